Background: an optimization exercise with open tools, aiming at a short achievable clock period and few clock cycles per item. Do not read the settings as production practice.
Where RTL was checked, it was by simulation tests only, not by an equivalence proof against the original.
The runs stand in the order in which they began. Some may have run side by side, so a run need not build on the results above it, and the first need not be the original design.
The series may have gaps, and a smaller design here may also do less where the tests do not look.
Only the layout flow was run in runs 4 and 5; the RTL was not checked for function there.
The clock cells of runs 5 to 7 and 9 to 11 come from the design's own scripts or RTL, not from TritonCTS.
The flow treats the clock pin as an ideal source. Dropping or thinning the clock tree relies on that and would not hold on a real chip.
No activity file was given, so power comes from the tool's default toggle rates.

[design/flow/config.mk]
export PLATFORM = sky130hd
export DESIGN_NAME = repacketizer
export DESIGN_NICKNAME = repacketizer
export VERILOG_FILES = /design/flow/design.v
export SDC_FILE = /design/flow/constraint.sdc
export NUM_CORES = 4
export LEC_CHECK = 0
export CAP_MARGIN = 20
export CORE_MARGIN = 10
export CORE_UTILIZATION = 40
export SLEW_MARGIN = 20
[design/flow/constraint.sdc]
create_clock -name core_clock -period 5.0 [get_ports {CLK}]
set_input_delay 1.0000 -clock core_clock [delete_from_list [all_inputs] [get_ports {CLK}]]
set_output_delay 1.0000 -clock core_clock [all_outputs]
set_load 0.01 [all_outputs]
[design/flow/design.v]
module repacketizer
  #( parameter MAXPACKET = 16,
     parameter DEST_PORT_NUMBER = 8'hdd,
     parameter SRC_PORT_NUMBER = 8'hee,
     parameter NAGLE_COUNTER = 16'h40 )
  ( CLK, RESET,
    dataFifoData, dataFifoDataEnable,
    sizeFifoData, sizeFifoDataEnable, sizeFifoDataEmpty,
    packetout, packetoutValid );
   input             CLK;
   input             RESET;
   input [7:0]       dataFifoData;
   output reg        dataFifoDataEnable;
   input [7:0]       sizeFifoData;
   output reg        sizeFifoDataEnable;
   input             sizeFifoDataEmpty;
   output [7:0]      packetout;
   output            packetoutValid;
   localparam [2:0] S_NEXT = 3'd0, S_PLAN = 3'd1, S_HDR = 3'd2,
                    S_DATA = 3'd3, S_WAIT = 3'd4;
   reg [7:0]  ns;           
   reg        nsv;          
   reg        ns_take;      
   reg [5:0]  ecnt;         
   reg [7:0]  din;          
   reg        dvalid;       
   reg [3:0]  dcnt;         
   reg [2:0]  state;
   reg [7:0]  rem;          
   reg [7:0]  totlen;
   reg [4:0]  pieceno;
   reg [7:0]  seqno;        
   reg [4:0]  used;         
   reg [3:0]  tl;           
   reg [15:0] wpos;         
   reg [7:0]  B [0:15];
   reg [7:0]  O [0:19];
   reg [19:0] V;
   reg        ld1, ld2, ld3;
   reg [7:0]  s1 [0:7];
   reg [7:0]  s2 [0:3];
   reg [7:0]  s3 [0:1];
   assign packetout = O[0];
   assign packetoutValid = V[0];
   wire       load = (state == S_WAIT) && !V[0];
   wire [3:0] space = 4'd12 - used[3:0];
   wire [3:0] tl_new = (rem[7:4] == 4'd0 && rem[3:0] < space) ? rem[3:0] : space;
   integer i;
   always @(*) begin
      ns_take = (state == S_NEXT) && (rem == 8'd0) && nsv;
   end
   always @(posedge CLK) begin
      if (RESET) begin
         sizeFifoDataEnable <= 1'b0;
         nsv <= 1'b0;
         ecnt <= 6'd0;
      end else begin
         sizeFifoDataEnable <= !sizeFifoDataEmpty && !sizeFifoDataEnable &&
                               (!nsv || ns_take);
         if (sizeFifoDataEnable)
           nsv <= 1'b1;
         else if (ns_take)
           nsv <= 1'b0;
         if (!sizeFifoDataEmpty)
           ecnt <= 6'd0;
         else if (!ecnt[5])
           ecnt <= ecnt + 6'd1;
      end
      if (sizeFifoDataEnable)
        ns <= sizeFifoData;
   end
   always @(posedge CLK) begin
      din <= dataFifoData;
      if (RESET) begin
         dataFifoDataEnable <= 1'b0;
         dvalid <= 1'b0;
         dcnt <= 4'd0;
      end else begin
         dvalid <= dataFifoDataEnable;
         if (state == S_PLAN) begin
            dataFifoDataEnable <= 1'b1;
            dcnt <= tl_new;
         end else if (dataFifoDataEnable) begin
            dataFifoDataEnable <= (dcnt != 4'd1);
            dcnt <= dcnt - 4'd1;
         end
      end
   end
   always @(posedge CLK) begin
      if (RESET) begin
         state <= S_NEXT;
         rem <= 8'd0;
         used <= 5'd0;
         seqno <= 8'd0;
         wpos <= 16'd1;
         for (i = 0; i < 16; i = i + 1) B[i] <= 8'd0;
      end else begin
         case (state)
           S_NEXT: begin
              if (rem != 8'd0) begin
                 state <= S_PLAN;
              end else if (nsv) begin
                 rem <= ns;
                 totlen <= ns;
                 pieceno <= 5'd0;
                 state <= S_PLAN;
              end else if (used != 5'd0 && ecnt[5] && !V[0]) begin
                 state <= S_WAIT;
              end
           end
           S_PLAN: begin
              tl <= tl_new;
              state <= S_HDR;
           end
           S_HDR: begin
              for (i = 0; i < 16; i = i + 1) begin
                 if (wpos[i]) B[i] <= totlen;
                 if (i >= 1 && wpos[(i+15)%16]) B[i] <= {4'd0, tl};
                 if (i >= 2 && wpos[(i+14)%16]) B[i] <= {3'd0, pieceno};
                 if (i >= 3 && wpos[(i+13)%16]) B[i] <= seqno;
              end
              wpos <= wpos << 4;
              used <= used + 5'd4 + {1'b0, tl};
              rem <= rem - {4'd0, tl};
              pieceno <= pieceno + 5'd1;
              state <= S_DATA;
           end
           S_DATA: begin
              if (dvalid) begin
                 for (i = 0; i < 16; i = i + 1)
                   if (wpos[i]) B[i] <= din;
                 wpos <= wpos << 1;
                 if (!dataFifoDataEnable)
                   state <= (used[4] || used[3:2] == 2'b11) ? S_WAIT : S_NEXT;
              end
           end
           S_WAIT: begin
              if (!V[0]) begin
                 for (i = 0; i < 16; i = i + 1) B[i] <= 8'd0;
                 wpos <= 16'd1;
                 used <= 5'd0;
                 seqno <= seqno + 8'd1;
                 state <= S_NEXT;
              end
           end
           default: state <= S_NEXT;
         endcase
      end
   end
   always @(posedge CLK) begin
      for (i = 0; i < 8; i = i + 1) s1[i] <= B[2*i] + B[2*i+1];
      for (i = 0; i < 4; i = i + 1) s2[i] <= s1[2*i] + s1[2*i+1];
      for (i = 0; i < 2; i = i + 1) s3[i] <= s2[2*i] + s2[2*i+1];
   end
   always @(posedge CLK) begin
      if (RESET) begin
         V <= 20'd0;
         ld1 <= 1'b0;
         ld2 <= 1'b0;
         ld3 <= 1'b0;
         for (i = 0; i < 20; i = i + 1) O[i] <= 8'd0;
      end else begin
         ld1 <= load;
         ld2 <= ld1;
         ld3 <= ld2;
         if (load) begin
            O[0] <= DEST_PORT_NUMBER;
            O[1] <= SRC_PORT_NUMBER;
            O[2] <= {3'd0, used};
            O[3] <= 8'd0;
            for (i = 0; i < 16; i = i + 1) O[4+i] <= B[i];
            for (i = 0; i < 20; i = i + 1) V[i] <= (i < used + 4);
         end else begin
            for (i = 0; i < 19; i = i + 1) O[i] <= O[i+1];
            O[19] <= 8'd0;
            if (ld3) O[0] <= s3[0] + s3[1];
            V <= {1'b0, V[19:1]};
         end
      end
   end
endmodule
[design/flow/run.sh]
#!/bin/bash
# synth_recipe.tcl (not shown) runs the flow's synth.tcl, then flattens the netlist and writes it again
# the make line also repeats each setting of config.mk as NAME=value (left out here)
make -C /OpenROAD-flow-scripts/flow DESIGN_CONFIG=/design/flow/config.mk WORK_HOME=/design/flow/orfs CLKGATE_MAP_FILE= SYNTH_SCRIPT=/design/flow/synth_recipe.tcl finish
==> results.sh, run 1 <==
export IMPL_post_route_drc_count=0
export IMPL_relSlewSlack=0.270
export IMPL_finalMaxSlewViolations=0
export IMPL_wl_per_cell_um=19.5
export IMPL_worst_slack_ps=1950
export IMPL_critPathLaunchType="flip-flop"
export IMPL_cpMaxStageDelayCell="dfxtp_1"
export IMPL_leakage_uw=0.0103
export IMPL_grt_overflow=0
export IMPL_placedInstanceArea_um2=24900
export IMPL_synth_compound_area_frac=0.223
export IMPL_fin_nets=2856
export IMPL_max_stage_delay_ps=620
export IMPL_ir_drop_mv=0.294
export IMPL_post_cts_resized=0
export IMPL_syn_to_final_growth_pct=10.0
export IMPL_gp_congestion=0.864
export IMPL_arrival_ps=3560
export IMPL_synthDistinctLibCells=71
export IMPL_maxCapViolations=0
export IMPL_yosys_area_share_simple=0.144
export IMPL_power_density_nw_per_um2=570
export IMPL_hpwl_um=45300
export IMPL_synth_fp_nets=2958
export IMPL_netlist_instances=2788
export IMPL_critical_path_top_delay_family="compound AO/OA/AOI/OAI gates"
export IMPL_root_buffer="clkbuf_16"
export IMPL_synth_edff_count=25
export IMPL_use_met1=0.248
export IMPL_drt_iter0_markers=2233
export IMPL_clkTransAtPathRegs_ps=60
export IMPL_synthArstFlopShare=0
export IMPL_synth_top_family_by_area="compound AO/OA/AOI/OAI gates"
export IMPL_grtUsageTotal=0.186
export IMPL_finalSetupViolCount=0
export IMPL_endpoint_kind="flip-flop"
export IMPL_finalCritPeriodShare=0.610
export IMPL_min_path_type="reg2reg"
export IMPL_cts_buffers=54
export IMPL_top_usage_layer="met2"
export IMPL_drt_pass1_iterations=6
export IMPL_crit_type="reg2reg"
export IMPL_clock_latency_ps=630
export IMPL_dp_slack_ps=1640
export IMPL_rsz0062_at_grt="no"
export IMPL_diodes=0
export IMPL_yosysSeqAreaShare=0.430
export IMPL_fin_skew_ps=36.0
export IMPL_yosysWarningCount=6
export IMPL_drtAntennaViolNets=0
export IMPL_cts_tree="done"
export IMPL_grtUsageMet3=0.0290
export IMPL_fin_util=0.444
export IMPL_synthFlopType="dfxtp_1"
export IMPL_rr_worst_depth=6
export IMPL_clk_path_buf_depth=3
export IMPL_fp_row_count=90
export IMPL_grt_max_degree=160
export IMPL_cts_sinks=510
export IMPL_muxShareOfSynthArea=0.0315
export IMPL_layout_drive_gt1_share=0.0506
export IMPL_path_buf_inv=1
export IMPL_crit_fanout=159
export IMPL_final_cell_area_um2=26700
export IMPL_fill_cells=5791
export IMPL_port_buffers=29
export IMPL_chipWidth_um=267
export IMPL_vias=19920
export IMPL_setup_tns_ps=0
export IMPL_hold_viol=0
export IMPL_synthAdderAreaFrac=0.0830
export IMPL_hold_path_cell_count=1
export IMPL_io_pins=30
export IMPL_cts_hold_buf=0
export IMPL_min_period_ps=3050
export IMPL_core_area_um2=60200
export IMPL_die_area_um2=71000
export IMPL_via_per_inst=5.67
export IMPL_synth_area_um2=24300
export IMPL_first_global_vias=18929
export IMPL_post_cts_buffers=0
export IMPL_grt_util_met2=0.300
export IMPL_path_depth=6
export IMPL_die_h_um=267
export IMPL_grt_pass1_wl_um=107000
export IMPL_fmax_mhz=328
export IMPL_syn_mean_instance_area_um2=8.72
export IMPL_h_tree_depth=2
export IMPL_worst_pin_slew_ps=1100
export IMPL_routed_wl_um=68500
export IMPL_start_util=0.404
export IMPL_antenna_found_initial=0
export IMPL_ys_ff_latch=510
export IMPL_crit_path_cell_trace="nor4b_4 > buf_12 > a211o_2 > o21a_1 > nor2_1 > a311oi_1"
export IMPL_crit_required_ps=5510
export IMPL_synth_xor_area_frac=0.0339
export IMPL_status="finished clean"
[kinds of logic (layout without fill, tap and decap cells)]
| family | after synthesis | count (layout) |
|---|---|---|
| multiplexers | 76 | 76 |
| adder cells (fa/ha/maj) | 151 | 151 |
| AND/OR/NAND/NOR | 798 | 798 |
| buffers and inverters | 325 | 266 |
| flip-flops | 510 | 510 |
| AO/OA/AOI/OAI | 834 | 834 |
| XOR/XNOR | 94 | 94 |
[metrics by stage]
step                      hold slack, ps  power, µW  instances
after floorplan                      403       9610       2788
after global placement               411      10900       3412
after detailed placement             414      11100       3412
after CTS                            429      15300       3511
after global routing                 439      16200       3511
final                                421      15200       3511
[power by group]
group	internal [µW]	leakage, µW	total, µW	switching, µW
sequential	4970	0.00419	5960	991
clock	2490	0.000899	4180	1690
combinational	2200	0.00517	5100	2900
[flip-flops by register name, summed over array words and instances (netlist names), 3 cells and up]
register and count:
O 160, B 128, s1 64, s2 32, V 20, s3 16
wpos 16, din 8, ns 8, rem 8, seqno 8, totlen 8
ecnt 6, pieceno 5, used 5, dcnt 4, tl 4, state 3
[cell usage after synthesis (19+ instances only)]
| cell | count | area [µm²] |
|---|---|---|
| a21o_1 | 20 | 150 |
| mux2i_1 | 71 | 711 |
| and3_1 | 23 | 144 |
| ha_1 | 134 | 1680 |
| o22ai_1 | 55 | 344 |
| o21a_1 | 19 | 143 |
| inv_1 | 125 | 469 |
| dfxtp_1 | 485 | 9710 |
| o211a_1 | 19 | 190 |
| a22o_1 | 30 | 263 |
| a31oi_1 | 27 | 169 |
| o21ai_0 | 69 | 345 |
| a21oi_1 | 328 | 1640 |
| nand2_1 | 345 | 1290 |
| nor3_1 | 35 | 175 |
| xor2_1 | 28 | 245 |
| and2_1 | 23 | 144 |
| nor2b_1 | 32 | 200 |
| o211ai_1 | 35 | 263 |
| buf_2 | 32 | 160 |
| edfxtp_1 | 25 | 751 |
| clkbuf_1 | 146 | 548 |
| a211oi_1 | 94 | 706 |
| a311oi_1 | 27 | 236 |
| nand3_1 | 30 | 150 |
| nor2_1 | 250 | 938 |
| xnor2_1 | 66 | 578 |
[metal layers]
metal,vias up,part of all wire
met3,174,0.070
met5,-,0
met4,0,0.035
li1,9620,-
met2,720,0.45
met1,9406,0.45
[worst paths after layout]
kind	start	endpoint	slack [ps]
setup / recovery	state[2]$_SDFFE_PP0P_	B[15][5]$_SDFFE_PP0P_	1950
hold / removal	V[8]$_SDFF_PP0_	V[7]$_SDFF_PP0_	420
setup reg to reg	state[2]$_SDFFE_PP0P_	B[15][5]$_SDFFE_PP0P_	1950
hold reg to reg	V[8]$_SDFF_PP0_	V[7]$_SDFF_PP0_	420
[final cells by class]
| cell class | instances | area, µm² | area share |
|---|---|---|---|
| Clock buffer | 76 | 1530 | 0.0570 |
| Tap cell | 782 | 978 | 0.0366 |
| Timing Repair Buffer | 41 | 423 | 0.0158 |
| Clock inverter | 23 | 329 | 0.0123 |
| Inverter | 126 | 473 | 0.0177 |
| Sequential cell | 510 | 10500 | 0.391 |
| Multi-Input combinational cell | 1953 | 12600 | 0.469 |
[cells in the final DEF, fill, tap and decap left out, types with 14 or more instances in the layout]
| cell type | instances |
|---|---|
| clkbuf_16 | 55 |
| nand3_1 | 30 |
| nor2_1 | 250 |
| or4_1 | 14 |
| o211a_1 | 19 |
| o21a_1 | 18 |
| clkbuf_1 | 14 |
| a311oi_1 | 27 |
| a21oi_1 | 328 |
| nor3_1 | 35 |
| mux2i_1 | 71 |
| a31oi_1 | 27 |
| and3_1 | 23 |
| a21o_1 | 20 |
| dfxtp_1 | 485 |
| a22oi_1 | 16 |
| fa_1 | 17 |
| xor2_1 | 28 |
| a211oi_1 | 94 |
| o22ai_1 | 55 |
| inv_1 | 124 |
| edfxtp_1 | 25 |
| clkdlybuf4s50_1 | 28 |
| xnor2_1 | 66 |
| o41ai_1 | 17 |
| nand2b_1 | 17 |
| ha_1 | 134 |
| o21ai_0 | 69 |
| nand2_1 | 345 |
| o211ai_1 | 35 |
| a22o_1 | 30 |
| and2_1 | 23 |
| a21boi_0 | 14 |
| nor2b_1 | 32 |
Testbench counts, summed over its fixed seeds: cycles 104,017, bytes 56,698.
==> run 2, diff against run 1 <==
--- a/design/flow/config.mk
+++ b/design/flow/config.mk
@@ -6,6 +6,8 @@
 export NUM_CORES = 4
 export LEC_CHECK = 0
+export ABC_CLOCK_PERIOD_IN_PS = 1500
 export CAP_MARGIN = 20
 export CORE_MARGIN = 10
 export CORE_UTILIZATION = 40
+export SETUP_SLACK_MARGIN = 3.2
 export SLEW_MARGIN = 20
==> run 2 against run 1 <==
Against the previous run: sequential share of layout area is 6.7 points lower; highest routed layer unchanged; first-iteration DRC count decreased by 4.5%; sequential power grew 2%; cell count increased by 7.0%; largest power group is now combinational cells; area after synthesis unchanged; largest cell class unchanged; final area rose by 22%; utilization grew 10 points; total power is 16% higher; critical path type unchanged.
==> results.sh, run 2 <==
export IMPL_via_per_inst=5.99
export IMPL_diodes=0
export IMPL_finalMaxSlewViolations=0
export IMPL_crit_path_cell_trace="buf_12 > nor4b_4 > buf_6 > a211oi_4 > buf_6 > buf_6 > buf_16 > a21oi_4 > buf_12 > nor2_1 > a311oi_1"
export IMPL_critPathLaunchType="flip-flop"
export IMPL_clkTransAtPathRegs_ps=70
export IMPL_rsz0062_at_grt="yes"
export IMPL_max_stage_delay_ps=360
export IMPL_regMostFlops="O"
export IMPL_hold_ws_ps=426
export IMPL_first_global_vias=21028
export IMPL_drt_pass1_iterations=7
export IMPL_grt_max_degree=119
export IMPL_cts_buffers=53
export IMPL_setup_tns_ps=0
export IMPL_cts_tree="done"
export IMPL_die_area_um2=71000
export IMPL_fin_skew_ps=40.5
export IMPL_wl_per_cell_um=23.2
export IMPL_syn_mean_instance_area_um2=8.72
export IMPL_ir_drop_mv=0.347
export IMPL_min_period_ps=2110
export IMPL_synthFlopType="dfxtp_1"
export IMPL_synth_common_cells="dfxtp_1 (485), nand2_1 (345), a21oi_1 (328)"
export IMPL_routed_wl_um=87200
export IMPL_port_buffers=29
export IMPL_drt_iter0_markers=2132
export IMPL_vias=22497
export IMPL_cts_sinks=510
export IMPL_gp_congestion=0.865
export IMPL_finalCritPeriodShare=0.422
export IMPL_start_util=0.404
export IMPL_synth_area_leaders="dfxtp_1 (40%), ha_1 (6.9%), a21oi_1 (6.8%), nand2_1 (5.3%), nor2_1 (3.9%)"
export IMPL_yosys_area_top_type="dfxtp_1"
export IMPL_core_area_um2=60200
export IMPL_cpMaxStageDelayCell="dfxtp_4"
export IMPL_yosysMostFrequentCell="dfxtp_1"
export IMPL_root_buffer="clkbuf_16"
export IMPL_power_density_nw_per_um2=538
export IMPL_finalSetupViolCount=0
export IMPL_leakage_uw=0.0125
export IMPL_crit_type="reg2reg"
export IMPL_io_pins=30
export IMPL_relSlewSlack=0.270
export IMPL_hold_viol=0
export IMPL_synth_top_area_share=0.399
export IMPL_synth_fp_nets=2958
export IMPL_worst_pin_slew_ps=1100
export IMPL_grt_overflow=0
export IMPL_endpoint_kind="flip-flop"
export IMPL_yosysWarningCount=6
export IMPL_h_tree_depth=2
export IMPL_grt_pass1_wl_um=122000
export IMPL_clk_path_buf_depth=3
export IMPL_clock_latency_ps=630
export IMPL_drtAntennaViolNets=0
export IMPL_synth_area_um2=24300
export IMPL_post_route_drc_count=0
export IMPL_grtUsageTotal=0.217
export IMPL_die_h_um=267
export IMPL_yosysSeqAreaShare=0.430
export IMPL_final_cell_mix="dfxtp_1 (415), nand2_1 (271), a21oi_1 (235), nor2_1 (194)"
export IMPL_fill_cells=4951
export IMPL_netlist_instances=2788
export IMPL_crit_fanout=7
export IMPL_ys_ff_latch=510
export IMPL_chipWidth_um=267
export IMPL_final_common_cell="dfxtp_1"
export IMPL_cts_hold_buf=0
export IMPL_status="finished clean"
export IMPL_fin_nets=3104
export IMPL_min_path_type="reg2reg"
export IMPL_crit_required_ps=5500
export IMPL_crit_top_cell="buf_6"
export IMPL_maxCapViolations=0
export IMPL_fp_row_count=90
export IMPL_synthDistinctLibCells=71
export IMPL_top_regs="O: 160 flops, B: 128 flops, s1: 64 flops"
export IMPL_synthArstFlopShare=0
export IMPL_r2r_setup_slack_ps=2890
export IMPL_largest_reg_flops=160
export IMPL_arrival_ps=2610
export IMPL_layout_drive_gt1_share=0.316
export IMPL_syn_to_final_growth_pct=34.7
export IMPL_synth_edff_count=25
export IMPL_fmax_mhz=474
export IMPL_antenna_found_initial=0
export IMPL_hpwl_um=46100
[run 2: cell types whose count changed in the layout (fill, tap and decap cells not counted), moves of 35 or more]
cell / before / now
nand2_1: 345 / 271
dfxtp_1: 485 / 415
nor2_2: 2 / 37
buf_6: 0 / 55
buf_12: 3 / 39
nand2_4: 0 / 63
a21oi_2: 5 / 89
dfxtp_2: 0 / 47
a21oi_1: 328 / 235
nor2_1: 250 / 194
a211oi_2: 2 / 71
buf_4: 9 / 106
a211oi_1: 94 / 23
[run 2: critical path, delay by kind of cell (launching register included)]
family	cells	cell delay, ps
compound gates	3	460
buf+inv	6	890
flops	1	360
simple gates	2	260
[run 2: cell type report]
cell class	instances	area (µm²)	area share
flip-flops and latches	510	10600	0.324
multi-input cells	1983	15600	0.475
repair buffers	260	3310	0.101
well taps	782	978	0.0299
clock buffers	70	1570	0.0478
clock inverters	25	229	0.00699
inverters	126	499	0.0152
[run 2: final timing paths]
check	start	end	depth (start not counted)
max reg2reg	V[0]$_SDFF_PP0_	B[9][6]$_SDFFE_PP0P_	11
max	V[0]$_SDFF_PP0_	B[9][6]$_SDFFE_PP0P_	11
min	V[12]$_SDFF_PP0_	V[11]$_SDFF_PP0_	1
min reg2reg	V[12]$_SDFF_PP0_	V[11]$_SDFF_PP0_	1
[run 2: metrics by stage]
step                       util  setup WS (ps)  power (µW)  cell area, µm²  instances
after global routing      0.543           2870       18500           32700       3756
after global placement    0.415           1670       11000           25000       3414
after CTS                 0.486           2870       16400           29300       3646
after floorplan               -           3040        9710           24600       2788
final                     0.543           2890       17600           32700       3756
after detailed placement  0.415           1660       11200           25000       3414
[run 2: cells by family (layout without fill, tap and decap cells)]
kind of cell / Yosys count / after routing / synth area share
buffers and inverters: 325 / 481 / 0.0544
multiplexers: 76 / 76 / 0.0315
flip-flops: 510 / 510 / 0.430
XOR/XNOR: 94 / 94 / 0.0339
AO/OA/AOI/OAI: 834 / 852 / 0.223
AND/OR/NAND/NOR: 798 / 810 / 0.144
adder cells (fa/ha/maj): 151 / 151 / 0.0830
[run 2: power by group]
part | switching [µW] | total (µW) | leakage (µW) | internal [µW]
sequential | 1070 | 6090 | 0.00422 | 5020
clock | 1730 | 4090 | 0.000896 | 2360
combinational | 4010 | 7450 | 0.00741 | 3430
[run 2: per-layer routing]
layer,part of all wire,track usage,vias up
li1,-,-,10205
met1,0.40,0.278,10772
met2,0.45,0.346,1184
met3,0.099,0.0451,336
met4,0.053,0.0987,0
met5,0,0,-
[run 2: repair_timing]
item                       in CTS  in global routing
buffers inserted              101                 86
pin swaps                      89                286
cloned                         36                 24
setup endpoints to repair     419                330
resized for setup             327                585
==> run 3, diff against run 2 <==
--- a/design/flow/config.mk
+++ b/design/flow/config.mk
@@ -6,5 +6,4 @@
 export NUM_CORES = 4
 export LEC_CHECK = 0
-export ABC_CLOCK_PERIOD_IN_PS = 1500
 export CAP_MARGIN = 20
 export CORE_MARGIN = 10
==> run 3 against run 2 <==
Against the previous run: non-clock buffer count unchanged; area after synthesis unchanged; critical path depth unchanged; cell count unchanged; critical endpoint unchanged; largest power group unchanged.
==> results.sh, run 3 <==
export IMPL_status="finished clean"
export IMPL_io_pins=30
export IMPL_die_area_um2=71000
export IMPL_synth_common_cells="dfxtp_1 (485), nand2_1 (345), a21oi_1 (328)"
export IMPL_rsz0062_at_grt="yes"
export IMPL_relSlewSlack=0.270
export IMPL_top_regs="O: 160 flops, B: 128 flops, s1: 64 flops"
export IMPL_hpwl_um=46100
export IMPL_synth_area_um2=24300
export IMPL_clkTransAtPathRegs_ps=70
export IMPL_endpoint_kind="flip-flop"
export IMPL_hold_viol=0
export IMPL_yosysWarningCount=6
export IMPL_antenna_found_initial=0
export IMPL_ir_drop_mv=0.347
export IMPL_post_route_drc_count=0
export IMPL_multi_input_area_um2=15600
export IMPL_syn_to_final_growth_pct=34.7
export IMPL_worst_slack_ps=2890
export IMPL_p_int_uw=10800
export IMPL_via_per_inst=5.99
export IMPL_h_tree_depth=2
export IMPL_fill_cells=4951
export IMPL_dp_slack_ps=1660
export IMPL_largest_reg_flops=160
export IMPL_synthArstFlopShare=0
export IMPL_grt_overflow=0
export IMPL_min_path_type="reg2reg"
export IMPL_power_density_nw_per_um2=538
export IMPL_layout_drive_gt1_share=0.316
export IMPL_fp_row_count=90
export IMPL_synth_fp_nets=2958
export IMPL_switchingPower_uw=6810
export IMPL_power_share_clock=0.232
export IMPL_port_buffers=29
export IMPL_netlist_instances=2788
export IMPL_synthDistinctLibCells=71
export IMPL_swShare=0.386
export IMPL_finalSetupViolCount=0
export IMPL_fmax_mhz=474
export IMPL_root_buffer="clkbuf_16"
export IMPL_crit_required_ps=5500
export IMPL_crit_type="reg2reg"
export IMPL_finalMaxSlewViolations=0
export IMPL_cts_buffers=53
export IMPL_syn_mean_instance_area_um2=8.72
export IMPL_chipWidth_um=267
export IMPL_finalCritPeriodShare=0.422
export IMPL_fin_nets=3104
export IMPL_combinationalPowerShare=0.423
export IMPL_clk_path_buf_depth=3
export IMPL_max_stage_delay_ps=360
export IMPL_wl_per_cell_um=23.2
export IMPL_die_h_um=267
export IMPL_cts_tree="done"
export IMPL_cpMaxStageDelayCell="dfxtp_4"
export IMPL_worst_pin_slew_ps=1100
export IMPL_routed_wl_um=87200
export IMPL_first_global_vias=21028
export IMPL_power_frac_seq=0.346
export IMPL_fin_skew_ps=40.5
export IMPL_min_period_ps=2110
export IMPL_gp_congestion=0.865
export IMPL_clock_latency_ps=630
export IMPL_cts_sinks=510
export IMPL_final_common_cell="dfxtp_1"
export IMPL_drt_iter0_markers=2132
export IMPL_seq_area_um2=10600
export IMPL_final_cell_mix="dfxtp_1 (415), nand2_1 (271), a21oi_1 (235), nor2_1 (194)"
export IMPL_setup_tns_ps=0
export IMPL_path_buf_inv=6
export IMPL_fin_util=0.543
export IMPL_grt_max_degree=119
export IMPL_maxCapViolations=0
export IMPL_crit_fanout=7
export IMPL_synth_area_leaders="dfxtp_1 (40%), ha_1 (6.9%), a21oi_1 (6.8%), nand2_1 (5.3%), nor2_1 (3.9%)"
export IMPL_ys_ff_latch=510
export IMPL_yosysSeqAreaShare=0.430
export IMPL_drtAntennaViolNets=0
export IMPL_regMostFlops="O"
export IMPL_crit_path_cell_trace="buf_12 > nor4b_4 > buf_6 > a211oi_4 > buf_6 > buf_6 > buf_16 > a21oi_4 > buf_12 > nor2_1 > a311oi_1"
export IMPL_core_area_um2=60200
export IMPL_vias=22497
export IMPL_synth_top_area_share=0.399
export IMPL_grtUsageTotal=0.217
export IMPL_leakage_uw=0.0125
export IMPL_start_util=0.404
export IMPL_diodes=0
export IMPL_yosysMostFrequentCell="dfxtp_1"
export IMPL_yosys_area_top_type="dfxtp_1"
export IMPL_drt_pass1_iterations=7
export IMPL_grt_pass1_wl_um=122000
export IMPL_crit_top_cell="buf_6"
export IMPL_critPathLaunchType="flip-flop"
export IMPL_synth_edff_count=25
export IMPL_cts_hold_buf=0
export IMPL_arrival_ps=2610
export IMPL_synthFlopType="dfxtp_1"
export IMPL_critical_path_top_delay_family="buffers and inverters"
-- run 3: cell counts in the layout (fill, tap and decap cells not counted) --
No cell type changed its count.
-- run 3: path summary, 6_finish.rpt --
| check | start | cells after the start | to | slack [ps] |
|---|---|---|---|---|
| setup / recovery | V[0]$_SDFF_PP0_ | 11 | B[9][6]$_SDFFE_PP0P_ | 2890 |
| hold / removal | V[12]$_SDFF_PP0_ | 1 | V[11]$_SDFF_PP0_ | 430 |
| setup reg to reg | V[0]$_SDFF_PP0_ | 11 | B[9][6]$_SDFFE_PP0P_ | 2890 |
| hold reg to reg | V[12]$_SDFF_PP0_ | 1 | V[11]$_SDFF_PP0_ | 430 |
-- run 3: metrics by stage --
| stage | cells | power [µW] | hold WS, ps | instance area, µm² |
|---|---|---|---|---|
| 2_1_floorplan | 2788 | 9710 | 403 | 24600 |
| 3_3_place_gp | 3414 | 11000 | 412 | 25000 |
| 3_5_place_dp | 3414 | 11200 | 412 | 25000 |
| 4_1_cts | 3646 | 16400 | 427 | 29300 |
| 5_1_grt | 3756 | 18500 | 449 | 32700 |
| 6_report | 3756 | 17600 | 426 | 32700 |
-- run 3: cells by family after synthesis --
family / share of synthesized area
simple gates: 0.144
fa+ha+maj: 0.0830
compound gates: 0.223
buf+inv: 0.0544
xor+xnor: 0.0339
flops: 0.430
mux: 0.0315
-- run 3: timing repair --
item / 4_1_cts / 5_1_grt
gates resized for setup: 327 / 585
setup buffers: 101 / 86
pin swaps: 89 / 286
gates cloned: 36 / 24
setup endpoints to repair: 419 / 330
-- run 3: per-layer routing --
| layer | vias up | GRT usage | share of wire |
|---|---|---|---|
| li1 | 10205 | - | - |
| met1 | 10772 | 0.278 | 0.40 |
| met2 | 1184 | 0.346 | 0.45 |
| met3 | 336 | 0.0451 | 0.099 |
| met4 | 0 | 0.0987 | 0.053 |
| met5 | - | 0 | 0 |
-- run 3: final cells by class --
type                    instances  share of cell area
multi-input cells            1983               0.475
clock inverters                25             0.00699
clock buffers                  70              0.0478
inverters                     126              0.0152
repair buffers                260               0.101
well taps                     782              0.0299
flip-flops and latches        510               0.324
-- run 3: power by group through the flow --
stage	Clock [µW]	Sequential, µW	Combinational [µW]
2_1_floorplan	0	5440	4270
3_3_place_gp	0	6050	4990
3_5_place_dp	0	6070	5130
4_1_cts	4120	5980	6260
5_1_grt	4290	6150	8030
6_report	4090	6090	7450
==> run 4, diff against run 3 <==
==> design/flow/design.v (replaced) <==
module repacketizer
  #( parameter MAXPACKET = 16,
     parameter DEST_PORT_NUMBER = 8'hdd,
     parameter SRC_PORT_NUMBER = 8'hee,
     parameter NAGLE_COUNTER = 16'h40 )
  ( CLK, RESET,
    dataFifoData, dataFifoDataEnable,
    sizeFifoData, sizeFifoDataEnable, sizeFifoDataEmpty,
    packetout, packetoutValid );
   input             CLK;
   input             RESET;
   input [7:0]       dataFifoData;
   output reg        dataFifoDataEnable;
   input [7:0]       sizeFifoData;
   output reg        sizeFifoDataEnable;
   input             sizeFifoDataEmpty;
   output [7:0]      packetout;
   output            packetoutValid;
   reg        rst;          
   reg [7:0]  ns;           
   reg        nsv;          
   reg [5:0]  ecnt;         
   reg [7:0]  din;          
   reg        dvalid;       
   reg [3:0]  dcnt;         
   reg        st_next, st_plan, st_hdr, st_data, st_wait;
   reg [7:0]  rem;          
   reg [7:0]  totlen;
   reg [4:0]  pieceno;
   reg [7:0]  seqno;        
   reg [4:0]  used;         
   reg [3:0]  space;        
   reg [3:0]  tl;           
   reg [15:0] wpos;         
   reg [7:0]  B [0:15];
   reg [7:0]  O [0:19];
   reg [19:0] V;
   reg        load;         
   reg        ld1, ld2, ld3;
   reg [7:0]  s1 [0:7];
   reg [7:0]  s2 [0:3];
   reg [7:0]  s3 [0:1];
   assign packetout = O[0];
   assign packetoutValid = V[0];
   wire [3:0] tl_new = (rem[7:4] == 4'd0 && rem[3:0] < space) ? rem[3:0] : space;
   wire       ns_take = st_next && (rem == 8'd0) && nsv;
   wire       piece_end = st_data && dvalid && !dataFifoDataEnable;
   wire       full = used[4] || used[3:2] == 2'b11;
   wire       flush = st_next && rem == 8'd0 && !nsv && used != 5'd0 &&
                      ecnt[5] && !V[0];
   wire       go_wait = (piece_end && full) || flush;
   integer i;
   always @(posedge CLK)
     rst <= RESET;
   always @(posedge CLK) begin
      if (rst) begin
         sizeFifoDataEnable <= 1'b0;
         nsv <= 1'b0;
         ecnt <= 6'd0;
      end else begin
         sizeFifoDataEnable <= !sizeFifoDataEmpty && !sizeFifoDataEnable &&
                               (!nsv || ns_take);
         if (sizeFifoDataEnable)
           nsv <= 1'b1;
         else if (ns_take)
           nsv <= 1'b0;
         if (!sizeFifoDataEmpty)
           ecnt <= 6'd0;
         else if (!ecnt[5])
           ecnt <= ecnt + 6'd1;
      end
      if (sizeFifoDataEnable)
        ns <= sizeFifoData;
   end
   always @(posedge CLK) begin
      din <= dataFifoData;
      if (rst) begin
         dataFifoDataEnable <= 1'b0;
         dvalid <= 1'b0;
         dcnt <= 4'd0;
      end else begin
         dvalid <= dataFifoDataEnable;
         if (st_plan) begin
            dataFifoDataEnable <= 1'b1;
            dcnt <= tl_new;
         end else if (dataFifoDataEnable) begin
            dataFifoDataEnable <= (dcnt != 4'd1);
            dcnt <= dcnt - 4'd1;
         end
      end
   end
   always @(posedge CLK) begin
      if (rst) begin
         st_next <= 1'b1;
         st_plan <= 1'b0;
         st_hdr <= 1'b0;
         st_data <= 1'b0;
         st_wait <= 1'b0;
         load <= 1'b0;
         rem <= 8'd0;
         used <= 5'd0;
         space <= 4'd12;
         seqno <= 8'd0;
         wpos <= 16'd1;
         for (i = 0; i < 16; i = i + 1) B[i] <= 8'd0;
      end else begin
         load <= !V[1] && !load && ((st_wait && V[0]) || go_wait);
         if (st_next) begin
            if (rem != 8'd0 || nsv) begin
               st_next <= 1'b0;
               st_plan <= 1'b1;
            end else if (flush) begin
               st_next <= 1'b0;
               st_wait <= 1'b1;
            end
            if (ns_take) begin
               rem <= ns;
               totlen <= ns;
               pieceno <= 5'd0;
            end
         end
         if (st_plan) begin
            tl <= tl_new;
            st_plan <= 1'b0;
            st_hdr <= 1'b1;
         end
         if (st_hdr) begin
            for (i = 0; i < 16; i = i + 1) begin
               if (wpos[i]) B[i] <= totlen;
               if (i >= 1 && wpos[(i+15)%16]) B[i] <= {4'd0, tl};
               if (i >= 2 && wpos[(i+14)%16]) B[i] <= {3'd0, pieceno};
               if (i >= 3 && wpos[(i+13)%16]) B[i] <= seqno;
            end
            wpos <= wpos << 4;
            used <= used + 5'd4 + {1'b0, tl};
            space <= space - 4'd4 - tl;
            rem <= rem - {4'd0, tl};
            pieceno <= pieceno + 5'd1;
            st_hdr <= 1'b0;
            st_data <= 1'b1;
         end
         if (st_data && dvalid) begin
            for (i = 0; i < 16; i = i + 1)
              if (wpos[i]) B[i] <= din;
            wpos <= wpos << 1;
            if (!dataFifoDataEnable) begin
               st_data <= 1'b0;
               if (full)
                 st_wait <= 1'b1;
               else
                 st_next <= 1'b1;
            end
         end
         if (load) begin
            for (i = 0; i < 16; i = i + 1) B[i] <= 8'd0;
            wpos <= 16'd1;
            used <= 5'd0;
            space <= 4'd12;
            seqno <= seqno + 8'd1;
            st_wait <= 1'b0;
            st_next <= 1'b1;
         end
      end
   end
   always @(posedge CLK) begin
      for (i = 0; i < 8; i = i + 1) s1[i] <= B[2*i] + B[2*i+1];
      for (i = 0; i < 4; i = i + 1) s2[i] <= s1[2*i] + s1[2*i+1];
      for (i = 0; i < 2; i = i + 1) s3[i] <= s2[2*i] + s2[2*i+1];
   end
   always @(posedge CLK) begin
      if (rst) begin
         V <= 20'd0;
         ld1 <= 1'b0;
         ld2 <= 1'b0;
         ld3 <= 1'b0;
         for (i = 0; i < 20; i = i + 1) O[i] <= 8'd0;
      end else begin
         ld1 <= load;
         ld2 <= ld1;
         ld3 <= ld2;
         if (load) begin
            O[0] <= DEST_PORT_NUMBER;
            O[1] <= SRC_PORT_NUMBER;
            O[2] <= {3'd0, used};
            O[3] <= 8'd0;
            for (i = 0; i < 16; i = i + 1) O[4+i] <= B[i];
            for (i = 0; i < 20; i = i + 1) V[i] <= (i < used + 4);
         end else begin
            for (i = 0; i < 19; i = i + 1) O[i] <= O[i+1];
            O[19] <= 8'd0;
            if (ld3) O[0] <= s3[0] + s3[1];
            V <= {1'b0, V[19:1]};
         end
      end
   end
endmodule
--- a/design/flow/config.mk
+++ b/design/flow/config.mk
@@ -9,4 +9,4 @@
 export CORE_MARGIN = 10
 export CORE_UTILIZATION = 40
-export SETUP_SLACK_MARGIN = 3.2
+export SETUP_SLACK_MARGIN = 3.3
 export SLEW_MARGIN = 20
==> run 4 against run 3 <==
Against the previous run: first-iteration DRC count increased by 12%; final area increased by 0.76%; synthesized cell count increased by 3.2%; count of clock-buffer cells in the layout grew 10; clock skew is 23 ps lower; maximum frequency rose by 0.65%; combinational power shrank 58%; largest power group is now sequential cells; routed wire length is 5.2% higher; die area up 5.3%; non-clock buffer count is 10 higher; worst setup slack gained 14 ps; register-to-register slack gained 80 ps.
==> results.sh, run 4 <==
export IMPL_syn_mean_instance_area_um2=8.93
export IMPL_power_share_clock=0.346
export IMPL_grtUsageTotal=0.229
export IMPL_die_h_um=273
export IMPL_grt_pass1_wl_um=134000
export IMPL_layout_drive_gt1_share=0.277
export IMPL_grt_max_degree=112
export IMPL_setup_tns_ps=0
export IMPL_synth_top_area_share=0.384
export IMPL_post_route_drc_count=0
export IMPL_largest_reg_flops=160
export IMPL_r2r_setup_slack_ps=2970
export IMPL_chipWidth_um=273
export IMPL_vias=23171
export IMPL_syn_to_final_growth_pct=28.4
export IMPL_synthFlopType="dfxtp_1"
export IMPL_power_frac_seq=0.403
export IMPL_fmax_mhz=477
export IMPL_swShare=0.312
export IMPL_top_regs="O: 160 flops, B: 128 flops, s1: 64 flops"
export IMPL_synth_fp_nets=3050
export IMPL_first_global_vias=21954
export IMPL_clock_latency_ps=630
export IMPL_grt_overflow=0
export IMPL_root_buffer="clkbuf_16"
export IMPL_cts_tree="done"
export IMPL_io_pins=30
export IMPL_fp_row_count=92
export IMPL_cpMaxStageDelayCell="dfxtp_4"
export IMPL_hpwl_um=54300
export IMPL_regMostFlops="O"
export IMPL_finalMaxSlewViolations=0
export IMPL_relSlewSlack=0.185
export IMPL_arrival_ps=1090
export IMPL_crit_required_ps=4000
export IMPL_min_path_type="reg2reg"
export IMPL_crit_type="reg2out"
export IMPL_rr_endpoint="space[3]$_SDFFE_PP1P_"
export IMPL_final_cell_area_um2=33000
export IMPL_combinationalPowerShare=0.251
export IMPL_power_density_nw_per_um2=379
export IMPL_yosysSeqAreaShare=0.413
export IMPL_fin_skew_ps=17.8
export IMPL_clkTransAtPathRegs_ps=60
export IMPL_critical_path_top_delay_family="flip-flops"
export IMPL_endpoint_kind="output pin"
export IMPL_r2r_start="tl[2]$_DFFE_PP_"
export IMPL_critPathLaunchType="flip-flop"
export IMPL_routed_wl_um=91700
export IMPL_crit_fanout=2
export IMPL_clk_path_buf_depth=3
export IMPL_max_stage_delay_ps=360
export IMPL_yosysWarningCount=6
export IMPL_synthArstFlopShare=0
export IMPL_fin_nets=3174
export IMPL_crit_path_cell_trace="buf_6"
export IMPL_antenna_found_initial=2
export IMPL_ys_ff_latch=518
export IMPL_finalSetupViolCount=0
export IMPL_drt_iter0_markers=2380
export IMPL_fill_cells=5598
export IMPL_final_common_cell="dfxtp_1"
export IMPL_diodes=0
export IMPL_leakage_uw=0.0123
export IMPL_finalCritPeriodShare=0.419
export IMPL_min_period_ps=2090
export IMPL_status="finished clean"
export IMPL_h_tree_depth=2
export IMPL_min_to="O[3][1]$_SDFF_PP0_"
export IMPL_placedInstanceArea_um2=26800
export IMPL_core_area_um2=63300
export IMPL_drt_pass1_iterations=8
export IMPL_final_cell_mix="dfxtp_1 (362), nor2_1 (314), a21oi_1 (183), nand2_1 (178), mux2i_1 (178)"
export IMPL_maxCapViolations=0
export IMPL_cts_sinks=518
export IMPL_synthDistinctLibCells=75
export IMPL_path_depth=1
export IMPL_yosysMostFrequentCell="dfxtp_1"
export IMPL_worst_pin_slew_ps=1220
export IMPL_rsz0062_at_grt="yes"
export IMPL_p_int_uw=8600
export IMPL_rr_worst_depth=8
export IMPL_switchingPower_uw=3910
export IMPL_start_util=0.406
export IMPL_port_buffers=29
export IMPL_netlist_instances=2878
export IMPL_synth_edff_count=25
export IMPL_wl_per_cell_um=23.6
export IMPL_yosys_area_top_type="dfxtp_1"
export IMPL_drtAntennaViolNets=0
export IMPL_ir_drop_mv=0.281
export IMPL_synth_common_cells="dfxtp_1 (493), nor2_1 (332), a21oi_1 (202)"
export IMPL_hold_path_cell_count=1
export IMPL_synth_area_leaders="dfxtp_1 (38%), mux2i_1 (7.0%), ha_1 (6.6%), nor2_1 (4.8%), a21oi_1 (3.9%)"
export IMPL_min_from="O[4][1]$_SDFF_PP0_"
export IMPL_hold_viol=0
export IMPL_die_area_um2=74800
export IMPL_synth_area_um2=25700
export IMPL_path_buf_inv=1
export IMPL_gp_congestion=0.891
export IMPL_via_per_inst=5.95
export IMPL_cts_buffers=56
==> run 4: layer usage <==
layer,vias up,global-route usage,share of wire
li1,10512,-,-
met1,11075,0.301,0.41
met5,-,0,0
met4,0,0.129,0.065
met2,1281,0.346,0.43
met3,303,0.0433,0.093
==> run 4: cell families after synthesis <==
family / share of synthesized area
buffers and inverters: 0.0537
muxes: 0.0897
and+or+nand+nor: 0.137
DFF: 0.413
AOI/OAI and AO/OA: 0.193
adders and majority gates: 0.0798
xor gates and xnor gates: 0.0331
==> run 4: layout make-up <==
class / instances / area [µm²] / share of cell area
Multi-Input combinational cell: 2014 / 15600 / 0.474
Sequential cell: 518 / 10900 / 0.331
Timing Repair Buffer: 270 / 2860 / 0.0865
Clock buffer: 80 / 1650 / 0.0501
Tap cell: 846 / 1060 / 0.0321
Inverter: 142 / 592 / 0.0179
Clock inverter: 23 / 265 / 0.00804
==> run 4: worst register-to-register path: stages (launching register included) <==
cell and delay, ps:
edfxtp_1 440, buf_6 210, ha_1 310, inv_1 70, fa_2 350, xnor2_2 150
xnor2_1 170, and3_1 170, o21ai_1 50
==> run 4: how the worst max path moves through the flow <==
stage,from,to,slack (ps)
6_report,sizeFifoDataEnable$_SDFF_PP0_,sizeFifoDataEnable,2910
5_1_grt,sizeFifoDataEnable$_SDFF_PP0_,sizeFifoDataEnable,2880
4_1_cts,sizeFifoDataEnable$_SDFF_PP0_,sizeFifoDataEnable,2880
3_5_place_dp,rst$_DFF_P_,V[1]$_SDFF_PP0_,2280
3_3_place_gp,rst$_DFF_P_,B[14][3]$_SDFF_PP0_,2390
2_1_floorplan,tl[1]$_DFFE_PP_,space[3]$_SDFFE_PP1P_,2960
==> run 4: power groups by stage <==
stage | sequential (µW) | combinational, µW | clock (µW)
floorplan | 4850 | 1740 | 0
global placement | 5110 | 2200 | 0
detailed placement | 5120 | 2260 | 0
CTS | 5010 | 2860 | 4370
global route | 5070 | 3390 | 4550
finish | 5040 | 3140 | 4320
==> run 4: repair_timing <==
item                       4_1_cts  5_1_grt
gates cloned                     4        9
pin swaps                      105      129
buffers inserted               145       59
setup endpoints to repair      390      204
hold endpoints to repair         0        0
resized for setup              398      252
hold buffers                     0        0
==> run 4: stage by stage <==
step	instances	setup slack, ps	total power [µW]	utilization	hold WS (ps)
floorplan	2878	2960	6590	-	400
CTS	3825	2880	12200	0.495	424
detailed placement	3573	2280	7380	0.423	410
global route	3893	2880	13000	0.521	428
global placement	3573	2390	7310	0.423	409
finish	3893	2910	12500	0.521	424
==> run 5, diff against run 4 <==
--- a/design/flow/design.v
+++ b/design/flow/design.v
@@ -25,8 +25,11 @@
    reg [3:0]  dcnt;         
    reg        st_next, st_plan, st_hdr, st_data, st_wait;
+   reg        first;        
    reg [7:0]  rem;          
+   reg        remnz;        
    reg [7:0]  totlen;
    reg [4:0]  pieceno;
    reg [7:0]  seqno;        
+   reg [7:0]  ps;           
    reg [4:0]  used;         
    reg [3:0]  space;        
@@ -34,18 +37,16 @@
    reg [15:0] wpos;         
    reg [7:0]  B [0:15];
+   reg [7:0]  csd, csh;     
    reg [7:0]  O [0:19];
    reg [19:0] V;
    reg        load;         
-   reg        ld1, ld2, ld3;
-   reg [7:0]  s1 [0:7];
-   reg [7:0]  s2 [0:3];
-   reg [7:0]  s3 [0:1];
    assign packetout = O[0];
    assign packetoutValid = V[0];
-   wire [3:0] tl_new = (rem[7:4] == 4'd0 && rem[3:0] < space) ? rem[3:0] : space;
-   wire       ns_take = st_next && (rem == 8'd0) && nsv;
+   wire       le = rem[7:4] == 4'd0 && rem[3:0] <= space;
+   wire [3:0] tl_new = le ? rem[3:0] : space;
+   wire       ns_take = st_next && !remnz && nsv;
+   wire       full = used[4] || used[3:2] == 2'b11;
    wire       piece_end = st_data && dvalid && !dataFifoDataEnable;
-   wire       full = used[4] || used[3:2] == 2'b11;
-   wire       flush = st_next && rem == 8'd0 && !nsv && used != 5'd0 &&
+   wire       flush = st_next && !remnz && !nsv && used != 5'd0 &&
                       ecnt[5] && !V[0];
    wire       go_wait = (piece_end && full) || flush;
@@ -97,15 +98,18 @@
          st_data <= 1'b0;
          st_wait <= 1'b0;
+         first <= 1'b0;
          load <= 1'b0;
-         rem <= 8'd0;
+         remnz <= 1'b0;
          used <= 5'd0;
          space <= 4'd12;
          seqno <= 8'd0;
          wpos <= 16'd1;
-         for (i = 0; i < 16; i = i + 1) B[i] <= 8'd0;
+         csd <= 8'd0;
+         csh <= 8'd0;
       end else begin
          load <= !V[1] && !load && ((st_wait && V[0]) || go_wait);
+         first <= st_hdr;
          if (st_next) begin
-            if (rem != 8'd0 || nsv) begin
+            if (remnz || nsv) begin
                st_next <= 1'b0;
                st_plan <= 1'b1;
@@ -116,10 +120,22 @@
             if (ns_take) begin
                rem <= ns;
+               remnz <= 1'b1;
                totlen <= ns;
                pieceno <= 5'd0;
+               ps <= seqno;
             end
          end
          if (st_plan) begin
             tl <= tl_new;
+            remnz <= !le;
+            if (le) begin
+               rem <= 8'd0;
+               used <= used + 5'd4 + {1'b0, rem[3:0]};
+               space <= space - 4'd4 - rem[3:0];
+            end else begin
+               rem <= rem - {4'd0, space};
+               used <= 5'd16;
+            end
+            csh <= csh + totlen;
             st_plan <= 1'b0;
             st_hdr <= 1'b1;
@@ -133,15 +149,17 @@
             end
             wpos <= wpos << 4;
-            used <= used + 5'd4 + {1'b0, tl};
-            space <= space - 4'd4 - tl;
-            rem <= rem - {4'd0, tl};
+            csh <= csh + ps;
             pieceno <= pieceno + 5'd1;
+            ps <= ps + 8'd1;
             st_hdr <= 1'b0;
             st_data <= 1'b1;
          end
+         if (first)
+           csh <= csh + {4'd0, tl};
          if (st_data && dvalid) begin
             for (i = 0; i < 16; i = i + 1)
               if (wpos[i]) B[i] <= din;
             wpos <= wpos << 1;
+            csd <= csd + din;
             if (!dataFifoDataEnable) begin
                st_data <= 1'b0;
@@ -153,9 +171,11 @@
          end
          if (load) begin
-            for (i = 0; i < 16; i = i + 1) B[i] <= 8'd0;
             wpos <= 16'd1;
             used <= 5'd0;
             space <= 4'd12;
             seqno <= seqno + 8'd1;
+            ps <= ps + 8'd1;
+            csd <= 8'd0;
+            csh <= 8'd0;
             st_wait <= 1'b0;
             st_next <= 1'b1;
@@ -164,32 +184,18 @@
    end
    always @(posedge CLK) begin
-      for (i = 0; i < 8; i = i + 1) s1[i] <= B[2*i] + B[2*i+1];
-      for (i = 0; i < 4; i = i + 1) s2[i] <= s1[2*i] + s1[2*i+1];
-      for (i = 0; i < 2; i = i + 1) s3[i] <= s2[2*i] + s2[2*i+1];
-   end
-   always @(posedge CLK) begin
       if (rst) begin
          V <= 20'd0;
-         ld1 <= 1'b0;
-         ld2 <= 1'b0;
-         ld3 <= 1'b0;
-         for (i = 0; i < 20; i = i + 1) O[i] <= 8'd0;
-      end else begin
-         ld1 <= load;
-         ld2 <= ld1;
-         ld3 <= ld2;
-         if (load) begin
-            O[0] <= DEST_PORT_NUMBER;
-            O[1] <= SRC_PORT_NUMBER;
-            O[2] <= {3'd0, used};
-            O[3] <= 8'd0;
-            for (i = 0; i < 16; i = i + 1) O[4+i] <= B[i];
-            for (i = 0; i < 20; i = i + 1) V[i] <= (i < used + 4);
-         end else begin
-            for (i = 0; i < 19; i = i + 1) O[i] <= O[i+1];
-            O[19] <= 8'd0;
-            if (ld3) O[0] <= s3[0] + s3[1];
-            V <= {1'b0, V[19:1]};
-         end
+         O[0] <= 8'd0;
+      end else if (load) begin
+         O[0] <= DEST_PORT_NUMBER;
+         O[1] <= SRC_PORT_NUMBER;
+         O[2] <= {3'd0, used};
+         O[3] <= csd + csh;
+         for (i = 0; i < 16; i = i + 1) O[4+i] <= B[i];
+         for (i = 0; i < 20; i = i + 1) V[i] <= (i < used + 4);
+      end else begin
+         O[0] <= V[1] ? O[1] : 8'd0;
+         for (i = 1; i < 19; i = i + 1) O[i] <= O[i+1];
+         V <= {1'b0, V[19:1]};
       end
    end
==> design/flow/flow/run.sh (new file) <==
#!/bin/bash
# The standard ORFS layout, with a hand-built two-level clock tree
# (flow/clock_tree.tcl, run as ORFS's PRE_CTS_TCL hook) in place of TritonCTS.
set -euo pipefail
here=$(pwd)
export PRE_CTS_TCL=$here/flow/clock_tree.tcl
export CLOCK_MIDS=4
export CLUSTER_TARGET=20
bash standard.sh > "$here/standard.log" 2>&1
==> design/flow/flow/clock_tree.tcl (new file) <==
# Two-level clock tree built by hand, sourced as the PRE hook of ORFS's CTS step.
# The clock port drives one root buffer at the centre of the flip-flops; the
# root drives leaf buffers placed at the centres of location-based clusters
# of flip-flops (k-means), about CLUSTER_TARGET flip-flops each.  All paths
# from the port to a flip-flop go through the same two buffers, so the tree
# is balanced; ORFS's clock_tree_synthesis is then skipped.

set ctarget 26
if {[info exists ::env(CLUSTER_TARGET)]} { set ctarget $::env(CLUSTER_TARGET) }
set bufname sky130_fd_sc_hd__clkbuf_16

set block [ord::get_db_block]
set db [ord::get_db]
set master [$db findMaster $bufname]
set clk [$block findNet CLK]

set sinks {}
set xs {}
set ys {}
foreach it [$clk getITerms] {
  set inst [$it getInst]
  set bb [$inst getBBox]
  lappend sinks $it
  lappend xs [expr {([$bb xMin] + [$bb xMax]) / 2.0}]
  lappend ys [expr {([$bb yMin] + [$bb yMax]) / 2.0}]
}
set n [llength $sinks]
set k [expr {max(1, int(ceil(double($n) / $ctarget)))}]
puts "clock_tree: $n sinks, $k leaf buffers"

# k-means, seeded along a serpentine over the bounding box
set cx {}
set cy {}
set xmin [tcl::mathfunc::min {*}$xs]; set xmax [tcl::mathfunc::max {*}$xs]
set ymin [tcl::mathfunc::min {*}$ys]; set ymax [tcl::mathfunc::max {*}$ys]
set g [expr {int(ceil(sqrt($k)))}]
for {set i 0} {$i < $k} {incr i} {
  set r [expr {$i / $g}]
  set c [expr {$i % $g}]
  lappend cx [expr {$xmin + ($c + 0.5) * ($xmax - $xmin) / $g}]
  lappend cy [expr {$ymin + ($r + 0.5) * ($ymax - $ymin) / $g}]
}
set assign [lrepeat $n 0]
for {set iter 0} {$iter < 40} {incr iter} {
  # capacity-limited assignment: nearest centre with room
  set cap [expr {int(ceil(double($n) / $k)) + 2}]
  set cnt [lrepeat $k 0]
  # order sinks by distance to their nearest centre (closest first)
  set order {}
  for {set s 0} {$s < $n} {incr s} {
    set best 1e30
    for {set j 0} {$j < $k} {incr j} {
      set d [expr {abs([lindex $xs $s] - [lindex $cx $j]) + abs([lindex $ys $s] - [lindex $cy $j])}]
      if {$d < $best} { set best $d }
    }
    lappend order [list $s $best]
  }
  set order [lsort -real -index 1 $order]
  foreach e $order {
    set s [lindex $e 0]
    set best 1e30; set bj 0
    for {set j 0} {$j < $k} {incr j} {
      if {[lindex $cnt $j] >= $cap} continue
      set d [expr {abs([lindex $xs $s] - [lindex $cx $j]) + abs([lindex $ys $s] - [lindex $cy $j])}]
      if {$d < $best} { set best $d; set bj $j }
    }
    lset assign $s $bj
    lset cnt $bj [expr {[lindex $cnt $bj] + 1}]
  }
  set sx [lrepeat $k 0.0]; set sy [lrepeat $k 0.0]
  for {set s 0} {$s < $n} {incr s} {
    set j [lindex $assign $s]
    lset sx $j [expr {[lindex $sx $j] + [lindex $xs $s]}]
    lset sy $j [expr {[lindex $sy $j] + [lindex $ys $s]}]
  }
  for {set j 0} {$j < $k} {incr j} {
    set c [lindex $cnt $j]
    if {$c > 0} {
      lset cx $j [expr {[lindex $sx $j] / $c}]
      lset cy $j [expr {[lindex $sy $j] / $c}]
    }
  }
}
puts "clock_tree: leaf loads $cnt"

# NMID mid buffers, fed by the clock port, each at the centre of a group of
# leaf buffers (k-means on the leaf positions)
set nmid 1
if {[info exists ::env(CLOCK_MIDS)]} { set nmid $::env(CLOCK_MIDS) }
set mx {}; set my {}
for {set m 0} {$m < $nmid} {incr m} {
  lappend mx [expr {$xmin + ($m % 2 + 0.5) * ($xmax - $xmin) / min(2, $nmid)}]
  lappend my [expr {$ymin + ($m / 2 + 0.5) * ($ymax - $ymin) / max(1, ($nmid + 1) / 2)}]
}
set lassign [lrepeat $k 0]
for {set iter 0} {$iter < 30} {incr iter} {
  set mcap [expr {int(ceil(double($k) / $nmid))}]
  set mcnt [lrepeat $nmid 0]
  for {set j 0} {$j < $k} {incr j} {
    set best 1e30; set bm 0
    for {set m 0} {$m < $nmid} {incr m} {
      if {[lindex $mcnt $m] >= $mcap} continue
      set d [expr {abs([lindex $cx $j] - [lindex $mx $m]) + abs([lindex $cy $j] - [lindex $my $m])}]
      if {$d < $best} { set best $d; set bm $m }
    }
    lset lassign $j $bm
    lset mcnt $bm [expr {[lindex $mcnt $bm] + 1}]
  }
  set sx [lrepeat $nmid 0.0]; set sy [lrepeat $nmid 0.0]
  for {set j 0} {$j < $k} {incr j} {
    set m [lindex $lassign $j]
    lset sx $m [expr {[lindex $sx $m] + [lindex $cx $j]}]
    lset sy $m [expr {[lindex $sy $m] + [lindex $cy $j]}]
  }
  for {set m 0} {$m < $nmid} {incr m} {
    set c [lindex $mcnt $m]
    if {$c > 0} {
      lset mx $m [expr {[lindex $sx $m] / $c}]
      lset my $m [expr {[lindex $sy $m] / $c}]
    }
  }
}
puts "clock_tree: mid loads $mcnt"
set midnets {}
for {set m 0} {$m < $nmid} {incr m} {
  set b [odb::dbInst_create $block $master clkbuf_mid_$m]
  $b setLocation [expr {int([lindex $mx $m])}] [expr {int([lindex $my $m])}]
  $b setPlacementStatus PLACED
  set net [odb::dbNet_create $block clknet_mid_$m]
  $net setSigType CLOCK
  [$b findITerm A] connect $clk
  [$b findITerm X] connect $net
  lappend midnets $net
}

set leafnets {}
for {set j 0} {$j < $k} {incr j} {
  set b [odb::dbInst_create $block $master clkbuf_leaf_$j]
  $b setLocation [expr {int([lindex $cx $j])}] [expr {int([lindex $cy $j])}]
  $b setPlacementStatus PLACED
  set net [odb::dbNet_create $block clknet_leaf_$j]
  $net setSigType CLOCK
  [$b findITerm A] connect [lindex $midnets [lindex $lassign $j]]
  [$b findITerm X] connect $net
  lappend leafnets $net
}
for {set s 0} {$s < $n} {incr s} {
  set it [lindex $sinks $s]
  $it disconnect
  $it connect [lindex $leafnets [lindex $assign $s]]
}
$clk setSigType CLOCK

# skip ORFS's own clock tree synthesis
rename clock_tree_synthesis orfs_clock_tree_synthesis
proc clock_tree_synthesis {args} {
  puts "clock_tree: clock_tree_synthesis skipped (tree built by hand)"
  set_propagated_clock [all_clocks]
}
==> design/flow/standard.sh (new file) <==
#!/bin/bash
# synth_recipe.tcl (not shown) runs the flow's synth.tcl, then flattens the netlist and writes it again
# the make line also repeats each setting of config.mk as NAME=value (left out here)
make -C /OpenROAD-flow-scripts/flow DESIGN_CONFIG=/design/flow/config.mk WORK_HOME=/design/flow/orfs CLKGATE_MAP_FILE= SYNTH_SCRIPT=/design/flow/synth_recipe.tcl "${@:-finish}"
--- a/design/flow/config.mk
+++ b/design/flow/config.mk
@@ -8,5 +8,5 @@
 export CAP_MARGIN = 20
 export CORE_MARGIN = 10
-export CORE_UTILIZATION = 40
+export CORE_UTILIZATION = 55
 export SETUP_SLACK_MARGIN = 3.3
 export SLEW_MARGIN = 20
removed: design/flow/run.sh
==> run 5 against run 4 <==
Against the previous run: total power shrank 43%; worst hold slack worse by 18 ps; critical path depth up 10; maximum frequency fell by 5.8%; sequential cell count is 89 lower; clock skew rose by 39 ps; combinational power shrank 71%; final area shrank 16%; cell count decreased by 27%; die area down 32%; sequential power decreased by 17%; critical path type is now reg2reg; largest cell class is now flip-flops and latches; largest power group unchanged.
==> results.sh, run 5 <==
export IMPL_hold_ws_ps=406
export IMPL_gp_congestion=0.848
export IMPL_maxCapViolations=0
export IMPL_drt_iter0_markers=1969
export IMPL_final_cell_area_um2=27700
export IMPL_yosysSeqAreaShare=0.505
export IMPL_chipWidth_um=226
export IMPL_die_h_um=226
export IMPL_crit_path_cell_trace="mux2i_1 > o21ai_1 > ha_2 > inv_2 > fa_2 > nor2b_2 > o21ai_1 > a21boi_1 > o21ai_1 > or4_1 > nand3_1"
export IMPL_antenna_found_initial=0
export IMPL_setup_tns_ps=0
export IMPL_instances_no_fill=2850
export IMPL_drt_pass1_iterations=8
export IMPL_min_path_type="reg2reg"
export IMPL_core_area_um2=41900
export IMPL_finalMaxSlewViolations=0
export IMPL_synth_edff_count=321
export IMPL_regMostFlops="O"
export IMPL_synthArstFlopShare=0
export IMPL_hpwl_um=37600
export IMPL_crit_required_ps=5290
export IMPL_placedInstanceArea_um2=23800
export IMPL_synthFlopType="edfxtp_1"
export IMPL_power_density_nw_per_um2=258
export IMPL_dp_cells=2635
export IMPL_min_period_ps=2220
export IMPL_critPathLaunchType="flip-flop"
export IMPL_first_global_vias=16322
export IMPL_fin_nets=2387
export IMPL_max_stage_delay_ps=430
export IMPL_synth_top_area_share=0.412
export IMPL_cpMaxStageDelayCell="edfxtp_1"
export IMPL_grt_pass1_wl_um=100000
export IMPL_netlist_instances=2244
export IMPL_grtUsageTotal=0.250
export IMPL_fmax_mhz=449
export IMPL_port_buffers=29
export IMPL_worst_pin_slew_ps=686
export IMPL_synth_area_um2=23400
export IMPL_fp_row_count=75
export IMPL_routed_wl_um=70500
export IMPL_grt_overflow=0
export IMPL_start_util=0.557
export IMPL_io_pins=30
export IMPL_finalSetupViolCount=0
export IMPL_post_route_drc_count=0
export IMPL_drtAntennaViolNets=0
export IMPL_diodes=0
export IMPL_syn_mean_instance_area_um2=10.4
export IMPL_vias=17883
export IMPL_p_total_uw=7160
export IMPL_critical_path_top_delay_family="simple AND/OR/NAND/NOR gates"
export IMPL_die_area_um2=51200
export IMPL_path_buf_inv=1
export IMPL_ys_ff_latch=429
export IMPL_clock_latency_ps=370
export IMPL_synth_fp_nets=2318
export IMPL_arrival_ps=2520
export IMPL_leakage_uw=0.00992
export IMPL_crit_type="reg2reg"
export IMPL_synth_common_cells="edfxtp_1 (321), nand2_1 (262), a21oi_1 (202)"
export IMPL_yosysWarningCount=3
export IMPL_layout_drive_gt1_share=0.273
export IMPL_clkTransAtPathRegs_ps=90
export IMPL_top_regs="O: 160 flops, B: 128 flops, V: 20 flops"
export IMPL_fin_skew_ps=57.2
export IMPL_finalCritPeriodShare=0.445
export IMPL_wl_per_cell_um=24.7
export IMPL_status="finished clean"
export IMPL_yosys_area_top_type="edfxtp_1"
export IMPL_via_per_inst=6.27
export IMPL_crit_top_cell="o21ai_1"
export IMPL_grt_max_degree=87
export IMPL_largest_reg_flops=160
export IMPL_endpoint_kind="flip-flop"
export IMPL_hold_viol=0
export IMPL_synthDistinctLibCells=78
export IMPL_crit_fanout=2
export IMPL_ir_drop_mv=0.237
export IMPL_yosysMostFrequentCell="edfxtp_1"
export IMPL_relSlewSlack=0.542
export IMPL_rsz0062_at_grt="yes"
export IMPL_final_common_cell="edfxtp_1"
export IMPL_final_cell_mix="edfxtp_1 (321), nand2_1 (233), a21oi_1 (192), mux2i_1 (181), nor2_1 (180)"
export IMPL_synth_area_leaders="edfxtp_1 (41%), dfxtp_1 (9.2%), mux2i_1 (7.9%), mux2_2 (6.8%), a21oi_1 (4.3%)"
export IMPL_syn_to_final_growth_pct=18.6
-- run 5: power by group --
part	internal (µW)	switching (µW)	leakage [µW]
logic	433	492	0.00558
clock network	934	1110	0.000320
registers	4040	149	0.00402
-- run 5: what timing repair did --
action | in CTS | in global routing
buffers inserted | 82 | 85
gates resized for setup | 230 | 197
cloned | 6 | 16
pin swaps | 33 | 82
endpoints found under the setup margin | 563 | 224
hold buffers | 0 | 0
-- run 5: cells by family after synthesis --
family	Yosys count	share of synthesized area
XOR/XNOR	41	0.0154
flip-flops	429	0.505
AO/OA/AOI/OAI	528	0.136
buffers and inverters	257	0.0491
multiplexers	329	0.149
adder cells (fa/ha/maj)	55	0.0314
AND/OR/NAND/NOR	605	0.115
-- run 5: layer usage --
metal | wire [µm] | GRT usage | part of all wire | up-vias
met5 | 0 | 0 | 0 | -
met4 | 1980 | 0.0586 | 0.028 | 0
met3 | 6150 | 0.0425 | 0.087 | 108
met2 | 32100 | 0.391 | 0.45 | 784
met1 | 30300 | 0.356 | 0.43 | 8763
li1 | - | - | - | 8228
-- run 5: final cells by class --
| type | count | area, µm² |
|---|---|---|
| buffer | 26 | 651 |
| fill | 3224 | 14200 |
| sequential | 429 | 11900 |
| inverter | 45 | 211 |
| tap | 539 | 674 |
| multi-input combinational | 1558 | 11400 |
| timing repair inverter | 2 | 16.3 |
| timing repair buffer | 251 | 2860 |
-- run 5: worst paths after layout --
kind | endpoint | slack (ps) | cells after the start | from
max | csh[6]$_SDFFE_PP0P_ | 2780 | 11 | totlen[0]$_DFFE_PP_
min | V[12]$_SDFF_PP0_ | 410 | 2 | V[13]$_SDFF_PP0_
max reg2reg | csh[6]$_SDFFE_PP0P_ | 2780 | 11 | totlen[0]$_DFFE_PP_
min reg2reg | V[12]$_SDFF_PP0_ | 410 | 2 | V[13]$_SDFF_PP0_
-- run 5: metrics by stage --
step / setup WS (ps) / utilization
3_5_place_dp: 1950 / 0.568
6_report: 2780 / 0.661
5_1_grt: 2660 / 0.661
3_3_place_gp: 2060 / 0.568
2_1_floorplan: 2450 / -
4_1_cts: 2790 / 0.618
-- run 5: worst register-to-register path, cell delays in order (launching register included) --
cell and delay [ps]:
edfxtp_1 430, mux2i_1 90, o21ai_1 140, ha_2 200
inv_2 40, fa_2 340, nor2b_2 130, o21ai_1 80
a21boi_1 180, o21ai_1 90, or4_1 400, nand3_1 80
==> run 6, diff against run 5 <==
--- a/design/flow/design.v
+++ b/design/flow/design.v
@@ -22,8 +22,8 @@
    reg [5:0]  ecnt;         
    reg [7:0]  din;          
+   reg [7:0]  dg;           
    reg        dvalid;       
    reg [3:0]  dcnt;         
    reg        st_next, st_plan, st_hdr, st_data, st_wait;
-   reg        first;        
    reg [7:0]  rem;          
    reg        remnz;        
@@ -36,13 +36,22 @@
    reg [3:0]  tl;           
    reg [15:0] wpos;         
+   reg [15:0] hpos;         
    reg [7:0]  B [0:15];
    reg [7:0]  csd, csh;     
+   reg [7:0]  hop;          
+   reg [7:0]  csum;         
+   reg        le_r;         
+   reg [3:0]  rlo_r;        
+   reg [7:0]  rms_r;        
+   reg [4:0]  up_r;         
+   reg [3:0]  sm_r;         
    reg [7:0]  O [0:19];
    reg [19:0] V;
    reg        load;         
+   reg        ld1;          
    assign packetout = O[0];
    assign packetoutValid = V[0];
-   wire       le = rem[7:4] == 4'd0 && rem[3:0] <= space;
-   wire [3:0] tl_new = le ? rem[3:0] : space;
+   wire [7:0] rcur = remnz ? rem : ns;
+   wire [3:0] tl_new = le_r ? rlo_r : space;
    wire       ns_take = st_next && !remnz && nsv;
    wire       full = used[4] || used[3:2] == 2'b11;
@@ -76,4 +85,5 @@
    always @(posedge CLK) begin
       din <= dataFifoData;
+      dg <= dataFifoDataEnable ? dataFifoData : 8'd0;
       if (rst) begin
          dataFifoDataEnable <= 1'b0;
@@ -92,4 +102,17 @@
    end
    always @(posedge CLK) begin
+      le_r <= rcur[7:4] == 4'd0 && rcur[3:0] <= space;
+      rlo_r <= rcur[3:0];
+      rms_r <= rcur - {4'd0, space};
+      up_r <= used + 5'd4 + {1'b0, rcur[3:0]};
+      sm_r <= space - 4'd4 - rcur[3:0];
+      csum <= csd + csh;
+      for (i = 0; i < 16; i = i + 1) begin
+         if (hpos[i]) B[i] <= totlen;
+         if (i >= 1 && hpos[(i+15)%16]) B[i] <= {4'd0, tl};
+         if (i >= 2 && hpos[(i+14)%16]) B[i] <= {3'd0, pieceno};
+         if (i >= 3 && hpos[(i+13)%16]) B[i] <= seqno;
+         if (dvalid && wpos[i]) B[i] <= din;
+      end
       if (rst) begin
          st_next <= 1'b1;
@@ -98,5 +121,4 @@
          st_data <= 1'b0;
          st_wait <= 1'b0;
-         first <= 1'b0;
          load <= 1'b0;
          remnz <= 1'b0;
@@ -105,9 +127,14 @@
          seqno <= 8'd0;
          wpos <= 16'd1;
+         hpos <= 16'd0;
+         hop <= 8'd0;
          csd <= 8'd0;
          csh <= 8'd0;
       end else begin
          load <= !V[1] && !load && ((st_wait && V[0]) || go_wait);
-         first <= st_hdr;
+         csd <= csd + dg;
+         csh <= csh + hop;
+         hop <= 8'd0;
+         hpos <= 16'd0;
          if (st_next) begin
             if (remnz || nsv) begin
@@ -128,26 +155,21 @@
          if (st_plan) begin
             tl <= tl_new;
-            remnz <= !le;
-            if (le) begin
+            remnz <= !le_r;
+            if (le_r) begin
                rem <= 8'd0;
-               used <= used + 5'd4 + {1'b0, rem[3:0]};
-               space <= space - 4'd4 - rem[3:0];
+               used <= up_r;
+               space <= sm_r;
             end else begin
-               rem <= rem - {4'd0, space};
+               rem <= rms_r;
                used <= 5'd16;
             end
-            csh <= csh + totlen;
+            hop <= totlen;
+            hpos <= wpos;
             st_plan <= 1'b0;
             st_hdr <= 1'b1;
          end
          if (st_hdr) begin
-            for (i = 0; i < 16; i = i + 1) begin
-               if (wpos[i]) B[i] <= totlen;
-               if (i >= 1 && wpos[(i+15)%16]) B[i] <= {4'd0, tl};
-               if (i >= 2 && wpos[(i+14)%16]) B[i] <= {3'd0, pieceno};
-               if (i >= 3 && wpos[(i+13)%16]) B[i] <= seqno;
-            end
             wpos <= wpos << 4;
-            csh <= csh + ps;
+            hop <= ps + {4'd0, tl};
             pieceno <= pieceno + 5'd1;
             ps <= ps + 8'd1;
@@ -155,11 +177,6 @@
             st_data <= 1'b1;
          end
-         if (first)
-           csh <= csh + {4'd0, tl};
-         if (st_data && dvalid) begin
-            for (i = 0; i < 16; i = i + 1)
-              if (wpos[i]) B[i] <= din;
+         if (dvalid) begin
             wpos <= wpos << 1;
-            csd <= csd + din;
             if (!dataFifoDataEnable) begin
                st_data <= 1'b0;
@@ -186,16 +203,20 @@
       if (rst) begin
          V <= 20'd0;
+         ld1 <= 1'b0;
          O[0] <= 8'd0;
-      end else if (load) begin
-         O[0] <= DEST_PORT_NUMBER;
-         O[1] <= SRC_PORT_NUMBER;
-         O[2] <= {3'd0, used};
-         O[3] <= csd + csh;
-         for (i = 0; i < 16; i = i + 1) O[4+i] <= B[i];
-         for (i = 0; i < 20; i = i + 1) V[i] <= (i < used + 4);
-      end else begin
-         O[0] <= V[1] ? O[1] : 8'd0;
-         for (i = 1; i < 19; i = i + 1) O[i] <= O[i+1];
-         V <= {1'b0, V[19:1]};
+      end else begin
+         ld1 <= load;
+         if (load) begin
+            O[0] <= DEST_PORT_NUMBER;
+            O[1] <= SRC_PORT_NUMBER;
+            O[2] <= {3'd0, used};
+            for (i = 0; i < 16; i = i + 1) O[4+i] <= B[i];
+            for (i = 0; i < 20; i = i + 1) V[i] <= (i < used + 4);
+         end else begin
+            O[0] <= V[1] ? O[1] : 8'd0;
+            for (i = 1; i < 19; i = i + 1) O[i] <= O[i+1];
+            if (ld1) O[2] <= csum;
+            V <= {1'b0, V[19:1]};
+         end
       end
    end
==> run 6 against run 5 <==
Against the previous run: still clean; via count fell by 16%; clock skew fell by 14 ps; sequential cell count rose by 61; utilization fell by 3.9 points; total power rose by 4.1%; cell count fell by 8.7%; area after synthesis fell by 1.8%; register-to-register slack improved by 320 ps; worst hold slack improved by 14 ps; maximum frequency rose by 17%; critical path depth fell by 4; die area fell by 1.6%; critical path type unchanged; critical endpoint is now rms_r[7]$_DFF_P_.
==> results.sh, run 6 <==
export IMPL_switchingPower_uw=1660
export IMPL_setup_tns_ps=0
export IMPL_grt_max_degree=59
export IMPL_seq_area_um2=13100
export IMPL_crit_fanout=6
export IMPL_syn_to_final_growth_pct=11.2
export IMPL_final_cell_mix="edfxtp_1 (321), nand2_1 (233), nor2_1 (174), o21ai_0 (165)"
export IMPL_grtUsageTotal=0.215
export IMPL_post_route_drc_count=0
export IMPL_finalCritPeriodShare=0.381
export IMPL_multi_input_area_um2=9510
export IMPL_clock_latency_ps=370
export IMPL_relSlewSlack=0.263
export IMPL_fin_nets=2150
export IMPL_fill_cells=3272
export IMPL_gp_congestion=0.818
export IMPL_io_pins=30
export IMPL_finalSetupViolCount=0
export IMPL_chipWidth_um=224
export IMPL_crit_type="reg2reg"
export IMPL_combinationalPowerShare=0.082
export IMPL_finalMaxSlewViolations=0
export IMPL_worst_slack_ps=3090
export IMPL_yosysMostFrequentCell="edfxtp_1"
export IMPL_antenna_found_initial=0
export IMPL_rsz0062_at_grt="yes"
export IMPL_placedInstanceArea_um2=23500
export IMPL_synth_common_cells="edfxtp_1 (321), nand2_1 (239), nor2_1 (181)"
export IMPL_fmax_mhz=524
export IMPL_dp_slack_ps=2470
export IMPL_yosysSeqAreaShare=0.567
export IMPL_min_period_ps=1910
export IMPL_fp_row_count=74
export IMPL_min_path_type="reg2reg"
export IMPL_largest_reg_flops=160
export IMPL_wl_per_cell_um=21.4
export IMPL_grt_util_met2=0.352
export IMPL_endpoint_kind="flip-flop"
export IMPL_layout_drive_gt1_share=0.203
export IMPL_worst_pin_slew_ps=1110
export IMPL_drt_iter0_markers=1436
export IMPL_port_buffers=29
export IMPL_netlist_instances=2067
export IMPL_critPathLaunchType="flip-flop"
export IMPL_arrival_ps=2190
export IMPL_synth_area_leaders="edfxtp_1 (42%), dfxtp_1 (15%), mux2_2 (6.5%), mux2i_1 (6.2%), nand2_1 (3.9%)"
export IMPL_hpwl_um=34000
export IMPL_routed_wl_um=55600
export IMPL_hold_viol=0
export IMPL_top_usage_layer="met2"
export IMPL_clkTransAtPathRegs_ps=90
export IMPL_yosysWarningCount=3
export IMPL_die_h_um=224
export IMPL_yosys_area_top_type="edfxtp_1"
export IMPL_power_share_clock=0.300
export IMPL_synthDistinctLibCells=57
export IMPL_synth_area_um2=23000
export IMPL_start_util=0.560
export IMPL_syn_mean_instance_area_um2=11.1
export IMPL_power_density_nw_per_um2=292
export IMPL_crit_required_ps=5280
export IMPL_status="finished clean"
export IMPL_drtAntennaViolNets=0
export IMPL_diodes=0
export IMPL_final_cell_area_um2=25500
export IMPL_regMostFlops="O"
export IMPL_cts_hold_buf=0
export IMPL_first_global_vias=14396
export IMPL_core_area_um2=41000
export IMPL_p_total_uw=7460
export IMPL_grt_overflow=0
export IMPL_maxCapViolations=0
export IMPL_power_frac_seq=0.618
export IMPL_grt_pass1_wl_um=85200
export IMPL_synth_fp_nets=2146
export IMPL_p_int_uw=5800
export IMPL_use_met1=0.299
export IMPL_grtUsageMet3=0.0223
export IMPL_die_area_um2=50300
export IMPL_swShare=0.222
export IMPL_drt_pass1_iterations=5
export IMPL_synthFlopType="edfxtp_1"
export IMPL_leakage_uw=0.00892
export IMPL_ir_drop_mv=0.294
export IMPL_synth_edff_count=321
export IMPL_via_per_inst=5.78
export IMPL_top_regs="O: 160 flops, B: 128 flops, V: 20 flops"
export IMPL_synth_top_area_share=0.420
export IMPL_fin_skew_ps=43.7
export IMPL_final_common_cell="edfxtp_1"
export IMPL_vias=15045
export IMPL_synthArstFlopShare=0
export IMPL_ys_ff_latch=490
export IMPL_hold_ws_ps=420
-- run 6: logic make-up after synthesis --
kind of cell,Yosys count,share of synthesized area
adder cells (fa/ha/maj),60,0.0350
buffers and inverters,214,0.0405
AO/OA/AOI/OAI,371,0.0918
multiplexers,276,0.128
flip-flops,490,0.567
XOR/XNOR,50,0.0191
AND/OR/NAND/NOR,606,0.119
-- run 6: path summary, 6_finish.rpt --
path                       from            endpoint  slack (ps)  cells after the start
max          remnz$_SDFFE_PP0P_    rms_r[7]$_DFF_P_        3090                      7
min          B[15][1]$_DFFE_PP_  O[19][1]$_DFFE_PP_         420                      0
max reg2reg  remnz$_SDFFE_PP0P_    rms_r[7]$_DFF_P_        3090                      7
min reg2reg  B[15][1]$_DFFE_PP_  O[19][1]$_DFFE_PP_         420                      0
-- run 6: critical path: stages, from the launching register on --
cell and delay [ps]:
dfxtp_4 450, mux2i_4 290, inv_2 100, ha_4 240, a21o_1 170, a221o_1 380, nor2_2 110, xnor2_1 110
-- run 6: through the flow --
stage,std cells,utilization
after floorplan,2067,-
after global placement,2482,0.572
after detailed placement,2482,0.572
after CTS,2572,0.611
after global routing,2601,0.623
final,2601,0.623
-- run 6: area by class of cell --
cell class,count,area share
inverter,46,0.00799
sequential,490,0.512
timing repair inverter,2,0.000539
buffer,29,0.0284
multi-input combinational,1363,0.372
timing repair buffer,139,0.0525
tap,532,0.0261
-- run 6: timing repair --
| item | 4_1_cts | 5_1_grt |
|---|---|---|
| buffers inserted | 58 | 29 |
| gates cloned | 3 | 0 |
| pin swaps | 17 | 34 |
| endpoints found under the setup margin | 609 | 209 |
| resized for setup | 146 | 67 |
-- run 6: per-layer routing --
layer	routed length, µm	vias up
li1	-	7273
met1	24900	7247
met2	26200	434
met3	3040	91
met4	1490	0
met5	0	-
-- run 6: power by group through the flow --
stage               Sequential [µW]  Combinational [µW]  Clock, µW
floorplan                      4620                 420          0
global placement               4710                 487          0
detailed placement             4720                 503          0
CTS                            4610                 581       2300
global route                   4620                 679       2430
finish                         4600                 612       2240
Testbench counts for the RTL of run 6, summed over its fixed seeds: cycles 104,025, bytes 56,698.
==> run 7, diff against run 6 <==
--- a/design/flow/design.v
+++ b/design/flow/design.v
@@ -41,9 +41,9 @@
    reg [7:0]  hop;          
    reg [7:0]  csum;         
-   reg        le_r;         
-   reg [3:0]  rlo_r;        
-   reg [7:0]  rms_r;        
-   reg [4:0]  up_r;         
-   reg [3:0]  sm_r;         
+   reg        took;         
+   reg        le_m, le_n;   
+   reg [7:0]  rms_m, rms_n; 
+   reg [4:0]  up_m, up_n;   
+   reg [3:0]  sm_m, sm_n;   
    reg [7:0]  O [0:19];
    reg [19:0] V;
@@ -52,6 +52,6 @@
    assign packetout = O[0];
    assign packetoutValid = V[0];
-   wire [7:0] rcur = remnz ? rem : ns;
-   wire [3:0] tl_new = le_r ? rlo_r : space;
+   wire       le_r = took ? le_n : le_m;
+   wire [3:0] tl_new = le_r ? rem[3:0] : space;
    wire       ns_take = st_next && !remnz && nsv;
    wire       full = used[4] || used[3:2] == 2'b11;
@@ -85,5 +85,6 @@
    always @(posedge CLK) begin
       din <= dataFifoData;
-      dg <= dataFifoDataEnable ? dataFifoData : 8'd0;
+      dg <= dataFifoDataEnable ? dataFifoData :
+            st_plan ? {4'd0, tl_new} : 8'd0;
       if (rst) begin
          dataFifoDataEnable <= 1'b0;
@@ -102,9 +103,13 @@
    end
    always @(posedge CLK) begin
-      le_r <= rcur[7:4] == 4'd0 && rcur[3:0] <= space;
-      rlo_r <= rcur[3:0];
-      rms_r <= rcur - {4'd0, space};
-      up_r <= used + 5'd4 + {1'b0, rcur[3:0]};
-      sm_r <= space - 4'd4 - rcur[3:0];
+      le_m <= rem[7:4] == 4'd0 && rem[3:0] <= space;
+      rms_m <= rem - {4'd0, space};
+      up_m <= used + 5'd4 + {1'b0, rem[3:0]};
+      sm_m <= space - 4'd4 - rem[3:0];
+      le_n <= ns[7:4] == 4'd0 && ns[3:0] <= space;
+      rms_n <= ns - {4'd0, space};
+      up_n <= used + 5'd4 + {1'b0, ns[3:0]};
+      sm_n <= space - 4'd4 - ns[3:0];
+      took <= ns_take;
       csum <= csd + csh;
       for (i = 0; i < 16; i = i + 1) begin
@@ -115,4 +120,25 @@
          if (dvalid && wpos[i]) B[i] <= din;
       end
+      hpos <= st_plan ? wpos : 16'd0;
+      hop <= st_plan ? totlen : st_hdr ? ps : 8'd0;
+      if (ns_take) begin
+         rem <= ns;
+         totlen <= ns;
+         pieceno <= 5'd0;
+         ps <= seqno;
+      end
+      if (st_plan) begin
+         tl <= tl_new;
+         if (le_r)
+           rem <= 8'd0;
+         else
+           rem <= took ? rms_n : rms_m;
+      end
+      if (st_hdr) begin
+         pieceno <= pieceno + 5'd1;
+         ps <= ps + 8'd1;
+      end
+      if (load)
+        ps <= ps + 8'd1;
       if (rst) begin
          st_next <= 1'b1;
@@ -127,6 +153,4 @@
          seqno <= 8'd0;
          wpos <= 16'd1;
-         hpos <= 16'd0;
-         hop <= 8'd0;
          csd <= 8'd0;
          csh <= 8'd0;
@@ -135,6 +159,4 @@
          csd <= csd + dg;
          csh <= csh + hop;
-         hop <= 8'd0;
-         hpos <= 16'd0;
          if (st_next) begin
             if (remnz || nsv) begin
@@ -145,25 +167,15 @@
                st_wait <= 1'b1;
             end
-            if (ns_take) begin
-               rem <= ns;
-               remnz <= 1'b1;
-               totlen <= ns;
-               pieceno <= 5'd0;
-               ps <= seqno;
-            end
+            if (ns_take)
+              remnz <= 1'b1;
          end
          if (st_plan) begin
-            tl <= tl_new;
             remnz <= !le_r;
             if (le_r) begin
-               rem <= 8'd0;
-               used <= up_r;
-               space <= sm_r;
+               used <= took ? up_n : up_m;
+               space <= took ? sm_n : sm_m;
             end else begin
-               rem <= rms_r;
                used <= 5'd16;
             end
-            hop <= totlen;
-            hpos <= wpos;
             st_plan <= 1'b0;
             st_hdr <= 1'b1;
@@ -171,7 +183,4 @@
          if (st_hdr) begin
             wpos <= wpos << 4;
-            hop <= ps + {4'd0, tl};
-            pieceno <= pieceno + 5'd1;
-            ps <= ps + 8'd1;
             st_hdr <= 1'b0;
             st_data <= 1'b1;
@@ -192,5 +201,4 @@
             space <= 4'd12;
             seqno <= seqno + 8'd1;
-            ps <= ps + 8'd1;
             csd <= 8'd0;
             csh <= 8'd0;
@@ -201,4 +209,12 @@
    end
    always @(posedge CLK) begin
+      if (load) begin
+         O[1] <= SRC_PORT_NUMBER;
+         O[2] <= {3'd0, used};
+         for (i = 0; i < 16; i = i + 1) O[4+i] <= B[i];
+      end else begin
+         for (i = 1; i < 19; i = i + 1) O[i] <= O[i+1];
+         if (ld1) O[2] <= csum;
+      end
       if (rst) begin
          V <= 20'd0;
@@ -209,12 +225,7 @@
          if (load) begin
             O[0] <= DEST_PORT_NUMBER;
-            O[1] <= SRC_PORT_NUMBER;
-            O[2] <= {3'd0, used};
-            for (i = 0; i < 16; i = i + 1) O[4+i] <= B[i];
             for (i = 0; i < 20; i = i + 1) V[i] <= (i < used + 4);
          end else begin
             O[0] <= V[1] ? O[1] : 8'd0;
-            for (i = 1; i < 19; i = i + 1) O[i] <= O[i+1];
-            if (ld1) O[2] <= csum;
             V <= {1'b0, V[19:1]};
          end
==> run 7 against run 6 <==
Against the previous run: still clean on timing, DRC and antenna; clock skew grew 14 ps; total power grew 0.59%; die area shrank 2.9%; area after synthesis shrank 3.2%; sequential cell count grew 14; combinational power grew 16%; utilization shrank 0.26 points; final area shrank 3.3%; synthesized cell count grew 1.6%; maximum frequency grew 3.3%; via count shrank 0.42%; cell count shrank 0.19%; critical path type is now reg2out; critical endpoint is now dataFifoDataEnable; largest power group unchanged.
==> results.sh, run 7 <==
export IMPL_status="finished clean"
export IMPL_grt_pass1_wl_um=85400
export IMPL_fin_util=0.620
export IMPL_drt_iter0_markers=1295
export IMPL_drt_pass1_iterations=7
export IMPL_path_buf_inv=1
export IMPL_grtUsageMet3=0.0206
export IMPL_die_area_um2=48900
export IMPL_finalMaxSlewViolations=0
export IMPL_clock_latency_ps=360
export IMPL_post_route_drc_count=0
export IMPL_rsz0062_at_grt="yes"
export IMPL_via_per_inst=5.77
export IMPL_routed_wl_um=56200
export IMPL_chipWidth_um=221
export IMPL_multi_input_area_um2=9890
export IMPL_synth_top_area_share=0.287
export IMPL_fin_nets=2157
export IMPL_worst_slack_ps=3150
export IMPL_netlist_instances=2101
export IMPL_power_density_nw_per_um2=304
export IMPL_critical_path_top_delay_family="flip-flops"
export IMPL_final_cell_mix="dfxtp_1 (280), edfxtp_1 (185), nor2_1 (183), nand2_1 (168), mux2i_1 (163)"
export IMPL_hpwl_um=35300
export IMPL_fill_cells=3314
export IMPL_seq_area_um2=12000
export IMPL_synth_area_leaders="dfxtp_1 (29%), edfxtp_1 (25%), mux2i_1 (7.5%), mux2_2 (6.6%), a21oi_1 (3.5%)"
export IMPL_top_usage_layer="met2"
export IMPL_yosysSeqAreaShare=0.537
export IMPL_vias=14982
export IMPL_gp_congestion=0.845
export IMPL_die_h_um=221
export IMPL_worst_pin_slew_ps=1140
export IMPL_maxCapViolations=0
export IMPL_grtUsageTotal=0.215
export IMPL_io_pins=30
export IMPL_synthDistinctLibCells=58
export IMPL_synth_common_cells="dfxtp_1 (319), edfxtp_1 (185), nor2_1 (185)"
export IMPL_finalSetupViolCount=0
export IMPL_first_global_vias=14378
export IMPL_ys_ff_latch=504
export IMPL_min_path_type="reg2reg"
export IMPL_crit_type="reg2out"
export IMPL_syn_to_final_growth_pct=11.0
export IMPL_endpoint_kind="output pin"
export IMPL_drtAntennaViolNets=0
export IMPL_arrival_ps=850
export IMPL_ir_drop_mv=0.216
export IMPL_diodes=0
export IMPL_relSlewSlack=0.240
export IMPL_synthArstFlopShare=0
export IMPL_grt_overflow=0
export IMPL_regMostFlops="O"
export IMPL_cpMaxStageDelayCell="dfxtp_4"
export IMPL_synth_edff_count=185
export IMPL_yosysMostFrequentCell="dfxtp_1"
export IMPL_start_util=0.558
export IMPL_largest_reg_flops=160
export IMPL_min_period_ps=1850
export IMPL_yosys_area_top_type="dfxtp_1"
export IMPL_core_area_um2=39800
export IMPL_top_regs="O: 160 flops, B: 128 flops, V: 20 flops"
export IMPL_grt_util_met2=0.360
export IMPL_hold_viol=0
export IMPL_p_total_uw=7500
export IMPL_fin_skew_ps=57.9
export IMPL_fp_row_count=73
export IMPL_synth_fp_nets=2185
export IMPL_max_stage_delay_ps=360
export IMPL_antenna_found_initial=0
export IMPL_crit_required_ps=4000
export IMPL_setup_tns_ps=0
export IMPL_synth_area_um2=22200
export IMPL_use_met1=0.297
export IMPL_final_common_cell="dfxtp_1"
export IMPL_dp_slack_ps=2580
export IMPL_finalCritPeriodShare=0.369
export IMPL_grt_max_degree=59
export IMPL_fmax_mhz=542
export IMPL_crit_fanout=2
export IMPL_yosysWarningCount=3
export IMPL_layout_drive_gt1_share=0.197
export IMPL_syn_mean_instance_area_um2=10.6
export IMPL_critPathLaunchType="flip-flop"
export IMPL_synthFlopType="dfxtp_1"
export IMPL_wl_per_cell_um=21.7
export IMPL_leakage_uw=0.00905
export IMPL_clkTransAtPathRegs_ps=80
export IMPL_port_buffers=29
export IMPL_crit_path_cell_trace="buf_6"
-- run 7: changes by cell type in the layout (fill, tap and decap cells not counted), moves of 13 or more --
cell / previous run / this run
nand2_1: 233 / 168
buf_4: 89 / 54
dfxtp_1: 140 / 280
mux2i_1: 140 / 163
a21oi_1: 104 / 146
o21a_1: 1 / 16
a22o_1: 19 / 6
a31oi_1: 3 / 18
and2_1: 16 / 30
edfxtp_1: 321 / 185
and3_1: 25 / 5
inv_1: 31 / 48
o21ai_0: 165 / 113
-- run 7: report_power, final --
part | total [µW] | internal (µW) | switching, µW
Clock | 2270 | 1070 | 1200
Combinational | 710 | 314 | 396
Sequential | 4520 | 4390 | 128
-- run 7: cell type report --
cell class | instances | share of cell area
sequential | 504 | 0.487
multi-input combinational | 1372 | 0.401
timing repair buffer | 108 | 0.0464
buffer | 30 | 0.0304
tap | 525 | 0.0266
inverter | 57 | 0.00882
-- run 7: cell families after synthesis --
logic type | after synthesis | share of synthesized area
AO/OA/AOI/OAI | 392 | 0.101
buffers and inverters | 226 | 0.0416
adder cells (fa/ha/maj) | 65 | 0.0396
AND/OR/NAND/NOR | 566 | 0.119
flip-flops | 504 | 0.537
XOR/XNOR | 50 | 0.0197
multiplexers | 298 | 0.142
-- run 7: per-layer routing --
metal | wire (µm) | share of wire
met1 | 25000 | 0.44
met2 | 26500 | 0.47
met3 | 3290 | 0.059
met4 | 1500 | 0.027
met5 | 0 | 0
-- run 7: path summary, 6_finish.rpt --
path,start,end,slack (ps),cells past startpoint
hold reg to reg,O[4][1]$_DFF_P_,O[3][1]$_DFFE_PN_,410,0
setup reg to reg,csh[0]$_SDFF_PP0_,csum[6]$_DFF_P_,3210,7
hold / removal,O[4][1]$_DFF_P_,O[3][1]$_DFFE_PN_,410,0
setup / recovery,dataFifoDataEnable$_SDFF_PP0_,dataFifoDataEnable,3150,1
-- run 7: what timing repair did --
action	CTS	global route
setup endpoints to repair	491	268
setup buffers	39	26
cloned	0	2
pin swaps	5	20
hold buffers	0	0
gates resized for setup	161	90
-- run 7: per-stage QoR --
step,instances,hold WS [ps],cell area (µm²)
after global routing,2596,414,24700
after detailed placement,2499,391,22600
after global placement,2499,388,22600
final,2596,410,24700
after floorplan,2101,386,22200
after CTS,2568,410,24100
Testbench counts for the RTL of run 7, summed over its fixed seeds: cycles 104,025, bytes 56,698.
==> run 8, diff against run 7 <==
==> design/flow/run.sh (new file) <==
#!/bin/bash
# synth_recipe.tcl (not shown) runs the flow's synth.tcl, then flattens the netlist and writes it again
# the make line also repeats each setting of config.mk as NAME=value (left out here)
make -C /OpenROAD-flow-scripts/flow DESIGN_CONFIG=/design/flow/config.mk WORK_HOME=/design/flow/orfs CLKGATE_MAP_FILE= SYNTH_SCRIPT=/design/flow/synth_recipe.tcl finish
removed: design/flow/flow/run.sh
removed: design/flow/flow/clock_tree.tcl
removed: design/flow/standard.sh
==> run 8 against run 7 <==
Against the previous run: highest routed layer unchanged; worst setup slack worse by 230 ps; sequential share of layout area down 1.9 points; die area unchanged; register-to-register slack better by 70 ps; clock power up 73%; area after synthesis unchanged; final area up 4.2%; critical endpoint unchanged; sequential cell count unchanged.
==> results.sh, run 8 <==
export IMPL_finalCritPeriodShare=0.414
export IMPL_yosysWarningCount=3
export IMPL_die_area_um2=48900
export IMPL_ys_ff_latch=504
export IMPL_final_common_cell="dfxtp_1"
export IMPL_leakage_uw=0.00954
export IMPL_via_per_inst=5.72
export IMPL_clock_latency_ps=600
export IMPL_fill_cells=3189
export IMPL_diodes=0
export IMPL_post_route_drc_count=0
export IMPL_root_buffer="clkbuf_16"
export IMPL_status="finished clean"
export IMPL_synth_fp_nets=2185
export IMPL_worst_slack_ps=2930
export IMPL_path_depth=1
export IMPL_synthFlopType="dfxtp_1"
export IMPL_synth_common_cells="dfxtp_1 (319), edfxtp_1 (185), nor2_1 (185)"
export IMPL_cp_endpoint="dataFifoDataEnable"
export IMPL_syn_to_final_growth_pct=15.7
export IMPL_setup_tns_ps=0
export IMPL_rsz0062_at_grt="yes"
export IMPL_clkTransAtPathRegs_ps=60
export IMPL_instances_no_fill=2662
export IMPL_grt_pass1_wl_um=87300
export IMPL_hpwl_um=35300
export IMPL_synthDistinctLibCells=58
export IMPL_antenna_found_initial=0
export IMPL_port_buffers=29
export IMPL_regMostFlops="O"
export IMPL_vias=15227
export IMPL_routed_wl_um=57100
export IMPL_synthArstFlopShare=0
export IMPL_cts_tree="done"
export IMPL_rr_worst_depth=7
export IMPL_critical_path_top_delay_family="flip-flops"
export IMPL_top_regs="O: 160 flops, B: 128 flops, V: 20 flops"
export IMPL_r2r_start="csh[0]$_SDFF_PP0_"
export IMPL_syn_mean_instance_area_um2=10.6
export IMPL_fin_nets=2177
export IMPL_layout_drive_gt1_share=0.219
export IMPL_worst_pin_slew_ps=1160
export IMPL_drt_pass1_iterations=5
export IMPL_drtAntennaViolNets=0
export IMPL_gp_congestion=0.845
export IMPL_dp_slack_ps=2580
export IMPL_synth_edff_count=185
export IMPL_synth_area_leaders="dfxtp_1 (29%), edfxtp_1 (25%), mux2i_1 (7.5%), mux2_2 (6.6%), a21oi_1 (3.5%)"
export IMPL_hold_ws_ps=407
export IMPL_endpoint_kind="output pin"
export IMPL_wl_per_cell_um=21.4
export IMPL_fp_row_count=73
export IMPL_min_path_type="reg2reg"
export IMPL_synth_top_area_share=0.287
export IMPL_drt_iter0_markers=1372
export IMPL_netlist_instances=2101
export IMPL_arrival_ps=1070
export IMPL_hold_viol=0
export IMPL_io_pins=30
export IMPL_finalSetupViolCount=0
export IMPL_cpMaxStageDelayCell="dfxtp_4"
export IMPL_largest_reg_flops=160
export IMPL_crit_path_cell_trace="buf_6"
export IMPL_chipWidth_um=221
export IMPL_die_h_um=221
export IMPL_crit_required_ps=4000
export IMPL_h_tree_depth=2
export IMPL_grtUsageTotal=0.223
export IMPL_power_density_nw_per_um2=357
export IMPL_maxCapViolations=0
export IMPL_yosysSeqAreaShare=0.537
export IMPL_min_period_ps=2070
export IMPL_path_buf_inv=1
export IMPL_start_util=0.558
export IMPL_core_area_um2=39800
export IMPL_r2r_setup_slack_ps=3280
export IMPL_crit_fanout=2
export IMPL_yosys_area_top_type="dfxtp_1"
export IMPL_yosysMostFrequentCell="dfxtp_1"
export IMPL_cts_sinks=504
export IMPL_critPathLaunchType="flip-flop"
export IMPL_fmax_mhz=483
export IMPL_cts_hold_buf=0
export IMPL_relSlewSlack=0.228
export IMPL_final_cell_mix="dfxtp_1 (277), edfxtp_1 (185), nor2_1 (182), nand2_1 (171), mux2i_1 (163)"
export IMPL_max_stage_delay_ps=360
export IMPL_cts_buffers=52
export IMPL_finalMaxSlewViolations=0
export IMPL_fin_skew_ps=16.2
export IMPL_dp_cells=2499
export IMPL_crit_start="dataFifoDataEnable$_SDFF_PP0_"
export IMPL_grt_max_degree=59
export IMPL_clk_path_buf_depth=3
export IMPL_rr_endpoint="csum[6]$_DFF_P_"
export IMPL_p_total_uw=9180
export IMPL_crit_type="reg2out"
export IMPL_grt_overflow=0
export IMPL_ir_drop_mv=0.270
export IMPL_first_global_vias=14725
export IMPL_synth_area_um2=22200
-- run 8: cell families after synthesis --
kind of cell | Yosys count | synth area share
compound gates | 392 | 0.101
xor+xnor | 50 | 0.0197
fa+ha+maj | 65 | 0.0396
buf+inv | 226 | 0.0416
flops | 504 | 0.537
mux | 298 | 0.142
simple gates | 566 | 0.119
-- run 8: worst min-delay path by stage --
stage | end | slack [ps] | cells after the start | from
2_1_floorplan | O[3][0]$_DFFE_PN_ | 390 | 0 | O[4][0]$_DFF_P_
3_3_place_gp | O[3][0]$_DFFE_PN_ | 390 | 0 | O[4][0]$_DFF_P_
3_5_place_dp | O[3][4]$_DFFE_PN_ | 390 | 0 | O[4][4]$_DFF_P_
4_1_cts | O[3][7]$_DFFE_PN_ | 410 | 0 | O[4][7]$_DFF_P_
5_1_grt | O[3][4]$_DFFE_PN_ | 420 | 0 | O[4][4]$_DFF_P_
6_report | O[3][7]$_DFFE_PN_ | 410 | 0 | O[4][7]$_DFF_P_
-- run 8: area by class of cell --
cell class	count	area, µm²	share of cell area
clock inverter	22	246	0.00958
clock buffer	76	1500	0.0585
multi-input combinational	1372	9940	0.386
inverter	57	214	0.00832
sequential	504	12000	0.468
tap	525	657	0.0255
timing repair buffer	106	1130	0.0439
-- run 8: report_power, final --
group / switching (µW) / total (µW) / leakage [µW] / internal (µW)
Combinational: 402 / 721 / 0.00432 / 319
Clock: 1590 / 3930 / 0.000855 / 2340
Sequential: 126 / 4530 / 0.00436 / 4400
-- run 8: stage by stage --
step                instance area, µm²  utilization
CTS                              25100        0.630
floorplan                        22200            -
detailed placement               22600        0.567
finish                           25700        0.646
global route                     25700        0.646
global placement                 22600        0.567
-- run 8: what timing repair did --
item	4_1_cts	5_1_grt
pin swaps	12	27
setup buffers	42	21
setup endpoints to repair	493	232
resized for setup	163	101
gates cloned	0	2
-- run 8: metal layers --
layer,GRT usage,up-vias,part of all wire,routed length [µm]
li1,-,7357,-,-
met1,0.301,7317,0.44,25300
met2,0.365,452,0.47,27000
met3,0.0326,101,0.058,3320
met4,0.0694,0,0.026,1460
met5,0,-,0,0
==> run 9, diff against run 8 <==
--- a/design/flow/design.v
+++ b/design/flow/design.v
@@ -21,7 +21,9 @@
    reg        nsv;          
    reg [5:0]  ecnt;         
+   reg        sen_i;        
    reg [7:0]  din;          
    reg [7:0]  dg;           
    reg        dvalid;       
+   reg        den_i;        
    reg [3:0]  dcnt;         
    reg        st_next, st_plan, st_hdr, st_data, st_wait;
@@ -40,5 +42,6 @@
    reg [7:0]  csd, csh;     
    reg [7:0]  hop;          
-   reg [7:0]  csum;         
+   reg [4:0]  cs_lo;        
+   reg [3:0]  cs_ha, cs_hb; 
    reg        took;         
    reg        le_m, le_n;   
@@ -50,4 +53,5 @@
    reg        load;         
    reg        ld1;          
+   reg        busy;         
    assign packetout = O[0];
    assign packetoutValid = V[0];
@@ -56,7 +60,7 @@
    wire       ns_take = st_next && !remnz && nsv;
    wire       full = used[4] || used[3:2] == 2'b11;
-   wire       piece_end = st_data && dvalid && !dataFifoDataEnable;
+   wire       piece_end = st_data && dvalid && !den_i;
    wire       flush = st_next && !remnz && !nsv && used != 5'd0 &&
-                      ecnt[5] && !V[0];
+                      ecnt[5] && !busy;
    wire       go_wait = (piece_end && full) || flush;
    integer i;
@@ -66,4 +70,5 @@
       if (rst) begin
          sizeFifoDataEnable <= 1'b0;
+         sen_i <= 1'b0;
          nsv <= 1'b0;
          ecnt <= 6'd0;
@@ -71,5 +76,6 @@
          sizeFifoDataEnable <= !sizeFifoDataEmpty && !sizeFifoDataEnable &&
                                (!nsv || ns_take);
-         if (sizeFifoDataEnable)
+         sen_i <= !sizeFifoDataEmpty && !sen_i && (!nsv || ns_take);
+         if (sen_i)
            nsv <= 1'b1;
          else if (ns_take)
@@ -80,22 +86,27 @@
            ecnt <= ecnt + 6'd1;
       end
-      if (sizeFifoDataEnable)
+      if (sen_i)
         ns <= sizeFifoData;
    end
    always @(posedge CLK) begin
       din <= dataFifoData;
-      dg <= dataFifoDataEnable ? dataFifoData :
+      dg <= den_i ? dataFifoData :
             st_plan ? {4'd0, tl_new} : 8'd0;
       if (rst) begin
          dataFifoDataEnable <= 1'b0;
+         den_i <= 1'b0;
          dvalid <= 1'b0;
          dcnt <= 4'd0;
       end else begin
-         dvalid <= dataFifoDataEnable;
+         dvalid <= den_i;
+         if (st_plan)
+           dataFifoDataEnable <= 1'b1;
+         else if (dataFifoDataEnable)
+           dataFifoDataEnable <= (dcnt != 4'd1);
          if (st_plan) begin
-            dataFifoDataEnable <= 1'b1;
+            den_i <= 1'b1;
             dcnt <= tl_new;
-         end else if (dataFifoDataEnable) begin
-            dataFifoDataEnable <= (dcnt != 4'd1);
+         end else if (den_i) begin
+            den_i <= (dcnt != 4'd1);
             dcnt <= dcnt - 4'd1;
          end
@@ -112,5 +123,7 @@
       sm_n <= space - 4'd4 - ns[3:0];
       took <= ns_take;
-      csum <= csd + csh;
+      cs_lo <= {1'b0, csd[3:0]} + {1'b0, csh[3:0]};
+      cs_ha <= csd[7:4];
+      cs_hb <= csh[7:4];
       for (i = 0; i < 16; i = i + 1) begin
          if (hpos[i]) B[i] <= totlen;
@@ -156,5 +169,5 @@
          csh <= 8'd0;
       end else begin
-         load <= !V[1] && !load && ((st_wait && V[0]) || go_wait);
+         load <= !V[1] && !load && ((st_wait && busy) || go_wait);
          csd <= csd + dg;
          csh <= csh + hop;
@@ -188,5 +201,5 @@
          if (dvalid) begin
             wpos <= wpos << 1;
-            if (!dataFifoDataEnable) begin
+            if (!den_i) begin
                st_data <= 1'b0;
                if (full)
@@ -215,12 +228,14 @@
       end else begin
          for (i = 1; i < 19; i = i + 1) O[i] <= O[i+1];
-         if (ld1) O[2] <= csum;
+         if (ld1) O[2] <= {cs_ha + cs_hb + {3'd0, cs_lo[4]}, cs_lo[3:0]};
       end
       if (rst) begin
          V <= 20'd0;
+         busy <= 1'b0;
          ld1 <= 1'b0;
          O[0] <= 8'd0;
       end else begin
          ld1 <= load;
+         busy <= load || (busy && V[1]);
          if (load) begin
             O[0] <= DEST_PORT_NUMBER;
==> design/flow/flow/run.sh (new file) <==
#!/bin/bash
# The standard ORFS layout, with a hand-built two-level clock tree
# (flow/clock_tree.tcl, run as ORFS's PRE_CTS_TCL hook) in place of TritonCTS.
set -euo pipefail
here=$(pwd)
export PRE_CTS_TCL=$here/flow/clock_tree.tcl
export CLOCK_MIDS=4
export CLUSTER_TARGET=20
bash standard.sh > "$here/standard.log" 2>&1
==> design/flow/flow/clock_tree.tcl: back to that of run 5 <==
==> design/flow/standard.sh (new file) <==
#!/bin/bash
# synth_recipe.tcl (not shown) runs the flow's synth.tcl, then flattens the netlist and writes it again
# the make line also repeats each setting of config.mk as NAME=value (left out here)
make -C /OpenROAD-flow-scripts/flow DESIGN_CONFIG=/design/flow/config.mk WORK_HOME=/design/flow/orfs CLKGATE_MAP_FILE= SYNTH_SCRIPT=/design/flow/synth_recipe.tcl "${@:-finish}"
removed: design/flow/run.sh
==> run 9 against run 8 <==
Against the previous run: still clean on timing, DRC and antenna; global-route usage down 1.0 points; sequential cell count up 8; total power down 17%; via count down 0.95%; die area up 1.0%; worst hold slack worse by 51 ps; sequential power up 2%; clock skew up 17 ps; synthesized cell count about the same; clock power down 42%; critical path depth unchanged; critical path type unchanged; critical endpoint unchanged; highest routed layer unchanged.
==> results.sh, run 9 <==
export IMPL_maxCapViolations=0
export IMPL_yosysSeqAreaShare=0.538
export IMPL_drt_pass1_iterations=6
export IMPL_start_util=0.553
export IMPL_yosysMostFrequentCell="dfxtp_1"
export IMPL_crit_type="reg2out"
export IMPL_grtUsageTotal=0.213
export IMPL_antenna_found_initial=0
export IMPL_via_per_inst=5.74
export IMPL_finalSetupViolCount=0
export IMPL_synth_edff_count=185
export IMPL_die_h_um=222
export IMPL_post_route_drc_count=0
export IMPL_combinationalPowerShare=0.093
export IMPL_final_common_cell="dfxtp_1"
export IMPL_wl_per_cell_um=21.3
export IMPL_die_area_um2=49400
export IMPL_swShare=0.230
export IMPL_yosys_area_top_type="dfxtp_1"
export IMPL_rr_worst_depth=7
export IMPL_critical_path_top_delay_family="flip-flops"
export IMPL_synthDistinctLibCells=68
export IMPL_hold_path_cell_count=0
export IMPL_min_path_type="reg2reg"
export IMPL_largest_reg_flops=160
export IMPL_crit_path_cell_trace="buf_6"
export IMPL_setup_tns_ps=0
export IMPL_dp_slack_ps=2350
export IMPL_power_share_clock=0.301
export IMPL_fill_cells=3310
export IMPL_io_pins=30
export IMPL_worst_slack_ps=3190
export IMPL_drt_iter0_markers=1248
export IMPL_min_period_ps=1810
export IMPL_p_int_uw=5870
export IMPL_synth_fp_nets=2187
export IMPL_ys_ff_latch=512
export IMPL_regMostFlops="O"
export IMPL_hold_viol=0
export IMPL_hpwl_um=34400
export IMPL_relSlewSlack=0.208
export IMPL_top_regs="O: 160 flops, B: 128 flops, V: 20 flops"
export IMPL_cpMaxStageDelayCell="dfxtp_2"
export IMPL_power_density_nw_per_um2=305
export IMPL_synthFlopType="dfxtp_1"
export IMPL_rsz0062_at_grt="yes"
export IMPL_seq_area_um2=12200
export IMPL_synth_area_um2=22500
export IMPL_first_global_vias=14483
export IMPL_port_buffers=29
export IMPL_fin_skew_ps=33.0
export IMPL_fmax_mhz=553
export IMPL_final_cell_mix="dfxtp_1 (289), edfxtp_1 (185), nand2_1 (178), nor2_1 (168), mux2i_1 (154)"
export IMPL_path_buf_inv=1
export IMPL_layout_drive_gt1_share=0.209
export IMPL_leakage_uw=0.00925
export IMPL_max_stage_delay_ps=350
export IMPL_clock_latency_ps=370
export IMPL_chipWidth_um=222
export IMPL_path_depth=1
export IMPL_synth_area_leaders="dfxtp_1 (29%), edfxtp_1 (25%), mux2_2 (6.9%), mux2i_1 (6.9%), nand2_1 (3.1%)"
export IMPL_synthArstFlopShare=0
export IMPL_endpoint_kind="output pin"
export IMPL_core_area_um2=40600
export IMPL_vias=15082
export IMPL_grt_max_degree=66
export IMPL_diodes=0
export IMPL_crit_required_ps=4000
export IMPL_multi_input_area_um2=9840
export IMPL_grt_pass1_wl_um=85200
export IMPL_worst_pin_slew_ps=1190
export IMPL_synth_common_cells="dfxtp_1 (327), nand2_1 (187), edfxtp_1 (185)"
export IMPL_ir_drop_mv=0.237
export IMPL_syn_mean_instance_area_um2=10.7
export IMPL_gp_congestion=0.841
export IMPL_netlist_instances=2102
export IMPL_critPathLaunchType="flip-flop"
export IMPL_finalMaxSlewViolations=0
export IMPL_syn_to_final_growth_pct=11.3
export IMPL_arrival_ps=810
export IMPL_fin_nets=2183
export IMPL_drtAntennaViolNets=0
export IMPL_yosysWarningCount=3
export IMPL_status="finished clean"
export IMPL_crit_fanout=2
export IMPL_grt_overflow=0
export IMPL_clkTransAtPathRegs_ps=80
export IMPL_switchingPower_uw=1750
export IMPL_power_frac_seq=0.606
export IMPL_finalCritPeriodShare=0.362
export IMPL_routed_wl_um=55900
export IMPL_fp_row_count=74
export IMPL_synth_top_area_share=0.291
## run 9: changes by cell type after synthesis, sizes merged, moves of 8 or more
cell    previous run  this run
a21oi            157       135
buf               73       100
clkbuf            96        70
dfxtp            319       327
mux2i            167       156
nor2             185       174
o21ai            119       132
o22ai             11         1
## run 9: what timing repair did
item / CTS / global route
setup buffers: 49 / 39
setup endpoints to repair: 523 / 236
pin swaps: 21 / 31
gates resized for setup: 141 / 78
hold buffers: 0 / 0
gates cloned: 2 / 0
## run 9: worst paths after layout
| kind | to | slack, ps | from |
|---|---|---|---|
| worst max-delay path | dataFifoDataEnable | 3190 | dataFifoDataEnable$_SDFF_PP0_ |
| worst min-delay path | cs_ha[0]$_DFF_P_ | 360 | csd[4]$_SDFF_PP0_ |
| worst max register to register | le_m$_DFF_P_ | 3290 | rem[1]$_DFFE_PP_ |
| worst min register to register | cs_ha[0]$_DFF_P_ | 360 | csd[4]$_SDFF_PP0_ |
## run 9: power groups by stage
stage / clock, µW / combinational [µW] / sequential [µW]
after floorplan: 0 / 483 / 4630
after global placement: 0 / 545 / 4760
after detailed placement: 0 / 563 / 4760
after CTS: 2360 / 655 / 4630
after global routing: 2490 / 775 / 4640
final: 2290 / 707 / 4620
## run 9: cell families (layout without fill, tap and decap cells)
kind of cell    after synthesis  count (layout)  synth area share
buf+inv                     232             225            0.0442
flops                       512             512             0.538
xor+xnor                     50              50            0.0195
mux                         294             294             0.139
fa+ha+maj                    66              66            0.0404
compound gates              387             387             0.102
simple gates                561             562             0.117
## run 9: layout make-up
cell class | instances | area share
timing repair buffer | 133 | 0.0530
buffer | 30 | 0.0300
inverter | 62 | 0.00965
multi-input combinational | 1359 | 0.393
sequential | 512 | 0.487
tap | 532 | 0.0266
## run 9: per-stage QoR
stage	utilization	instances	hold WS (ps)	power, µW	cell area, µm²
3_5_place_dp	0.562	2508	341	5320	22800
4_1_cts	0.601	2589	357	7650	24400
6_report	0.616	2628	356	7620	25000
2_1_floorplan	-	2102	334	5110	22500
3_3_place_gp	0.562	2508	345	5300	22800
5_1_grt	0.616	2628	361	7910	25000
## run 9: metal layers
metal,share of wire,vias to the layer above,track usage,wire [µm]
met4,0.038,0,0.0650,2110
met1,0.43,7173,0.287,24200
met2,0.47,482,0.359,26400
met5,0,-,0,0
li1,-,7297,-,-
met3,0.056,130,0.0184,3120
Testbench counts for the RTL of run 9, summed over its fixed seeds: cycles 104,025, bytes 56,698.
==> run 10, diff against run 9 <==
--- a/design/flow/config.mk
+++ b/design/flow/config.mk
@@ -8,5 +8,5 @@
 export CAP_MARGIN = 20
 export CORE_MARGIN = 10
-export CORE_UTILIZATION = 55
+export CORE_UTILIZATION = 70
 export SETUP_SLACK_MARGIN = 3.3
 export SLEW_MARGIN = 20
==> run 10 against run 9 <==
Against the previous run: worst setup slack got worse by 6.5 ps; worst hold slack better by 4.8 ps; area after synthesis did not move; routed wire length down 0.47%; global-route usage is 5.8 points higher; sequential share of layout area increased by 0.21 points; die area decreased by 20%.
==> results.sh, run 10 <==
export IMPL_status="finished clean"
export IMPL_min_period_ps=1810
export IMPL_start_util=0.711
export IMPL_max_stage_delay_ps=360
export IMPL_netlist_instances=2102
export IMPL_hold_viol=0
export IMPL_path_buf_inv=1
export IMPL_synth_area_leaders="dfxtp_1 (29%), edfxtp_1 (25%), mux2_2 (6.9%), mux2i_1 (6.9%), nand2_1 (3.1%)"
export IMPL_die_area_um2=39700
export IMPL_r2r_setup_slack_ps=3250
export IMPL_hpwl_um=33100
export IMPL_via_per_inst=6.30
export IMPL_yosysMostFrequentCell="dfxtp_1"
export IMPL_syn_mean_instance_area_um2=10.7
export IMPL_synth_top_area_share=0.291
export IMPL_synth_edff_count=185
export IMPL_drt_iter0_markers=1861
export IMPL_layout_drive_gt1_share=0.205
export IMPL_ir_drop_mv=0.272
export IMPL_min_path_type="reg2reg"
export IMPL_drt_pass1_iterations=6
export IMPL_fin_nets=2174
export IMPL_chipWidth_um=199
export IMPL_gp_congestion=0.853
export IMPL_crit_start="O[0][4]$_SDFF_PP0_"
export IMPL_grtUsageTotal=0.271
export IMPL_crit_fanout=1
export IMPL_grt_max_degree=64
export IMPL_fmax_mhz=551
export IMPL_maxCapViolations=0
export IMPL_setup_tns_ps=0
export IMPL_first_global_vias=15082
export IMPL_yosys_area_top_type="dfxtp_1"
export IMPL_port_buffers=29
export IMPL_worst_pin_slew_ps=1030
export IMPL_wl_per_cell_um=22.4
export IMPL_synthDistinctLibCells=68
export IMPL_rr_endpoint="le_m$_DFF_P_"
export IMPL_fp_row_count=65
export IMPL_die_h_um=199
export IMPL_cp_endpoint="packetout[4]"
export IMPL_routed_wl_um=55600
export IMPL_synth_fp_nets=2187
export IMPL_grt_pass1_wl_um=84900
export IMPL_leakage_uw=0.00920
export IMPL_io_pins=30
export IMPL_vias=15670
export IMPL_dp_slack_ps=2370
export IMPL_arrival_ps=810
export IMPL_synth_common_cells="dfxtp_1 (327), nand2_1 (187), edfxtp_1 (185)"
export IMPL_crit_required_ps=4000
export IMPL_crit_type="reg2out"
export IMPL_synth_area_um2=22500
export IMPL_final_common_cell="dfxtp_1"
export IMPL_drtAntennaViolNets=0
export IMPL_critPathLaunchType="flip-flop"
export IMPL_rr_worst_depth=7
export IMPL_finalCritPeriodShare=0.363
export IMPL_rsz0062_at_grt="yes"
export IMPL_top_regs="O: 160 flops, B: 128 flops, V: 20 flops"
export IMPL_power_density_nw_per_um2=307
export IMPL_regMostFlops="O"
export IMPL_worst_slack_ps=3190
export IMPL_synthArstFlopShare=0
export IMPL_syn_to_final_growth_pct=10.7
export IMPL_yosysSeqAreaShare=0.538
export IMPL_fin_skew_ps=37.5
export IMPL_clock_latency_ps=360
export IMPL_antenna_found_initial=0
export IMPL_finalMaxSlewViolations=0
export IMPL_r2r_start="rem[0]$_DFFE_PP_"
export IMPL_largest_reg_flops=160
export IMPL_ys_ff_latch=512
export IMPL_diodes=0
export IMPL_endpoint_kind="output pin"
export IMPL_post_route_drc_count=0
export IMPL_clkTransAtPathRegs_ps=80
export IMPL_finalSetupViolCount=0
export IMPL_crit_path_cell_trace="buf_6"
export IMPL_cpMaxStageDelayCell="dfxtp_2"
export IMPL_relSlewSlack=0.313
export IMPL_synthFlopType="dfxtp_1"
export IMPL_path_depth=1
export IMPL_critical_path_top_delay_family="flip-flops"
export IMPL_grt_overflow=0
export IMPL_final_cell_mix="dfxtp_1 (288), edfxtp_1 (185), nand2_1 (178), nor2_1 (166), mux2i_1 (154)"
export IMPL_yosysWarningCount=3
export IMPL_core_area_um2=31600
run 10: cell type report:
| cell class | instances | area, µm² |
|---|---|---|
| plain buffers | 30 | 751 |
| fillers | 2013 | 6750 |
| inverters | 62 | 251 |
| multi-input cells | 1359 | 9870 |
| flip-flops and latches | 512 | 12200 |
| well taps | 402 | 503 |
| repair buffers | 124 | 1330 |
run 10: report_power, final:
group | total [µW] | internal (µW) | switching (µW)
logic | 721 | 326 | 396
clock network | 2300 | 1070 | 1230
registers | 4620 | 4480 | 147
run 10: per-layer routing:
metal  vias to the layer above  track usage  part of all wire
li1                       7272            -                 -
met2                       757        0.438              0.46
met3                       149       0.0343             0.076
met1                      7492        0.364              0.42
met5                         -            0                 0
met4                         0        0.109             0.043
run 10: logic make-up after synthesis:
logic type | after synthesis | share of synthesized area
AO/OA/AOI/OAI | 387 | 0.102
buffers and inverters | 232 | 0.0442
AND/OR/NAND/NOR | 561 | 0.117
adder cells (fa/ha/maj) | 66 | 0.0404
XOR/XNOR | 50 | 0.0195
flip-flops | 512 | 0.538
multiplexers | 294 | 0.139
run 10: repair_timing:
item | CTS | global route
cloned | 2 | 1
hold buffers | 0 | 0
gates resized for setup | 152 | 67
buffers inserted | 47 | 31
pin swaps | 20 | 25
setup endpoints to repair | 520 | 221
run 10: stage by stage:
| step | cell area, µm² | hold slack, ps | util | cells | total power, µW |
|---|---|---|---|---|---|
| finish | 24900 | 361 | 0.787 | 2489 | 7640 |
| global route | 24900 | 374 | 0.787 | 2489 | 7890 |
| CTS | 24300 | 362 | 0.768 | 2457 | 7610 |
| detailed placement | 22700 | 347 | 0.717 | 2378 | 5310 |
| global placement | 22700 | 343 | 0.717 | 2378 | 5280 |
| floorplan | 22500 | 334 | - | 2102 | 5110 |
run 10: worst min path at each step:
stage                            startpoint                to  slack (ps)  cells after the start
final                     csd[6]$_SDFF_PP0_  cs_ha[2]$_DFF_P_         360                      0
after global routing      csd[5]$_SDFF_PP0_  cs_ha[1]$_DFF_P_         370                      0
after CTS                 csd[6]$_SDFF_PP0_  cs_ha[2]$_DFF_P_         360                      0
after detailed placement  csd[6]$_SDFF_PP0_  cs_ha[2]$_DFF_P_         350                      0
after global placement    csd[6]$_SDFF_PP0_  cs_ha[2]$_DFF_P_         340                      0
after floorplan           csd[4]$_SDFF_PP0_  cs_ha[0]$_DFF_P_         330                      0
==> run 11, diff against run 10 <==
--- a/design/flow/design.v
+++ b/design/flow/design.v
@@ -27,4 +27,5 @@
    reg        den_i;        
    reg [3:0]  dcnt;         
+   reg [3:0]  dcnt2;        
    reg        st_next, st_plan, st_hdr, st_data, st_wait;
    reg [7:0]  rem;          
@@ -98,16 +99,16 @@
          dvalid <= 1'b0;
          dcnt <= 4'd0;
+         dcnt2 <= 4'd0;
       end else begin
          dvalid <= den_i;
-         if (st_plan)
-           dataFifoDataEnable <= 1'b1;
-         else if (dataFifoDataEnable)
-           dataFifoDataEnable <= (dcnt != 4'd1);
+         dataFifoDataEnable <= st_plan || (den_i && dcnt2 != 4'd1);
          if (st_plan) begin
             den_i <= 1'b1;
             dcnt <= tl_new;
+            dcnt2 <= tl_new;
          end else if (den_i) begin
             den_i <= (dcnt != 4'd1);
             dcnt <= dcnt - 4'd1;
+            dcnt2 <= dcnt2 - 4'd1;
          end
       end
--- a/design/flow/flow/clock_tree.tcl
+++ b/design/flow/flow/clock_tree.tcl
@@ -1,8 +1,2 @@
-# Two-level clock tree built by hand, sourced as the PRE hook of ORFS's CTS step.
-# The clock port drives one root buffer at the centre of the flip-flops; the
-# root drives leaf buffers placed at the centres of location-based clusters
-# of flip-flops (k-means), about CLUSTER_TARGET flip-flops each.  All paths
-# from the port to a flip-flop go through the same two buffers, so the tree
-# is balanced; ORFS's clock_tree_synthesis is then skipped.
 
 set ctarget 26
--- a/design/flow/config.mk
+++ b/design/flow/config.mk
@@ -8,5 +8,5 @@
 export CAP_MARGIN = 20
 export CORE_MARGIN = 10
-export CORE_UTILIZATION = 70
+export CORE_UTILIZATION = 55
 export SETUP_SLACK_MARGIN = 3.3
 export SLEW_MARGIN = 20
==> run 11 against run 10 <==
Against the previous run: still clean; area after synthesis is 0.73% higher; worst setup slack better by 28 ps; synthesized cell count is 1.1% higher; global-route usage is 5.6 points lower; critical path type unchanged; highest routed layer unchanged.
==> results.sh, run 11 <==
export IMPL_netlist_instances=2126
export IMPL_drt_pass1_iterations=5
export IMPL_largest_reg_flops=160
export IMPL_endpoint_kind="output pin"
export IMPL_hpwl_um=35800
export IMPL_maxCapViolations=0
export IMPL_synthArstFlopShare=0
export IMPL_start_util=0.556
export IMPL_via_per_inst=5.72
export IMPL_syn_to_final_growth_pct=9.64
export IMPL_crit_fanout=1
export IMPL_synthDistinctLibCells=60
export IMPL_rsz0062_at_grt="yes"
export IMPL_routed_wl_um=56200
export IMPL_critical_path_top_delay_family="flip-flops"
export IMPL_clock_latency_ps=370
export IMPL_crit_required_ps=4000
export IMPL_final_cell_area_um2=24800
export IMPL_min_period_ps=1790
export IMPL_min_from="csd[5]$_SDFF_PP0_"
export IMPL_fill_cells=3354
export IMPL_min_path_type="reg2reg"
export IMPL_dp_cells=2535
export IMPL_relSlewSlack=0.222
export IMPL_final_common_cell="dfxtp_1"
export IMPL_r2r_start="ns[0]$_DFFE_PP_"
export IMPL_syn_mean_instance_area_um2=10.7
export IMPL_critPathLaunchType="flip-flop"
export IMPL_setup_tns_ps=0
export IMPL_top_regs="O: 160 flops, B: 128 flops, V: 20 flops"
export IMPL_fin_util=0.610
export IMPL_status="finished clean"
export IMPL_io_pins=30
export IMPL_antenna_found_initial=0
export IMPL_die_h_um=223
export IMPL_synth_area_um2=22600
export IMPL_drtAntennaViolNets=0
export IMPL_gp_congestion=0.809
export IMPL_port_buffers=29
export IMPL_fin_nets=2179
export IMPL_hold_viol=0
export IMPL_final_cell_mix="dfxtp_1 (286), edfxtp_1 (185), nor2_1 (179), nand2_1 (175), a21oi_1 (156)"
export IMPL_finalSetupViolCount=0
export IMPL_leakage_uw=0.00921
export IMPL_wl_per_cell_um=21.4
export IMPL_fp_row_count=74
export IMPL_synth_area_leaders="dfxtp_1 (29%), edfxtp_1 (25%), mux2_2 (6.9%), mux2i_1 (6.9%), a21oi_1 (3.5%)"
export IMPL_synth_common_cells="dfxtp_1 (331), edfxtp_1 (185), nor2_1 (182)"
export IMPL_synth_edff_count=185
export IMPL_yosysWarningCount=3
export IMPL_worst_pin_slew_ps=1170
export IMPL_layout_drive_gt1_share=0.188
export IMPL_power_density_nw_per_um2=307
export IMPL_core_area_um2=40700
export IMPL_path_buf_inv=1
export IMPL_finalMaxSlewViolations=0
export IMPL_vias=14994
export IMPL_yosys_area_top_type="dfxtp_1"
export IMPL_diodes=0
export IMPL_yosysMostFrequentCell="dfxtp_1"
export IMPL_crit_path_cell_trace="buf_6"
export IMPL_chipWidth_um=223
export IMPL_fmax_mhz=560
export IMPL_die_area_um2=49700
export IMPL_post_route_drc_count=0
export IMPL_cpMaxStageDelayCell="dfxtp_2"
export IMPL_placedInstanceArea_um2=23000
export IMPL_finalCritPeriodShare=0.357
export IMPL_drt_iter0_markers=1294
export IMPL_synth_top_area_share=0.293
export IMPL_grt_pass1_wl_um=86000
export IMPL_grt_overflow=0
export IMPL_regMostFlops="O"
export IMPL_max_stage_delay_ps=330
export IMPL_clkTransAtPathRegs_ps=80
export IMPL_crit_type="reg2out"
export IMPL_grtUsageTotal=0.216
export IMPL_crit_start="O[0][2]$_SDFF_PP0_"
export IMPL_ys_ff_latch=516
export IMPL_ir_drop_mv=0.253
export IMPL_fin_skew_ps=32.2
export IMPL_instances_no_fill=2622
export IMPL_grt_max_degree=83
export IMPL_first_global_vias=14497
export IMPL_synthFlopType="dfxtp_1"
export IMPL_yosysSeqAreaShare=0.538
export IMPL_synth_fp_nets=2213
export IMPL_arrival_ps=790
-- run 11: logic make-up after synthesis --
group	Yosys count	share of synthesized area
compound gates	396	0.102
xor+xnor	50	0.0193
fa+ha+maj	68	0.0412
buf+inv	231	0.0426
flops	516	0.538
mux	295	0.139
simple gates	570	0.118
-- run 11: stage by stage --
step                      setup WS [ps]  hold slack, ps  power, µW
after floorplan                    3310             334       5120
final                              3210             351       7630
after CTS                          3100             356       7640
after global placement             2440             347       5320
after detailed placement           2560             349       5330
after global routing               3180             365       7920
-- run 11: final timing paths --
check                      to  slack, ps  depth (start not counted)
min          cs_ha[1]$_DFF_P_        350                          0
max reg2reg      le_n$_DFF_P_       3270                          7
min reg2reg  cs_ha[1]$_DFF_P_        350                          0
max              packetout[2]       3210                          1
-- run 11: repair_timing --
| action | CTS | global route |
|---|---|---|
| pin swaps | 7 | 22 |
| hold buffers | 0 | 0 |
| setup endpoints to repair | 516 | 377 |
| resized for setup | 130 | 79 |
| setup buffers | 32 | 25 |
-- run 11: final cells by class --
| class | instances | area (µm²) | area share |
|---|---|---|---|
| inverters | 63 | 241 | 0.00972 |
| multi-input cells | 1379 | 9880 | 0.398 |
| well taps | 532 | 666 | 0.0268 |
| flip-flops and latches | 516 | 12300 | 0.494 |
| plain buffers | 30 | 751 | 0.0302 |
| repair buffers | 102 | 1010 | 0.0409 |
-- run 11: power by group --
part,switching [µW],internal [µW],total (µW)
Combinational,362,304,666
Sequential,153,4500,4650
Clock,1240,1070,2310
-- run 11: worst register-to-register path, stage by stage (launching register included) --
cell and delay, ps:
edfxtp_1 400, inv_2 70, ha_4 160, fa_2 340, o21bai_1 170, a21oi_2 100
a41o_1 210, and4_1 160
-- run 11: layer usage --
layer	routed length (µm)	vias up	global-route usage
met4	1550	0	0.0514
li1	-	7319	-
met2	26300	391	0.358
met5	0	-	0
met3	2710	98	0.0194
met1	25700	7186	0.299
Testbench counts for the RTL of run 11, summed over its fixed seeds: cycles 104,025, bytes 56,698.

[afterwards: timing with drivers on the ports]
The results above use ideal ports. As a check the final layouts listed here were re-extracted and re-timed, cells and wires unchanged. Step 1 sets driving cells, clkbuf_16 on the clock port and buf_2 on the other inputs (assumed; they add their load-dependent delay and slew). Step 2 adds t to the input delays and takes it off the output delays; t is the mean of the earliest and latest rising clock arrival at the registers after step 1. Input paths then give back, and output paths get back, about the clock's delay inside the block. Three values: ideal ports, drivers, drivers and shift; two values: the first two.
| run | shift t [ns] | setup WS [ns] | cell pins on the clock port's net |
|---|---|---|---|
| run 1 | 0.675 | 1.949 / 1.949 / 1.631 | 1 |
| run 2 | 0.667 | 2.892 / 2.833 / 2.465 | 1 |
| run 3 | 0.667 | 2.892 / 2.833 / 2.465 | 1 |
| run 4 | 0.678 | 2.905 / 2.849 / 2.971 | 1 |
| run 5 | 0.472 | 2.775 / 2.775 / 2.775 | 4 |
| run 6 | 0.463 | 3.093 / 2.983 / 3.043 | 4 |
| run 7 | 0.462 | 3.153 / 3.029 / 3.020 | 4 |
| run 8 | 0.648 | 2.928 / 2.872 / 2.987 | 1 |
| run 9 | 0.464 | 3.192 / 3.078 / 2.987 | 4 |
| run 10 | 0.462 | 3.185 / 3.066 / 3.066 | 4 |
| run 11 | 0.474 | 3.214 / 3.087 / 3.087 | 4 |
After both steps setup and hold are still met in every run listed.
